Source: an optimization exercise on an open RTL-to-GDS flow (aim: small area, a short achievable clock period and few clock cycles per item). Production flows keep margins and buffers that such runs may drop.
RTL that was checked went through simulation tests only; none was proved equivalent to the original.
Runs are listed by start time; runs that overlapped did not see each other's results, and the first one shown may already differ from the original design.
Some runs may be left out. An edit can pass the tests and still lose a function that they never use.
Only the layout flow was run in runs 2 to 4; the RTL was not checked for function there.
Power is estimated from default activity; no workload was simulated.

<file path="design/flow/config.mk">
export PLATFORM = sky130hd
export DESIGN_NAME = FGHI
export DESIGN_NICKNAME = FGHI
export VERILOG_FILES = /design/flow/design.v
export SDC_FILE = /design/flow/constraint.sdc
export NUM_CORES = 4
export LEC_CHECK = 0
export CAP_MARGIN = 20
export CORE_MARGIN = 2
export CORE_UTILIZATION = 40
export SLEW_MARGIN = 20
</file>
<file path="design/flow/constraint.sdc">
create_clock -name core_clock -period 10.0 [get_ports {clk}]
set_input_delay 2.0000 -clock core_clock [delete_from_list [all_inputs] [get_ports {clk}]]
set_output_delay 2.0000 -clock core_clock [all_outputs]
set_load 0.01 [all_outputs]
</file>
<file path="design/flow/design.v">
module FGHI(
    input clk,
    input reset_n,
    input go,
    input [31 : 0] M_0,
    input [31 : 0] M_1,
    input [31 : 0] M_2,
    input [31 : 0] M_3,
    input [31 : 0] M_4,
    input [31 : 0] M_5,
    input [31 : 0] M_6,
    input [31 : 0] M_7,
    input [31 : 0] M_8,
    input [31 : 0] M_9,
    input [31 : 0] M_10,
    input [31 : 0] M_11,
    input [31 : 0] M_12,
    input [31 : 0] M_13,
    input [31 : 0] M_14,
    input [31 : 0] M_15,
    output reg valid,
    output reg [31 : 0] Oword_0,
    output reg [31 : 0] Oword_1,
    output reg [31 : 0] Oword_2,
    output reg [31 : 0] Oword_3
    );
reg         busy;
reg [6 : 0] j;           
reg [5 : 0] n;           
reg [31 : 0] a, b, c, d;
reg [31 : 0] P;          
reg [511 : 0] X;
reg [31 : 0] Kn;
reg [3 : 0]  gn;
reg [31 : 0] Xg;
reg [31 : 0] f;
reg [31 : 0] t;
reg [31 : 0] r;
always @(*) begin
  case (n)
    6'd0 : Kn = 32'hd76aa478;
    6'd1 : Kn = 32'he8c7b756;
    6'd2 : Kn = 32'h242070db;
    6'd3 : Kn = 32'hc1bdceee;
    6'd4 : Kn = 32'hf57c0faf;
    6'd5 : Kn = 32'h4787c62a;
    6'd6 : Kn = 32'ha8304613;
    6'd7 : Kn = 32'hfd469501;
    6'd8 : Kn = 32'h698098d8;
    6'd9 : Kn = 32'h8b44f7af;
    6'd10 : Kn = 32'hffff5bb1;
    6'd11 : Kn = 32'h895cd7be;
    6'd12 : Kn = 32'h6b901122;
    6'd13 : Kn = 32'hfd987193;
    6'd14 : Kn = 32'ha679438e;
    6'd15 : Kn = 32'h49b40821;
    6'd16 : Kn = 32'hf61e2562;
    6'd17 : Kn = 32'hc040b340;
    6'd18 : Kn = 32'h265e5a51;
    6'd19 : Kn = 32'he9b6c7aa;
    6'd20 : Kn = 32'hd62f105d;
    6'd21 : Kn = 32'h02441453;
    6'd22 : Kn = 32'hd8a1e681;
    6'd23 : Kn = 32'he7d3fbc8;
    6'd24 : Kn = 32'h21e1cde6;
    6'd25 : Kn = 32'hc33707d6;
    6'd26 : Kn = 32'hf4d50d87;
    6'd27 : Kn = 32'h455a14ed;
    6'd28 : Kn = 32'ha9e3e905;
    6'd29 : Kn = 32'hfcefa3f8;
    6'd30 : Kn = 32'h676f02d9;
    6'd31 : Kn = 32'h8d2a4c8a;
    6'd32 : Kn = 32'hfffa3942;
    6'd33 : Kn = 32'h8771f681;
    6'd34 : Kn = 32'h6d9d6122;
    6'd35 : Kn = 32'hfde5380c;
    6'd36 : Kn = 32'ha4beea44;
    6'd37 : Kn = 32'h4bdecfa9;
    6'd38 : Kn = 32'hf6bb4b60;
    6'd39 : Kn = 32'hbebfbc70;
    6'd40 : Kn = 32'h289b7ec6;
    6'd41 : Kn = 32'heaa127fa;
    6'd42 : Kn = 32'hd4ef3085;
    6'd43 : Kn = 32'h04881d05;
    6'd44 : Kn = 32'hd9d4d039;
    6'd45 : Kn = 32'he6db99e5;
    6'd46 : Kn = 32'h1fa27cf8;
    6'd47 : Kn = 32'hc4ac5665;
    6'd48 : Kn = 32'hf4292244;
    6'd49 : Kn = 32'h432aff97;
    6'd50 : Kn = 32'hab9423a7;
    6'd51 : Kn = 32'hfc93a039;
    6'd52 : Kn = 32'h655b59c3;
    6'd53 : Kn = 32'h8f0ccc92;
    6'd54 : Kn = 32'hffeff47d;
    6'd55 : Kn = 32'h85845dd1;
    6'd56 : Kn = 32'h6fa87e4f;
    6'd57 : Kn = 32'hfe2ce6e0;
    6'd58 : Kn = 32'ha3014314;
    6'd59 : Kn = 32'h4e0811a1;
    6'd60 : Kn = 32'hf7537e82;
    6'd61 : Kn = 32'hbd3af235;
    6'd62 : Kn = 32'h2ad7d2bb;
    6'd63 : Kn = 32'heb86d391;
  endcase
  case (n[5 : 4])
    2'd0 : gn = n[3 : 0];
    2'd1 : gn = 4'd5 * n[3 : 0] + 4'd1;
    2'd2 : gn = 4'd3 * n[3 : 0] + 4'd5;
    2'd3 : gn = 4'd7 * n[3 : 0];
  endcase
  case (gn)
    4'd0 : Xg = X[31 : 0];
    4'd1 : Xg = X[63 : 32];
    4'd2 : Xg = X[95 : 64];
    4'd3 : Xg = X[127 : 96];
    4'd4 : Xg = X[159 : 128];
    4'd5 : Xg = X[191 : 160];
    4'd6 : Xg = X[223 : 192];
    4'd7 : Xg = X[255 : 224];
    4'd8 : Xg = X[287 : 256];
    4'd9 : Xg = X[319 : 288];
    4'd10 : Xg = X[351 : 320];
    4'd11 : Xg = X[383 : 352];
    4'd12 : Xg = X[415 : 384];
    4'd13 : Xg = X[447 : 416];
    4'd14 : Xg = X[479 : 448];
    4'd15 : Xg = X[511 : 480];
  endcase
  case (j[5 : 4])
    2'd0 : f = (b & c) | (~b & d);
    2'd1 : f = (b & d) | (c & ~d);
    2'd2 : f = b ^ c ^ d;
    2'd3 : f = c ^ (b | ~d);
  endcase
  t = P + f;
  case ({j[5 : 4], j[1 : 0]})
    4'd0 : r = {t[24 : 0], t[31 : 25]};
    4'd1 : r = {t[19 : 0], t[31 : 20]};
    4'd2 : r = {t[14 : 0], t[31 : 15]};
    4'd3 : r = {t[9 : 0], t[31 : 10]};
    4'd4 : r = {t[26 : 0], t[31 : 27]};
    4'd5 : r = {t[22 : 0], t[31 : 23]};
    4'd6 : r = {t[17 : 0], t[31 : 18]};
    4'd7 : r = {t[11 : 0], t[31 : 12]};
    4'd8 : r = {t[27 : 0], t[31 : 28]};
    4'd9 : r = {t[20 : 0], t[31 : 21]};
    4'd10 : r = {t[15 : 0], t[31 : 16]};
    4'd11 : r = {t[8 : 0], t[31 : 9]};
    4'd12 : r = {t[25 : 0], t[31 : 26]};
    4'd13 : r = {t[21 : 0], t[31 : 22]};
    4'd14 : r = {t[16 : 0], t[31 : 17]};
    4'd15 : r = {t[10 : 0], t[31 : 11]};
  endcase
end
wire [31 : 0] nb  = b + r;
wire [31 : 0] fin = Oword_0 + b;
wire [31 : 0] Pn  = (busy ? d : Oword_0) + Kn + (busy ? Xg : M_0);
wire          fin_en = busy && (j >= 7'd61);
always @(posedge clk) begin
  if (!reset_n) begin
    busy    <= 1'b0;
    valid   <= 1'b0;
    n       <= 6'd0;
    Oword_0 <= 32'h67452301;
    Oword_1 <= 32'hefcdab89;
    Oword_2 <= 32'h98badcfe;
    Oword_3 <= 32'h10325476;
  end else begin
    if (!busy) begin
      if (go) begin
        X     <= {M_15, M_14, M_13, M_12, M_11, M_10, M_9, M_8,
                  M_7, M_6, M_5, M_4, M_3, M_2, M_1, M_0};
        a     <= Oword_0;
        b     <= Oword_1;
        c     <= Oword_2;
        d     <= Oword_3;
        P     <= Pn;
        j     <= 7'd0;
        n     <= 6'd1;
        busy  <= 1'b1;
        valid <= 1'b0;
      end
    end else begin
      a <= d;
      b <= nb;
      c <= b;
      d <= c;
      P <= Pn;
      j <= j + 7'd1;
      n <= (j == 7'd64) ? 6'd0 : n + 6'd1;
      if (j == 7'd64) begin
        busy  <= 1'b0;
        valid <= 1'b1;
      end
    end
    if (fin_en) begin
      Oword_0 <= Oword_3;
      Oword_1 <= fin;
      Oword_2 <= Oword_1;
      Oword_3 <= Oword_2;
    end
  end
end
endmodule
</file>
<file path="design/flow/run.sh">
#!/bin/bash
# synth_recipe.tcl (not shown) runs the flow's synth.tcl, then flattens the netlist and writes it again
# the make line also repeats each setting of config.mk as NAME=value (left out here)
make -C /OpenROAD-flow-scripts/flow DESIGN_CONFIG=/design/flow/config.mk WORK_HOME=/design/flow/orfs CLKGATE_MAP_FILE= SYNTH_SCRIPT=/design/flow/synth_recipe.tcl finish
</file>
==> results of run 1 <==
worst max path at each step:
stage	startpoint	slack, ns	to
floorplan	reset_n	-0.44	X[0]
global placement	n[0]	1.21	P[30]
detailed placement	n[0]	1.28	P[30]
CTS	n[0]	1.22	P[30]
global route	n[0]	0.79	P[30]
finish	n[0]	1.41	P[30]
per-stage QoR:
| step | worst slack (ns) | hold slack [ns] | cells | instance area, µm² | util (%) |
|---|---|---|---|---|---|
| final | 1.41 | 0.500 | 6545 | 57500 | 50.1 |
| after global routing | 0.794 | 0.522 | 6542 | 57500 | 50.1 |
| after CTS | 1.22 | 0.504 | 6533 | 57400 | 50.1 |
| after detailed placement | 1.28 | 0.497 | 6367 | 54400 | 47.5 |
| after global placement | 1.21 | 0.482 | 6367 | 54400 | 47.5 |
| after floorplan | -0.436 | 0.497 | 4438 | 46400 | - |
power by group through the flow:
stage	sequential (mW)	clock, mW	combinational [mW]
floorplan	4.22	0	3.69
global placement	4.34	0	5.69
detailed placement	4.34	0	5.69
CTS	4.27	3.50	5.71
global route	4.29	3.61	6.29
finish	4.28	3.45	5.93
sequential cells by signal, indices dropped and copies added (netlist names):
| name | flops |
|---|---|
| Oword_1 | 32 |
| busy | 1 |
| P | 32 |
| X | 512 |
| d | 32 |
| n | 6 |
| b | 32 |
| Oword_2 | 32 |
| Oword_3 | 32 |
| j | 7 |
| Kn | 32 |
| c | 32 |
| valid | 1 |
| Oword_0 | 32 |
cell type report:
type	instances	area (µm²)	share of cell area [%]
Sequential cell	815	22800	39.6
Multi-Input combinational cell	3206	22100	38.5
Timing Repair Buffer	742	7270	12.6
Clock buffer	115	2430	4.23
Tap cell	1512	1890	3.29
Clock inverter	51	594	1.03
Inverter	94	353	0.614
Antenna cell	10	25.0	0.0435
worst max-delay path: stages, from the launching register on:
cell	delay, ns
dfxtp_1	0.69
inv_1	0.19
fa_1	0.57
inv_1	0.04
ha_1	0.18
xnor2_1	0.18
xnor2_1	0.09
o21ai_1	0.25
mux2_2	0.65
nand2_1	0.40
nor2_4	0.72
a222oi_1	0.25
o21ai_0	0.31
o221ai_1	0.17
o21ai_0	0.36
fa_1	0.57
ha_1	0.24
a2111o_1	0.46
a211oi_1	0.29
a211o_1	0.26
o22a_1	0.25
o21ai_1	0.17
a21o_1	0.21
or4b_1	0.48
a31oi_1	0.23
xnor2_1	0.09
per-layer routing:
layer	GRT usage [%]	vias up	routed length (µm)
met5	0	-	127
met4	11.9	20	8420
met3	5.52	456	17100
met2	55.1	2426	95700
met1	43.7	20262	80200
li1	-	18074	-
kinds of logic after synthesis:
group                    after synthesis
adder cells (fa/ha/maj)              227
flip-flops                           815
AO/OA/AOI/OAI                       1424
XOR/XNOR                             169
buffers and inverters                417
multiplexers                         151
AND/OR/NAND/NOR                     1235
cells in the mapped netlist, types with 92 or more instances:
library cell,instances
a21oi_1,262
ha_1,188
edfxtp_1,647
o21ai_0,268
inv_1,92
clkbuf_1,258
nor2_1,245
o221ai_1,94
nand3_1,185
mux2_2,123
xnor2_1,121
a22oi_1,146
a221oi_1,100
nand2_1,526
dfxtp_1,168
==> summary.md, run 1 <==
| Metric | Value |
|---|---|
| Outcome | `no timing/DRC/antenna violations` |
| Root Buffer | `clkbuf_16` |
| Clock transition at path regs | `around 0.060 ns` |
| First-pass GRT wire length | `285000 µm` |
| Final slew viol count | `0` |
| Vias in the first global route | `just under 40000` |
| Starting density of the core | `approximately two fifths` |
| Flop pwr share | `around 31%` |
| Most common cell after layout, fill and taps aside | `edfxtp_1` |
| Peak supply drop | `about 140 µV` |
| Synth Warn # | `1` |
| Max Cap Viol | `0` |
| Setup Skew | `around 0.05 ns` |
| Startpoint Class | `flip-flop` |
| Crit. End Element | `flip-flop` |
| Synth Area in Adders | `around 6.7%` |
| Post-CTS setup buffer count | `0` |
| Asr flop ratio synth | `0%` |
| Multiplexer share of the synthesized area | `under 10%` |
| DR vias | `slightly above 40000` |
| GP Congestion | `approximately 1` |
| Die Width | `344 µm` |
| HP Class | `reg2reg` |
| Initial drt markers | `about 6000` |
| Total Power | `roughly 14 mW` |
| Synth Area in Compound Gates | `between 20% and 30%` |
| Total congestion overflow | `0` |
| Nets | `between 5000 and 6000` |
| Hold path depth | `2` |
| Drt pass-1 iters | `8` |
| Final period util | `85.9%` |
| Clk pwr share | `between 20% and 30%` |
| Largest cells by area after synthesis | `edfxtp_1 (42%), dfxtp_1 (7.3%), ha_1 (5.1%)` |
| Sw Pwr | `between 5 and 6 mW` |
| Reg2reg end | `P[30]` |
| Final Hold Fails | `0` |
| Yosys cell types | `100` |
| CTS tree | `done` |
| Vias per inst | `6.30` |
| Hold path startpoint | `Oword_3[18]` |
| Max Fanout on Critical Path | `29` |
| Combinational share of power | `43.4%` |
| Critical Path AT | `9.03 ns` |
| Post-Synth XOR/XNOR Area | `approximately 3.4%` |
| PostCTS Resize Cnt | `0` |
| Routed WL | `around 200000 µm` |
| Proportion of layout cells with a drive suffix above 1 | `under 10%` |
| FILL cells | `10361` |
| Syn_nets | `between 5000 and 6000` |
| DP HPWL | `around 150000 µm` |
| # DRC | `0` |
| Largest family of logic cells by synthesized area | `compound AO/OA/AOI/OAI gates` |
| CP Class | `reg2reg` |
| I/O Pins | `644` |
| Worst slew pin tran | `between 1 and 1.5 ns` |
| Area leader, netlist | `edfxtp_1` |
| Port bufs | `about 640` |
| GRT Util Overall | `between 30% and 40%` |
| Deepest clock path buffer count | `3` |
| Synthesis-stage register bit count | `slightly above 800` |
| Setup_tns | `0 ns` |
| Slew headroom | `a little over a fifth` |
| Minimum clock period | `roughly 8.6 ns` |
| ANT nets after route | `0` |
| Internal | `~8.2 mW` |
| Post-synth top area share | `a little over two fifths` |
| Cell count of the worst reg-to-reg path | `25` |
| RSZ-0062 raised after global routing | `false` |
| FP Rows | `~120` |
| Post-synthesis to final-layout area growth | `24.1%` |
| Clk sinks | `around 820` |
| Initial antenna violation count | `27` |
| Simple-gate share of the synthesized area | `12.0%` |
| LEAKAGE | `a little over 20 nW` |
| CTS Hold Bufs | `0` |
| Synth Cell Area | `46300 µm²` |
| Number of enable flip-flop cells after synthesis | `between 600 and 700` |
| Max Clk Rate | `around 120 MHz` |
| Die area | `roughly 120000 µm²` |
| Die Span Y | `344 µm` |
| Synthesized area per cell | `roughly 10 µm²` |
| Largest net degree at the start of global routing | `roughly 190` |
| Dominant synthesized flop cell | `edfxtp_1` |
| CTS buffer count | `around 90` |
| Switching part of the total power | `a little over 40%` |
| Setup violations, final | `0` |
| Cells after synthesis | `approximately 4400` |
| Reg2reg start | `n[0]` |
| Hold Path End | `Oword_0[18]` |
| Clk latency of the worst-skew pair | `approximately 0.7 ns` |
| H-tree Lvls | `3` |
| Core area | `about 110000 µm²` |
| Register area share after synthesis | `between 40 and 50%` |
| Power Density | `approximately 240 nW/µm²` |
| Most frequent cells in the layout | `edfxtp_1 (647), clkdlybuf4s50_1 (642), nand2_1 (524)` |
| Wirelength per Cell | `a little over 30 µm` |
| Worst Path Required | `10.44 ns` |
| Worst R2R Setup Slack | `1.41 ns` |
Testbench counts, summed over its fixed seeds: cycles 8,448, items 128.
==> inputs of run 2 (changes only) <==
--- a/design/flow/design.v
+++ b/design/flow/design.v
@@ -26,11 +26,40 @@
     );
-reg         busy;
-reg [6 : 0] j;           
-reg [5 : 0] n;           
+reg          busy;
+reg [6 : 0]  j;           
+reg [5 : 0]  n;           
+reg [7 : 0]  xs;          
+reg [15 : 0] rh;          
+reg [3 : 0]  fh;          
+reg          finq;        
 reg [31 : 0] a, b, c, d;
-reg [31 : 0] P;          
-reg [511 : 0] X;
+reg [31 : 0] P;           
+reg [511 : 0] X;          
+function [31 : 0] bk_add(input [31 : 0] u, input [31 : 0] v);
+  reg [31 : 0] p, g, pp, gg;
+  integer i, l;
+  begin
+    p = u ^ v;
+    g = u & v;
+    pp = p;
+    gg = g;
+    for (l = 1; l < 32; l = l * 2)
+      for (i = 2 * l - 1; i < 32; i = i + 2 * l) begin
+        gg[i] = gg[i] | (pp[i] & gg[i - l]);
+        pp[i] = pp[i] & pp[i - l];
+      end
+    for (l = 8; l >= 1; l = l / 2)
+      for (i = 3 * l - 1; i < 32; i = i + 2 * l) begin
+        gg[i] = gg[i] | (pp[i] & gg[i - l]);
+        pp[i] = pp[i] & pp[i - l];
+      end
+    bk_add = p ^ {gg[30 : 0], 1'b0};
+  end
+endfunction
+wire       acc  = !busy && go;
+wire       last = j[6];
+wire [6 : 0] j_nx = acc ? 7'd0 : j + 7'd1;
+wire [5 : 0] n_nx = (busy && !last) ? n + 6'd1 : (acc ? 6'd1 : 6'd0);
 reg [31 : 0] Kn;
-reg [3 : 0]  gn;
 reg [31 : 0] Xg;
+reg [7 : 0]  xs_nx;
 reg [31 : 0] f;
@@ -105,57 +134,125 @@
   endcase
-  case (n[5 : 4])
-    2'd0 : gn = n[3 : 0];
-    2'd1 : gn = 4'd5 * n[3 : 0] + 4'd1;
-    2'd2 : gn = 4'd3 * n[3 : 0] + 4'd5;
-    2'd3 : gn = 4'd7 * n[3 : 0];
+  xs_nx = 8'd0;
+  case (j_nx[5 : 0])
+    6'd0 : xs_nx = 8'd2;
+    6'd1 : xs_nx = 8'd8;
+    6'd2 : xs_nx = 8'd16;
+    6'd3 : xs_nx = 8'd32;
+    6'd4 : xs_nx = 8'd32;
+    6'd5 : xs_nx = 8'd8;
+    6'd6 : xs_nx = 8'd16;
+    6'd7 : xs_nx = 8'd2;
+    6'd8 : xs_nx = 8'd2;
+    6'd9 : xs_nx = 8'd8;
+    6'd10 : xs_nx = 8'd16;
+    6'd11 : xs_nx = 8'd32;
+    6'd12 : xs_nx = 8'd32;
+    6'd13 : xs_nx = 8'd8;
+    6'd14 : xs_nx = 8'd16;
+    6'd15 : xs_nx = 8'd4;
+    6'd16 : xs_nx = 8'd128;
+    6'd17 : xs_nx = 8'd2;
+    6'd18 : xs_nx = 8'd1;
+    6'd19 : xs_nx = 8'd64;
+    6'd20 : xs_nx = 8'd128;
+    6'd21 : xs_nx = 8'd2;
+    6'd22 : xs_nx = 8'd8;
+    6'd23 : xs_nx = 8'd4;
+    6'd24 : xs_nx = 8'd128;
+    6'd25 : xs_nx = 8'd2;
+    6'd26 : xs_nx = 8'd1;
+    6'd27 : xs_nx = 8'd64;
+    6'd28 : xs_nx = 8'd128;
+    6'd29 : xs_nx = 8'd2;
+    6'd30 : xs_nx = 8'd8;
+    6'd31 : xs_nx = 8'd1;
+    6'd32 : xs_nx = 8'd16;
+    6'd33 : xs_nx = 8'd2;
+    6'd34 : xs_nx = 8'd2;
+    6'd35 : xs_nx = 8'd1;
+    6'd36 : xs_nx = 8'd16;
+    6'd37 : xs_nx = 8'd32;
+    6'd38 : xs_nx = 8'd32;
+    6'd39 : xs_nx = 8'd1;
+    6'd40 : xs_nx = 8'd16;
+    6'd41 : xs_nx = 8'd2;
+    6'd42 : xs_nx = 8'd2;
+    6'd43 : xs_nx = 8'd1;
+    6'd44 : xs_nx = 8'd16;
+    6'd45 : xs_nx = 8'd32;
+    6'd46 : xs_nx = 8'd32;
+    6'd47 : xs_nx = 8'd2;
+    6'd48 : xs_nx = 8'd1;
+    6'd49 : xs_nx = 8'd4;
+    6'd50 : xs_nx = 8'd128;
+    6'd51 : xs_nx = 8'd2;
+    6'd52 : xs_nx = 8'd8;
+    6'd53 : xs_nx = 8'd64;
+    6'd54 : xs_nx = 8'd128;
+    6'd55 : xs_nx = 8'd2;
+    6'd56 : xs_nx = 8'd1;
+    6'd57 : xs_nx = 8'd4;
+    6'd58 : xs_nx = 8'd128;
+    6'd59 : xs_nx = 8'd2;
+    6'd60 : xs_nx = 8'd8;
+    6'd61 : xs_nx = 8'd64;
+    6'd62 : xs_nx = 8'd128;
+    default : xs_nx = 8'd0;
   endcase
-  case (gn)
-    4'd0 : Xg = X[31 : 0];
-    4'd1 : Xg = X[63 : 32];
-    4'd2 : Xg = X[95 : 64];
-    4'd3 : Xg = X[127 : 96];
-    4'd4 : Xg = X[159 : 128];
-    4'd5 : Xg = X[191 : 160];
-    4'd6 : Xg = X[223 : 192];
-    4'd7 : Xg = X[255 : 224];
-    4'd8 : Xg = X[287 : 256];
-    4'd9 : Xg = X[319 : 288];
-    4'd10 : Xg = X[351 : 320];
-    4'd11 : Xg = X[383 : 352];
-    4'd12 : Xg = X[415 : 384];
-    4'd13 : Xg = X[447 : 416];
-    4'd14 : Xg = X[479 : 448];
-    4'd15 : Xg = X[511 : 480];
-  endcase
-  case (j[5 : 4])
-    2'd0 : f = (b & c) | (~b & d);
-    2'd1 : f = (b & d) | (c & ~d);
-    2'd2 : f = b ^ c ^ d;
-    2'd3 : f = c ^ (b | ~d);
-  endcase
+  Xg = 32'd0;
+  Xg = Xg | ({32{xs[0]}} & X[95 : 64]);
+  Xg = Xg | ({32{xs[1]}} & X[191 : 160]);
+  Xg = Xg | ({32{xs[2]}} & X[223 : 192]);
+  Xg = Xg | ({32{xs[3]}} & X[351 : 320]);
+  Xg = Xg | ({32{xs[4]}} & X[415 : 384]);
+  Xg = Xg | ({32{xs[5]}} & X[447 : 416]);
+  Xg = Xg | ({32{xs[6]}} & X[479 : 448]);
+  Xg = Xg | ({32{xs[7]}} & X[511 : 480]);
+  f = ({32{fh[0]}} & ((b & c) | (~b & d)))
+    | ({32{fh[1]}} & ((b & d) | (c & ~d)))
+    | ({32{fh[2]}} & (b ^ c ^ d))
+    | ({32{fh[3]}} & (c ^ (b | ~d)));
   t = P + f;
-  case ({j[5 : 4], j[1 : 0]})
-    4'd0 : r = {t[24 : 0], t[31 : 25]};
-    4'd1 : r = {t[19 : 0], t[31 : 20]};
-    4'd2 : r = {t[14 : 0], t[31 : 15]};
-    4'd3 : r = {t[9 : 0], t[31 : 10]};
-    4'd4 : r = {t[26 : 0], t[31 : 27]};
-    4'd5 : r = {t[22 : 0], t[31 : 23]};
-    4'd6 : r = {t[17 : 0], t[31 : 18]};
-    4'd7 : r = {t[11 : 0], t[31 : 12]};
-    4'd8 : r = {t[27 : 0], t[31 : 28]};
-    4'd9 : r = {t[20 : 0], t[31 : 21]};
-    4'd10 : r = {t[15 : 0], t[31 : 16]};
-    4'd11 : r = {t[8 : 0], t[31 : 9]};
-    4'd12 : r = {t[25 : 0], t[31 : 26]};
-    4'd13 : r = {t[21 : 0], t[31 : 22]};
-    4'd14 : r = {t[16 : 0], t[31 : 17]};
-    4'd15 : r = {t[10 : 0], t[31 : 11]};
-  endcase
+  r = 32'd0;
+  r = r | ({32{rh[0]}} & {t[24 : 0], t[31 : 25]});
+  r = r | ({32{rh[1]}} & {t[19 : 0], t[31 : 20]});
+  r = r | ({32{rh[2]}} & {t[14 : 0], t[31 : 15]});
+  r = r | ({32{rh[3]}} & {t[9 : 0], t[31 : 10]});
+  r = r | ({32{rh[4]}} & {t[26 : 0], t[31 : 27]});
+  r = r | ({32{rh[5]}} & {t[22 : 0], t[31 : 23]});
+  r = r | ({32{rh[6]}} & {t[17 : 0], t[31 : 18]});
+  r = r | ({32{rh[7]}} & {t[11 : 0], t[31 : 12]});
+  r = r | ({32{rh[8]}} & {t[27 : 0], t[31 : 28]});
+  r = r | ({32{rh[9]}} & {t[20 : 0], t[31 : 21]});
+  r = r | ({32{rh[10]}} & {t[15 : 0], t[31 : 16]});
+  r = r | ({32{rh[11]}} & {t[8 : 0], t[31 : 9]});
+  r = r | ({32{rh[12]}} & {t[25 : 0], t[31 : 26]});
+  r = r | ({32{rh[13]}} & {t[21 : 0], t[31 : 22]});
+  r = r | ({32{rh[14]}} & {t[16 : 0], t[31 : 17]});
+  r = r | ({32{rh[15]}} & {t[10 : 0], t[31 : 11]});
 end
 wire [31 : 0] nb  = b + r;
-wire [31 : 0] fin = Oword_0 + b;
+wire [31 : 0] fin = bk_add(Oword_0, b);
 wire [31 : 0] Pn  = (busy ? d : Oword_0) + Kn + (busy ? Xg : M_0);
-wire          fin_en = busy && (j >= 7'd61);
 always @(posedge clk) begin
+  j    <= j_nx;
+  xs   <= xs_nx;
+  rh   <= 16'd1 << {j_nx[5 : 4], j_nx[1 : 0]};
+  fh   <= 4'd1 << j_nx[5 : 4];
+  P    <= Pn;
+  if (busy) begin
+    a <= d;
+    b <= nb;
+    c <= b;
+    d <= c;
+  end else begin
+    a <= Oword_0;
+    b <= Oword_1;
+    c <= Oword_2;
+    d <= Oword_3;
+  end
+  if (acc)
+    X <= {M_6, M_3, M_9, M_8, M_2, M_15, M_13, M_12, M_14, M_11, M_1, M_0, M_10, M_7, M_5, M_4};
+  else
+    X <= {X[31 : 0], X[511 : 32]};
   if (!reset_n) begin
@@ -163,2 +260,3 @@
     valid   <= 1'b0;
+    finq    <= 1'b0;
     n       <= 6'd0;
@@ -169,30 +267,12 @@
   end else begin
-    if (!busy) begin
-      if (go) begin
-        X     <= {M_15, M_14, M_13, M_12, M_11, M_10, M_9, M_8,
-                  M_7, M_6, M_5, M_4, M_3, M_2, M_1, M_0};
-        a     <= Oword_0;
-        b     <= Oword_1;
-        c     <= Oword_2;
-        d     <= Oword_3;
-        P     <= Pn;
-        j     <= 7'd0;
-        n     <= 6'd1;
-        busy  <= 1'b1;
-        valid <= 1'b0;
-      end
-    end else begin
-      a <= d;
-      b <= nb;
-      c <= b;
-      d <= c;
-      P <= Pn;
-      j <= j + 7'd1;
-      n <= (j == 7'd64) ? 6'd0 : n + 6'd1;
-      if (j == 7'd64) begin
-        busy  <= 1'b0;
-        valid <= 1'b1;
-      end
+    n    <= n_nx;
+    finq <= busy && !last && (j[5 : 0] >= 6'd60);
+    if (acc) begin
+      busy  <= 1'b1;
+      valid <= 1'b0;
+    end else if (busy && last) begin
+      busy  <= 1'b0;
+      valid <= 1'b1;
     end
-    if (fin_en) begin
+    if (finq) begin
       Oword_0 <= Oword_3;
--- a/design/flow/config.mk
+++ b/design/flow/config.mk
@@ -10,2 +10,3 @@
 export CORE_UTILIZATION = 40
+export SETUP_SLACK_MARGIN = 5
 export SLEW_MARGIN = 20
==> run 2 against run 1 <==
Net effect: routed wire length rose by 1.6%; synthesized area is 5.9% lower; final area increased by 0.66%; via count is 7.3% higher; synthesized cell count increased by 26%; sequential cell count is 3 lower; worst setup slack better by 2.0 ns; combinational power rose by 89%; clock skew rose by 0.015 ns; non-clock buffer count rose by 155; clock-buffer cell count up 14; still clean; critical path depth grew 6.
==> summary.md, run 2 <==
| Metric | Value |
|---|---|
| Largest register FFs | `512 (unchanged)` |
| Worst Path Required | `10.59 ns (was 10.44 ns)` |
| Final Hold Fails | `0 (unchanged)` |
| Deepest clock path buffer count | `3 (unchanged)` |
| CTS Hold Bufs | `0 (unchanged)` |
| # DRC | `0 (unchanged)` |
| Crit-path max cell delay | `0.47 ns (was 0.72 ns)` |
| Critical Path AT | `7.22 ns (was 9.03 ns)` |
| Count leader, synth | `nand2_1 (was edfxtp_1)` |
| Register area share after synthesis | `37.3% (was 49.2%)` |
| Clk latency of the worst-skew pair | `0.72 ns (was 0.70 ns)` |
| Die Span Y | `334 µm (was 344 µm)` |
| Outcome | `no timing/DRC/antenna violations (unchanged)` |
| Die Width | `334 µm (was 344 µm)` |
| Synth Warn # | `1 (unchanged)` |
| H-tree Lvls | `3 (unchanged)` |
| Vias per inst | `5.77 (was 6.30)` |
| Most common cell after layout, fill and taps aside | `nand2_1 (was edfxtp_1)` |
| Largest net degree at the start of global routing | `223 (was 192)` |
| Yosys cell types | `101 (was 100)` |
| Final period util | `66.3% (was 85.9%)` |
| CP Class | `reg2reg (unchanged)` |
| Area leader, netlist | `dfxtp_1 (was edfxtp_1)` |
| Synth Cell Area | `43600 µm² (was 46300 µm²)` |
| Cells after synthesis | `5576 (was 4438)` |
| Post-synthesis to final-layout area growth | `32.8% (was 24.1%)` |
| Number of enable flip-flop cells after synthesis | `0 (was 647)` |
| Syn_nets | `6299 (was 5178)` |
| GRT Util Overall | `35.4% (was 33.2%)` |
| Area of the multi-input gates | `27300 µm² (was 22100 µm²)` |
| Max Clk Rate | `151 MHz (was 116 MHz)` |
| CTS buffer count | `91 (was 92)` |
| Clk sinks | `812 (was 815)` |
| Max Cap Viol | `0 (unchanged)` |
| Root Buffer | `clkbuf_16 (unchanged)` |
| Total congestion overflow | `0 (unchanged)` |
| Wirelength per Cell | `26.7 µm (was 30.8 µm)` |
| Nets | `6880 (was 5691)` |
| Reg area | `16300 µm² (was 22800 µm²)` |
| CP max stage cell | `dfxtp_4 (was nor2_4)` |
| Largest cells by area after synthesis | `dfxtp_1 (37%), nand2_1 (17%), ha_1 (4.5%) (was edfxtp_1 (42%), dfxtp_1 (7.3%), ha_1 (5.1%))` |
| Synthesis-stage register bit count | `812 (was 815)` |
| Proportion of layout cells with a drive suffix above 1 | `14.1% (was 8.64%)` |
| Setup violations, final | `0 (unchanged)` |
| Placed Cells | `7312 (was 6367)` |
| Synthesized area per cell | `7.82 µm² (was 10.4 µm²)` |
| ANT nets after route | `0 (unchanged)` |
| GP Congestion | `0.973 (was 1.02)` |
| Power Density | `328 nW/µm² (was 237 nW/µm²)` |
| Startpoint Class | `flip-flop (unchanged)` |
| Hold path depth | `2 (unchanged)` |
| Final slew viol count | `0 (unchanged)` |
| CTS tree | `done (unchanged)` |
| Cell count of the worst reg-to-reg path | `31 (was 25)` |
| CP dominant cell by count | `a221o_1 (was xnor2_1)` |
| RSZ-0062 raised after global routing | `true (was false)` |
| Starting density of the core | `40.2% (was 40.4%)` |
| Max Fanout on Critical Path | `7 (was 29)` |
| Worst slew pin tran | `1.15 ns (was 1.18 ns)` |
| DP HPWL | `153000 µm (was 152000 µm)` |
| Port bufs | `643 (unchanged)` |
| Minimum clock period | `6.63 ns (was 8.59 ns)` |
| Routed WL | `205000 µm (was 202000 µm)` |
| Clock transition at path regs | `0.06 ns (about the same)` |
| LEAKAGE | `24.4 nW (was 20.5 nW)` |
| Biggest register | `X (unchanged)` |
| Core area | `108000 µm² (was 115000 µm²)` |
| Peak supply drop | `255 µV (was 139 µV)` |
| DR vias | `44228 (was 41238)` |
| Initial antenna violation count | `49 (was 27)` |
| Crit. End Element | `flip-flop (unchanged)` |
| Initial drt markers | `5153 (was 5975)` |
| Die area | `112000 µm² (was 119000 µm²)` |
| Setup Skew | `0.0631 ns (was 0.0486 ns)` |
| Setup_tns | `0 ns (unchanged)` |
| Most frequent cells after synthesis | `nand2_1 (1925), dfxtp_1 (812), clkbuf_1 (357) (was edfxtp_1 (647), nand2_1 (526), o21ai_0 (268))` |
| I/O Pins | `644 (unchanged)` |
| Drt pass-1 iters | `12 (was 8)` |
| Vias in the first global route | `42291 (was 39195)` |
| Post-synth top area share | `37.3% (was 41.9%)` |
| HP Class | `reg2reg (unchanged)` |
| First-pass GRT wire length | `292000 µm (was 285000 µm)` |
| Dominant synthesized flop cell | `dfxtp_1 (was edfxtp_1)` |
| FP Rows | `121 (was 124)` |
| Asr flop ratio synth | `0% (unchanged)` |
| Final std cells w/o fill | `7666 (was 6545)` |
| FILL cells | `10290 (was 10361)` |
| Most frequent cells in the layout | `nand2_1 (1917), dfxtp_1 (780), clkdlybuf4s50_1 (641) (was edfxtp_1 (647), clkdlybuf4s50_1 (642), nand2_1 (524))` |
| Slew headroom | `23.3% (was 21.1%)` |
## run 2: cell types whose count changed in the layout (fill, tap and decap cells not counted), moves of 89 or more
cell,delta
a21oi_1,-115
nand2_1,+1393
dfxtp_1,+613
nand3_1,-115
o221ai_1,-89
o21ai_0,-170
buf_4,+95
mux2i_1,+103
edfxtp_1,-647
## run 2: cell families (layout without fill, tap and decap cells)
logic type / after synthesis / after routing / share of synthesized area [%]
AO/OA/AOI/OAI: 1071 / 1071 / 17.7
XOR/XNOR: 162 / 162 / 3.29
adder cells (fa/ha/maj): 208 / 208 / 6.83
buffers and inverters: 505 / 1160 / 4.43
flip-flops: 812 / 812 / 37.3
multiplexers: 249 / 249 / 6.19
other: 0 / 21 / 0
AND/OR/NAND/NOR: 2569 / 2569 / 24.3
## run 2: path summary, 6_finish.rpt
check	start	end	slack (ns)
max	fh[3]	b[30]	3.37
min	X[295]	X[263]	0.42
max reg2reg	fh[3]	b[30]	3.37
min reg2reg	X[295]	X[263]	0.42
## run 2: final cells by class
type / instances / area share (%)
Tap cell: 1414 / 3.06
Timing Repair Buffer: 897 / 15.3
Clock inverter: 38 / 0.886
Multi-Input combinational cell: 4259 / 47.2
Inverter: 96 / 0.679
Clock buffer: 129 / 4.54
Antenna cell: 21 / 0.0908
Sequential cell: 812 / 28.2
## run 2: routing by layer
metal / vias up / share of wire [%] / GRT usage (%) / wire length, µm
li1: 20401 / - / - / -
met1: 21124 / 39 / 43.1 / 79800
met2: 2172 / 45 / 56.6 / 92600
met3: 479 / 9.3 / 9.27 / 19100
met4: 52 / 6.3 / 20.1 / 13000
met5: - / 0.16 / 0 / 330
## run 2: per-stage QoR
stage	hold WS (ns)	power [mW]	setup slack [ns]	cell area, µm²	util [%]
after detailed placement	0.406	12.5	2.36	51100	47.1
after CTS	0.403	17.7	3.57	56700	52.3
after global routing	0.435	19.8	3.21	57900	53.4
final	0.415	19.0	3.37	57900	53.4
after global placement	0.402	12.4	2.48	51100	47.1
after floorplan	0.399	9.79	4.19	43700	-
## run 2: power by group
group / internal [mW] / switching, mW
clock network: 2.03 / 1.48
registers: 3.78 / 0.518
logic: 4.91 / 6.27
total: 10.7 / 8.26
## run 2: critical path: cells and delay by family, from the launching register on
family / cells / cell delay [ns]
AO/OA/AOI/OAI: 16 / 3.46
XOR/XNOR: 1 / 0.14
AND/OR/NAND/NOR: 6 / 0.95
adder cells (fa/ha/maj): 2 / 0.70
buffers and inverters: 6 / 0.76
flip-flops: 1 / 0.47
## run 2: timing repair
item,CTS,global route
gates cloned,5,2
endpoints found under the setup margin,55,41
setup buffers,118,41
hold endpoints to repair,0,0
resized for setup,306,163
pin swaps,109,118
==> inputs of run 3 (changes only) <==
--- a/design/flow/design.v
+++ b/design/flow/design.v
@@ -26,3 +26,3 @@
     );
-reg          busy;
+reg          busy;        
 reg [6 : 0]  j;           
@@ -30,8 +30,9 @@
 reg [7 : 0]  xs;          
-reg [15 : 0] rh;          
 reg [3 : 0]  fh;          
 reg          finq;        
-reg [31 : 0] a, b, c, d;
+reg [31 : 0] a, b, c, d;  
 reg [31 : 0] P;           
 reg [511 : 0] X;          
+reg [3 : 0]  rl;          
+reg [3 : 0]  rc;          
 function [31 : 0] bk_add(input [31 : 0] u, input [31 : 0] v);
@@ -57,6 +58,7 @@
 endfunction
-wire       acc  = !busy && go;
-wire       last = j[6];
-wire [6 : 0] j_nx = acc ? 7'd0 : j + 7'd1;
-wire [5 : 0] n_nx = (busy && !last) ? n + 6'd1 : (acc ? 6'd1 : 6'd0);
+wire         acc     = !busy && go;
+wire         last    = j[6];
+wire         busy_nx = acc || (busy && !last);
+wire [6 : 0] j_nx    = acc ? 7'd0 : j + 7'd1;
+wire [5 : 0] n_nx    = (busy && !last) ? n + 6'd1 : (acc ? 6'd1 : 6'd0);
 reg [31 : 0] Kn;
@@ -67,2 +69,5 @@
 reg [31 : 0] r;
+reg [31 : 0] r1;
+reg [3 : 0]  rl_nx;
+reg [3 : 0]  rc_nx;
 always @(*) begin
@@ -134,3 +139,2 @@
   endcase
-  xs_nx = 8'd0;
   case (j_nx[5 : 0])
@@ -201,11 +205,10 @@
   endcase
-  Xg = 32'd0;
-  Xg = Xg | ({32{xs[0]}} & X[95 : 64]);
-  Xg = Xg | ({32{xs[1]}} & X[191 : 160]);
-  Xg = Xg | ({32{xs[2]}} & X[223 : 192]);
-  Xg = Xg | ({32{xs[3]}} & X[351 : 320]);
-  Xg = Xg | ({32{xs[4]}} & X[415 : 384]);
-  Xg = Xg | ({32{xs[5]}} & X[447 : 416]);
-  Xg = Xg | ({32{xs[6]}} & X[479 : 448]);
-  Xg = Xg | ({32{xs[7]}} & X[511 : 480]);
+  Xg = ({32{xs[0]}} & X[95 : 64])
+     | ({32{xs[1]}} & X[191 : 160])
+     | ({32{xs[2]}} & X[223 : 192])
+     | ({32{xs[3]}} & X[351 : 320])
+     | ({32{xs[4]}} & X[415 : 384])
+     | ({32{xs[5]}} & X[447 : 416])
+     | ({32{xs[6]}} & X[479 : 448])
+     | ({32{xs[7]}} & X[511 : 480]);
   f = ({32{fh[0]}} & ((b & c) | (~b & d)))
@@ -215,21 +218,31 @@
   t = P + f;
-  r = 32'd0;
-  r = r | ({32{rh[0]}} & {t[24 : 0], t[31 : 25]});
-  r = r | ({32{rh[1]}} & {t[19 : 0], t[31 : 20]});
-  r = r | ({32{rh[2]}} & {t[14 : 0], t[31 : 15]});
-  r = r | ({32{rh[3]}} & {t[9 : 0], t[31 : 10]});
-  r = r | ({32{rh[4]}} & {t[26 : 0], t[31 : 27]});
-  r = r | ({32{rh[5]}} & {t[22 : 0], t[31 : 23]});
-  r = r | ({32{rh[6]}} & {t[17 : 0], t[31 : 18]});
-  r = r | ({32{rh[7]}} & {t[11 : 0], t[31 : 12]});
-  r = r | ({32{rh[8]}} & {t[27 : 0], t[31 : 28]});
-  r = r | ({32{rh[9]}} & {t[20 : 0], t[31 : 21]});
-  r = r | ({32{rh[10]}} & {t[15 : 0], t[31 : 16]});
-  r = r | ({32{rh[11]}} & {t[8 : 0], t[31 : 9]});
-  r = r | ({32{rh[12]}} & {t[25 : 0], t[31 : 26]});
-  r = r | ({32{rh[13]}} & {t[21 : 0], t[31 : 22]});
-  r = r | ({32{rh[14]}} & {t[16 : 0], t[31 : 17]});
-  r = r | ({32{rh[15]}} & {t[10 : 0], t[31 : 11]});
+  r1 = ({32{rl[0]}} & t)
+     | ({32{rl[1]}} & {t[30 : 0], t[31 : 31]})
+     | ({32{rl[2]}} & {t[29 : 0], t[31 : 30]})
+     | ({32{rl[3]}} & {t[28 : 0], t[31 : 29]});
+  r  = ({32{rc[0]}} & {r1[27 : 0], r1[31 : 28]})
+     | ({32{rc[1]}} & {r1[22 : 0], r1[31 : 23]})
+     | ({32{rc[2]}} & {r1[17 : 0], r1[31 : 18]})
+     | ({32{rc[3]}} & {r1[11 : 0], r1[31 : 12]});
+  case ({j_nx[5 : 4], j_nx[1 : 0]})
+    4'd0 : begin rl_nx = 4'd8; rc_nx = 4'd1; end
+    4'd1 : begin rl_nx = 4'd8; rc_nx = 4'd2; end
+    4'd2 : begin rl_nx = 4'd8; rc_nx = 4'd4; end
+    4'd3 : begin rl_nx = 4'd4; rc_nx = 4'd8; end
+    4'd4 : begin rl_nx = 4'd2; rc_nx = 4'd1; end
+    4'd5 : begin rl_nx = 4'd1; rc_nx = 4'd2; end
+    4'd6 : begin rl_nx = 4'd1; rc_nx = 4'd4; end
+    4'd7 : begin rl_nx = 4'd1; rc_nx = 4'd8; end
+    4'd8 : begin rl_nx = 4'd1; rc_nx = 4'd1; end
+    4'd9 : begin rl_nx = 4'd4; rc_nx = 4'd2; end
+    4'd10 : begin rl_nx = 4'd4; rc_nx = 4'd4; end
+    4'd11 : begin rl_nx = 4'd8; rc_nx = 4'd8; end
+    4'd12 : begin rl_nx = 4'd4; rc_nx = 4'd1; end
+    4'd13 : begin rl_nx = 4'd2; rc_nx = 4'd2; end
+    4'd14 : begin rl_nx = 4'd2; rc_nx = 4'd4; end
+    4'd15 : begin rl_nx = 4'd2; rc_nx = 4'd8; end
+  endcase
 end
-wire [31 : 0] nb  = b + r;
+wire [31 : 0] bo  = busy ? b : Oword_1;
+wire [31 : 0] nb  = bo + r;
 wire [31 : 0] fin = bk_add(Oword_0, b);
@@ -239,8 +252,9 @@
   xs   <= xs_nx;
-  rh   <= 16'd1 << {j_nx[5 : 4], j_nx[1 : 0]};
   fh   <= 4'd1 << j_nx[5 : 4];
+  rl   <= rl_nx;
+  rc   <= (reset_n && busy_nx) ? rc_nx : 4'd0;
   P    <= Pn;
+  b    <= nb;
   if (busy) begin
     a <= d;
-    b <= nb;
     c <= b;
@@ -249,3 +263,2 @@
     a <= Oword_0;
-    b <= Oword_1;
     c <= Oword_2;
@@ -267,11 +280,9 @@
   end else begin
+    busy <= busy_nx;
     n    <= n_nx;
     finq <= busy && !last && (j[5 : 0] >= 6'd60);
-    if (acc) begin
-      busy  <= 1'b1;
+    if (acc)
       valid <= 1'b0;
-    end else if (busy && last) begin
-      busy  <= 1'b0;
+    else if (busy && last)
       valid <= 1'b1;
-    end
     if (finq) begin
==> design/flow/flow/run.sh (new file) <==
#!/bin/bash
# Own layout flow: the standard ORFS flow, with two changes:
#  - the port buffers are the smallest buffer (buf_1) instead of ORFS's default pick;
#  - clock tree synthesis uses clkbuf_8 and inserts no dummy loads.
# Each make run's full output goes to a log file in the work folder.
set -euo pipefail
bash standard.sh \
  "BUFFER_PORTS_ARGS=-buffer_cell sky130_fd_sc_hd__buf_1" \
  "CTS_ARGS=-sink_clustering_enable -repair_clock_nets -dont_use_dummy_load -buf_list sky130_fd_sc_hd__clkbuf_8" \
  finish > flow_make.log 2>&1
==> design/flow/standard.sh (new file) <==
#!/bin/bash
# synth_recipe.tcl (not shown) runs the flow's synth.tcl, then flattens the netlist and writes it again
# the make line also repeats each setting of config.mk as NAME=value (left out here)
make -C /OpenROAD-flow-scripts/flow DESIGN_CONFIG=/design/flow/config.mk WORK_HOME=/design/flow/orfs CLKGATE_MAP_FILE= SYNTH_SCRIPT=/design/flow/synth_recipe.tcl "${@:-finish}"
removed: design/flow/run.sh
==> run 3 against run 2 <==
Net effect: sequential power about the same; highest routed layer unchanged; die area is 6.1% lower; sequential share of layout area is 4.4 points higher; largest power group unchanged; clock-buffer cell count grew 11; critical path type unchanged; still clean on timing, DRC and antenna; core utilization down 4.6 points.
==> summary.md, run 3 <==
| Metric | Value |
|---|---|
| Startpoint Class | `flip-flop (unchanged)` |
| DR vias | `40167 (was 44228)` |
| Nets | `6610 (was 6880)` |
| Clk pwr share | `18.7% (was 18.5%)` |
| Most common cell after layout, fill and taps aside | `nand2_1 (unchanged)` |
| Final std cells w/o fill | `7270 (was 7666)` |
| Initial drt markers | `3918 (was 5153)` |
| Power Density | `264 nW/µm² (was 328 nW/µm²)` |
| Dominant synthesized flop cell | `dfxtp_1 (unchanged)` |
| Biggest register | `X (unchanged)` |
| Die Width | `324 µm (was 334 µm)` |
| Initial antenna violation count | `34 (was 49)` |
| Wirelength per Cell | `22.5 µm (was 26.7 µm)` |
| Minimum clock period | `6.77 ns (was 6.63 ns)` |
| Synthesized area per cell | `7.87 µm² (was 7.82 µm²)` |
| Post-synth top area share | `39.3% (was 37.3%)` |
| Crit-path max cell delay | `0.45 ns (was 0.47 ns)` |
| Core area | `102000 µm² (was 108000 µm²)` |
| Final period util | `67.7% (was 66.3%)` |
| Critical Path AT | `7.40 ns (was 7.22 ns)` |
| Internal | `7.72 mW (was 10.7 mW)` |
| ANT nets after route | `0 (unchanged)` |
| Outcome | `no timing/DRC/antenna violations (unchanged)` |
| # DRC | `0 (unchanged)` |
| CTS buffer count | `140 (was 91)` |
| I/O Pins | `644 (unchanged)` |
| Vias in the first global route | `37704 (was 42291)` |
| Worst slew pin tran | `1.00 ns (was 1.15 ns)` |
| Largest cells by area after synthesis | `dfxtp_1 (39%), nand2_1 (17%), ha_1 (4.9%) (was dfxtp_1 (37%), nand2_1 (17%), ha_1 (4.5%))` |
| Total Power | `13.1 mW (was 19.0 mW)` |
| Port bufs | `643 (unchanged)` |
| Largest net degree at the start of global routing | `206 (was 223)` |
| Synth Warn # | `1 (unchanged)` |
| Most frequent cells in the layout | `nand2_1 (1887), dfxtp_1 (781), buf_1 (642) (was nand2_1 (1917), dfxtp_1 (780), clkdlybuf4s50_1 (641))` |
| Combinational share of power | `48.7% (was 58.9%)` |
| Proportion of layout cells with a drive suffix above 1 | `12.6% (was 14.1%)` |
| DP HPWL | `119000 µm (was 153000 µm)` |
| Setup Skew | `0.107 ns (was 0.0631 ns)` |
| H-tree Lvls | `4 (was 3)` |
| GRT Util Overall | `30.0% (was 35.4%)` |
| FP Rows | `117 (was 121)` |
| CTS tree | `done (unchanged)` |
| Switching part of the total power | `41.2% (was 43.5%)` |
| Flop pwr share | `32.6% (was 22.6%)` |
| Peak supply drop | `141 µV (was 255 µV)` |
| CTS Hold Bufs | `0 (unchanged)` |
| Clock transition at path regs | `0.06 ns (about the same)` |
| Synth Cell Area | `40900 µm² (was 43600 µm²)` |
| Clk sinks | `804 (was 812)` |
| LEAKAGE | `21.3 nW (was 24.4 nW)` |
| Vias per inst | `5.53 (was 5.77)` |
| Total congestion overflow | `0 (unchanged)` |
| Setup_tns | `0 ns (unchanged)` |
| Register area share after synthesis | `39.3% (was 37.3%)` |
| Number of enable flip-flop cells after synthesis | `0 (unchanged)` |
| Largest register FFs | `512 (unchanged)` |
| Max Fanout on Critical Path | `8 (was 7)` |
| CP max stage cell | `a2111o_1 (was dfxtp_4)` |
| Final slew viol count | `0 (unchanged)` |
| Slew headroom | `33.1% (was 23.3%)` |
| Sw Pwr | `5.40 mW (was 8.26 mW)` |
| Final Hold Fails | `0 (unchanged)` |
| Synthesis-stage register bit count | `804 (was 812)` |
| Syn_nets | `5923 (was 6299)` |
| Routed WL | `163000 µm (was 205000 µm)` |
| GP Congestion | `0.961 (was 0.973)` |
| Setup violations, final | `0 (unchanged)` |
| Yosys cell types | `80 (was 101)` |
| Starting density of the core | `40.3% (was 40.2%)` |
| Area leader, netlist | `dfxtp_1 (unchanged)` |
| Clk latency of the worst-skew pair | `0.85 ns (was 0.72 ns)` |
| Asr flop ratio synth | `0% (unchanged)` |
| Root Buffer | `clkbuf_8 (was clkbuf_16)` |
| Post-synthesis to final-layout area growth | `21.3% (was 32.8%)` |
| RSZ-0062 raised after global routing | `true (unchanged)` |
| Die area | `105000 µm² (was 112000 µm²)` |
| Crit. End Element | `flip-flop (unchanged)` |
| First-pass GRT wire length | `236000 µm (was 292000 µm)` |
| CP Class | `reg2reg (unchanged)` |
| Placed Cells | `6942 (was 7312)` |
| Max Clk Rate | `148 MHz (was 151 MHz)` |
| Drt pass-1 iters | `9 (was 12)` |
| Most frequent cells after synthesis | `nand2_1 (1898), dfxtp_1 (804), clkbuf_1 (276) (was nand2_1 (1925), dfxtp_1 (812), clkbuf_1 (357))` |
| Worst Path Required | `10.63 ns (was 10.59 ns)` |
| Max Cap Viol | `0 (unchanged)` |
| HP Class | `reg2reg (unchanged)` |
| Deepest clock path buffer count | `3 (unchanged)` |
| Cells after synthesis | `5199 (was 5576)` |
| Count leader, synth | `nand2_1 (unchanged)` |
| Die Span Y | `324 µm (was 334 µm)` |
| Util after Layout | `48.8% (was 53.4%)` |
run 3: cell types whose count changed after synthesis, moves of 30 or more:
cell	before	now
mux2_2	114	61
o22ai_1	44	14
and3_1	62	16
nor2_1	218	148
a221oi_1	98	67
a22oi_1	88	13
clkbuf_1	357	276
o21ai_0	144	194
o211ai_1	22	63
a31oi_1	110	49
run 3: logic make-up (layout without fill, tap and decap cells):
kind of cell,count (synthesis),in the layout,share of synthesized area [%]
buffers and inverters,434,1119,3.99
flip-flops,804,804,39.3
adder cells (fa/ha/maj),209,209,7.31
other,0,18,0
AND/OR/NAND/NOR,2427,2427,24.6
XOR/XNOR,178,178,3.81
multiplexers,167,167,4.40
AO/OA/AOI/OAI,980,980,16.6
run 3: final cells by class:
cell class              instances  area, µm²
repair buffers                859       4440
well taps                    1368       1710
repair inverters                4       60.1
diodes                         18       45.0
flip-flops and latches        804      16100
clock buffers                 140       1930
fillers                     10159      52000
multi-input cells            3961      24800
inverters                     116        477
run 3: per-stage QoR:
stage	hold slack [ns]	setup slack, ns	area (µm²)
detailed placement	0.403	2.28	44500
finish	0.383	3.23	49600
global placement	0.401	2.37	44500
global route	0.417	3.10	49600
CTS	0.372	3.51	48600
floorplan	0.399	4.07	41100
run 3: metal layers:
metal,GRT usage [%],up-vias,wire length [µm]
met4,13.4,24,7740
met3,6.07,420,13600
met2,47.3,1814,72700
li1,-,18965,-
met1,39.7,18944,69200
met5,0,-,159
run 3: power groups by stage:
| stage | registers (mW) | clock network [mW] | logic, mW |
|---|---|---|---|
| after CTS | 4.25 | 2.51 | 5.90 |
| final | 4.27 | 2.46 | 6.39 |
| after global placement | 4.29 | 0 | 5.20 |
| after detailed placement | 4.30 | 0 | 5.21 |
| after global routing | 4.32 | 2.64 | 6.89 |
| after floorplan | 4.10 | 0 | 3.78 |
run 3: what timing repair did:
item                       CTS  global route
setup buffers              123            41
setup endpoints to repair   59            44
pin swaps                  130           123
cloned                       6             0
gates resized for setup    257           147
run 3: worst paths after layout:
path              startpoint    end  slack, ns  depth (start not counted)
setup / recovery       fh[1]  b[31]       3.23                         29
hold / removal         X[62]  X[30]       0.38                          2
hold reg to reg        X[62]  X[30]       0.38                          2
setup reg to reg       fh[1]  b[31]       3.23                         29
run 3: worst max-delay path: cells and delay by family (launching register included):
family	cells	cell delay, ns
compound gates	16	3.74
flops	1	0.35
simple gates	5	0.90
xor+xnor	2	0.27
buf+inv	4	0.58
fa+ha+maj	2	0.75
==> inputs of run 4 (changes only) <==
--- a/design/flow/config.mk
+++ b/design/flow/config.mk
@@ -9,3 +9,3 @@
 export CORE_MARGIN = 2
-export CORE_UTILIZATION = 40
+export CORE_UTILIZATION = 55
 export SETUP_SLACK_MARGIN = 5
==> run 4 against run 3 <==
Net effect: still clean on timing, DRC and antenna; die area decreased by 27%; hold slack worse by 0.0078 ns; cell count decreased by 6.0%; clock power decreased by 2%; global-route usage up 8.5 points; sequential share of layout area rose by 0.81 points; first-iteration DRC count rose by 19%; maximum frequency increased by 0.11%; register-to-register slack about the same; combinational power decreased by 3.9%; via count rose by 0.40%; critical path type unchanged; largest power group unchanged; highest routed layer unchanged.
==> summary.md, run 4 <==
| Metric | Value |
|---|---|
| LEAKAGE | `20.9 nW (was 21.3 nW)` |
| Vias in the first global route | `37537 (was 37704)` |
| Clock transition at path regs | `0.06 ns (about the same)` |
| First-pass GRT wire length | `227000 µm (was 236000 µm)` |
| Core area | `73300 µm² (was 102000 µm²)` |
| Deepest clock path buffer count | `3 (unchanged)` |
| Number of enable flip-flop cells after synthesis | `0 (unchanged)` |
| Final slew viol count | `0 (unchanged)` |
| Clk sinks | `804 (unchanged)` |
| Worst Path Required | `10.70 ns (was 10.63 ns)` |
| Most frequent cells in the layout | `nand2_1 (1891), dfxtp_1 (783), buf_1 (642) (was nand2_1 (1887), dfxtp_1 (781), buf_1 (642))` |
| Nets | `6575 (was 6610)` |
| Yosys cell types | `80 (unchanged)` |
| GP Congestion | `0.990 (was 0.961)` |
| Max Fanout on Critical Path | `6 (was 8)` |
| Routed WL | `155000 µm (was 163000 µm)` |
| Setup Skew | `0.108 ns (was 0.107 ns)` |
| Placed Cells | `6534 (was 6942)` |
| Drt pass-1 iters | `14 (was 9)` |
| Synth Warn # | `1 (unchanged)` |
| Count leader, synth | `nand2_1 (unchanged)` |
| Die Span Y | `277 µm (was 324 µm)` |
| ANT nets after route | `0 (unchanged)` |
| FP Rows | `99 (was 117)` |
| Most common cell after layout, fill and taps aside | `nand2_1 (unchanged)` |
| Syn_nets | `5923 (unchanged)` |
| CTS buffer count | `135 (was 140)` |
| # DRC | `0 (unchanged)` |
| Largest net degree at the start of global routing | `215 (was 206)` |
| CTS Hold Bufs | `0 (unchanged)` |
| FILL cells | `6345 (was 10159)` |
| Starting density of the core | `55.8% (was 40.3%)` |
| Minimum clock period | `6.76 ns (was 6.77 ns)` |
| RSZ-0062 raised after global routing | `true (unchanged)` |
| Asr flop ratio synth | `0% (unchanged)` |
| Total congestion overflow | `0 (unchanged)` |
| Die Width | `277 µm (was 324 µm)` |
| Peak supply drop | `151 µV (was 141 µV)` |
| Startpoint Class | `flip-flop (unchanged)` |
| Crit-path max cell delay | `0.43 ns (was 0.45 ns)` |
| Clk latency of the worst-skew pair | `0.83 ns (was 0.85 ns)` |
| DR vias | `40329 (was 40167)` |
| Vias per inst | `5.90 (was 5.53)` |
| Max Clk Rate | `148 MHz (about the same)` |
| Reg area | `16100 µm² (about the same)` |
| HP Class | `reg2reg (unchanged)` |
| Proportion of layout cells with a drive suffix above 1 | `11.2% (was 12.6%)` |
| DP HPWL | `112000 µm (was 119000 µm)` |
| Util after Layout | `66.0% (was 48.8%)` |
| Largest register FFs | `512 (unchanged)` |
| Synthesized area per cell | `7.87 µm² (unchanged)` |
| Final period util | `67.6% (was 67.7%)` |
| Synth Cell Area | `40900 µm² (unchanged)` |
| Slew headroom | `19.6% (was 33.1%)` |
| Register area share after synthesis | `39.3% (unchanged)` |
| Outcome | `no timing/DRC/antenna violations (unchanged)` |
| Area leader, netlist | `dfxtp_1 (unchanged)` |
| Post-synth top area share | `39.3% (unchanged)` |
| Initial drt markers | `4646 (was 3918)` |
| Final std cells w/o fill | `6833 (was 7270)` |
| CTS tree | `done (unchanged)` |
| Die area | `76600 µm² (was 105000 µm²)` |
| CP max stage cell | `dfxtp_4 (was a2111o_1)` |
| Area of the multi-input gates | `24400 µm² (was 24800 µm²)` |
| CP dominant cell by count | `buf_6` |
| Crit. End Element | `flip-flop (unchanged)` |
| GRT Util Overall | `38.5% (was 30.0%)` |
| Worst slew pin tran | `1.19 ns (was 1.00 ns)` |
| Post-synthesis to final-layout area growth | `18.3% (was 21.3%)` |
| Biggest register | `X (unchanged)` |
| Most frequent cells after synthesis | `nand2_1 (1898), dfxtp_1 (804), clkbuf_1 (276) (unchanged)` |
| Initial antenna violation count | `34 (unchanged)` |
| I/O Pins | `644 (unchanged)` |
| Critical Path AT | `7.46 ns (was 7.40 ns)` |
| Power Density | `264 nW/µm² (about the same)` |
| Root Buffer | `clkbuf_8 (unchanged)` |
| Setup_tns | `0 ns (unchanged)` |
| Final Hold Fails | `0 (unchanged)` |
| Wirelength per Cell | `22.7 µm (was 22.5 µm)` |
| Dominant synthesized flop cell | `dfxtp_1 (unchanged)` |
| CP Class | `reg2reg (unchanged)` |
| Largest cells by area after synthesis | `dfxtp_1 (39%), nand2_1 (17%), ha_1 (4.9%) (unchanged)` |
| Port bufs | `643 (unchanged)` |
| Max Cap Viol | `0 (unchanged)` |
| Setup violations, final | `0 (unchanged)` |
| Synthesis-stage register bit count | `804 (unchanged)` |
| Cells after synthesis | `5199 (unchanged)` |
| H-tree Lvls | `4 (unchanged)` |
-- run 4: cell counts after synthesis --
No cell type changed its count.
-- run 4: power breakdown --
part / switching (mW) / internal (mW) / total, mW
sequential: 0.468 / 3.77 / 4.24
combinational: 3.57 / 2.57 / 6.14
clock: 1.21 / 1.19 / 2.40
total: 5.24 / 7.53 / 12.8
-- run 4: what timing repair did --
action / in CTS / in global routing
buffers inserted: 86 / 49
endpoints found under the setup margin: 59 / 45
pin swaps: 110 / 104
cloned: 3 / 1
resized for setup: 197 / 136
-- run 4: critical path: cells and delay by family, from the launching register on --
family / cells / cell delay [ns]
and+or+nand+nor: 9 / 1.53
buffers and inverters: 5 / 0.64
DFF: 1 / 0.43
adders and majority gates: 2 / 0.54
xor gates and xnor gates: 2 / 0.31
AOI/OAI and AO/OA: 15 / 3.23
-- run 4: metal layers --
| layer | vias to the layer above | part of all wire (%) | track usage (%) |
|---|---|---|---|
| met1 | 18897 | 41 | 50.9 |
| met2 | 2071 | 45 | 60.1 |
| met3 | 438 | 9.2 | 8.04 |
| li1 | 18905 | - | - |
| met5 | - | 0.10 | 0.625 |
| met4 | 18 | 5.1 | 18.4 |
-- run 4: final timing paths --
path                            slack (ns)     end  cells past startpoint    from
worst max-delay path                  3.24   b[31]                     33   fh[3]
worst min-delay path                  0.38  X[110]                      2  X[142]
worst max register to register        3.24   b[31]                     33   fh[3]
worst min register to register        0.38  X[110]                      2  X[142]
-- run 4: layout make-up --
cell class / instances / area share (%)
Multi-Input combinational cell: 3961 / 50.5
Clock buffer: 135 / 3.84
Tap cell: 959 / 2.48
Timing Repair Buffer: 832 / 8.67
Timing Repair inverter: 1 / 0.0103
Sequential cell: 804 / 33.4
Inverter: 116 / 0.983
Antenna cell: 25 / 0.129
-- run 4: per-stage QoR --
| step | hold slack (ns) | setup slack [ns] | power, mW | area [µm²] |
|---|---|---|---|---|
| 2_1_floorplan | 0.399 | 4.07 | 7.88 | 41100 |
| 3_3_place_gp | 0.401 | 2.47 | 9.38 | 43900 |
| 4_1_cts | 0.375 | 3.49 | 12.3 | 47300 |
| 5_1_grt | 0.402 | 2.98 | 13.4 | 48400 |
| 3_5_place_dp | 0.405 | 2.53 | 9.41 | 43900 |
| 6_report | 0.376 | 3.24 | 12.8 | 48400 |
-- run 4: cell families after synthesis --
logic type / Yosys count / share of synthesized area, %
xor+xnor: 178 / 3.81
fa+ha+maj: 209 / 7.31
buf+inv: 434 / 3.99
compound gates: 980 / 16.6
flops: 804 / 39.3
mux: 167 / 4.40
simple gates: 2427 / 24.6
==> inputs of run 5 (changes only) <==
--- a/design/flow/design.v
+++ b/design/flow/design.v
@@ -30,5 +30,5 @@
 reg [7 : 0]  xs;          
-reg [3 : 0]  fh;          
+reg [31 : 0] f1, f0;      
 reg          finq;        
-reg [31 : 0] a, b, c, d;  
+reg [31 : 0] b, c, d;     
 reg [31 : 0] P;           
@@ -205,3 +205,3 @@
   endcase
-  Xg = ({32{xs[0]}} & X[95 : 64])
+  Xg = {32{~j[0]}} ^ (({32{xs[0]}} & X[95 : 64])
      | ({32{xs[1]}} & X[191 : 160])
@@ -212,7 +212,4 @@
      | ({32{xs[6]}} & X[479 : 448])
-     | ({32{xs[7]}} & X[511 : 480]);
-  f = ({32{fh[0]}} & ((b & c) | (~b & d)))
-    | ({32{fh[1]}} & ((b & d) | (c & ~d)))
-    | ({32{fh[2]}} & (b ^ c ^ d))
-    | ({32{fh[3]}} & (c ^ (b | ~d)));
+     | ({32{xs[7]}} & X[511 : 480]));
+  f = (b & f1) | (~b & f0);
   t = P + f;
@@ -248,3 +245,14 @@
 wire [31 : 0] fin = bk_add(Oword_0, b);
-wire [31 : 0] Pn  = (busy ? d : Oword_0) + Kn + (busy ? Xg : M_0);
+wire [31 : 0] F0o = (Oword_1 & Oword_2) | (~Oword_1 & Oword_3);
+wire [31 : 0] Pn  = (busy ? d : Oword_0) + Kn + (busy ? Xg : F0o);
+wire [31 : 0] c_nx = busy ? b : Oword_2;
+wire [31 : 0] d_nx = busy ? c : Oword_3;
+reg [31 : 0] f1_nx, f0_nx;
+always @(*)
+  case (j_nx[5 : 4])
+    2'd0 : begin f1_nx = c_nx;           f0_nx = d_nx;           end
+    2'd1 : begin f1_nx = c_nx | d_nx;    f0_nx = c_nx & ~d_nx;   end
+    2'd2 : begin f1_nx = ~(c_nx ^ d_nx); f0_nx = c_nx ^ d_nx;    end
+    2'd3 : begin f1_nx = ~c_nx;          f0_nx = ~(c_nx ^ d_nx); end
+  endcase
 always @(posedge clk) begin
@@ -252,3 +260,4 @@
   xs   <= xs_nx;
-  fh   <= 4'd1 << j_nx[5 : 4];
+  f1   <= busy ? f1_nx : M_0;
+  f0   <= busy ? f0_nx : M_0;
   rl   <= rl_nx;
@@ -257,15 +266,8 @@
   b    <= nb;
-  if (busy) begin
-    a <= d;
-    c <= b;
-    d <= c;
-  end else begin
-    a <= Oword_0;
-    c <= Oword_2;
-    d <= Oword_3;
-  end
+  c    <= c_nx;
+  d    <= d_nx;
   if (acc)
-    X <= {M_6, M_3, M_9, M_8, M_2, M_15, M_13, M_12, M_14, M_11, M_1, M_0, M_10, M_7, M_5, M_4};
+    X <= ~{M_6, M_3, M_9, M_8, M_2, M_15, M_13, M_12, M_14, M_11, M_1, M_0, M_10, M_7, M_5, M_4};
   else
-    X <= {X[31 : 0], X[511 : 32]};
+    X <= ~{X[31 : 0], X[511 : 32]};
   if (!reset_n) begin
==> design/flow/flow/run.sh (replaced) <==
#!/bin/bash
# Own layout flow: the standard ORFS flow, with two changes:
#  - the port buffers are the smallest buffer (buf_1) instead of ORFS's default pick;
#  - clock tree synthesis uses clkbuf_8, larger sink clusters and no dummy loads.
# The make run's full output goes to flow_make.log in the work folder.
set -euo pipefail
bash standard.sh \
  "BUFFER_PORTS_ARGS=-buffer_cell sky130_fd_sc_hd__buf_1" \
  "CTS_ARGS=-sink_clustering_enable -repair_clock_nets -dont_use_dummy_load -sink_clustering_size 14 -sink_clustering_max_diameter 60 -buf_list sky130_fd_sc_hd__clkbuf_8" \
  finish > flow_make.log 2>&1
--- a/design/flow/config.mk
+++ b/design/flow/config.mk
@@ -7,5 +7,6 @@
 export LEC_CHECK = 0
+export ABC_AREA = 1
 export CAP_MARGIN = 20
 export CORE_MARGIN = 2
-export CORE_UTILIZATION = 55
+export CORE_UTILIZATION = 50
 export SETUP_SLACK_MARGIN = 5
==> run 5 against run 4 <==
Net effect: worst setup slack improved by 1.8 ns; non-clock buffer count is 112 lower; largest power group unchanged; combinational power up 4.4%; highest routed layer unchanged; core utilization decreased by 9.2 points; sequential share of layout area up 1.8 points; clock-buffer cell count shrank 53; synthesized cell count grew 4.3%; sequential cell count grew 60.
==> summary.md, run 5 <==
| Metric | Value |
|---|---|
| H-tree Lvls | `3 (was 4)` |
| Setup_tns | `0 ns (unchanged)` |
| Power Density | `260 nW/µm² (was 264 nW/µm²)` |
| Setup violations, final | `0 (unchanged)` |
| GP Congestion | `1.07 (was 0.990)` |
| CP Class | `in2reg (was reg2reg)` |
| Nets | `6747 (was 6575)` |
| LEAKAGE | `22.8 nW (was 20.9 nW)` |
| Vias in the first global route | `38799 (was 37537)` |
| Max Cap Viol | `0 (unchanged)` |
| Total congestion overflow | `0 (unchanged)` |
| Clk sinks | `864 (was 804)` |
| Final setup margin | `5.09 ns (was 3.24 ns)` |
| Final slew viol count | `0 (unchanged)` |
| # DRC | `0 (unchanged)` |
| Drt pass-1 iters | `6 (was 14)` |
| Routed WL | `180000 µm (was 155000 µm)` |
| Count leader, synth | `nand2_1 (unchanged)` |
| Synthesis-stage register bit count | `864 (was 804)` |
| Most common cell after layout, fill and taps aside | `nand2_1 (unchanged)` |
| Most frequent cells in the layout | `nand2_1 (994), dfxtp_1 (832), buf_1 (642) (was nand2_1 (1891), dfxtp_1 (783), buf_1 (642))` |
| Final Hold Fails | `0 (unchanged)` |
| Post-synth top area share | `39.4% (was 39.3%)` |
| Max Fanout on Critical Path | `54 (was 6)` |
| Cells after synthesis | `5422 (was 5199)` |
| DP HPWL | `140000 µm (was 112000 µm)` |
| Synth Cell Area | `43900 µm² (was 40900 µm²)` |
| Biggest register | `X (unchanged)` |
| Startpoint Class | `input port (was flip-flop)` |
| RSZ-0062 raised after global routing | `true (unchanged)` |
| Worst Path Required | `10.67 ns (was 10.70 ns)` |
| ANT nets after route | `0 (unchanged)` |
| Vias per inst | `5.80 (was 5.90)` |
| Root Buffer | `clkbuf_8 (unchanged)` |
| First-pass GRT wire length | `256000 µm (was 227000 µm)` |
| Worst slew pin tran | `1.15 ns (was 1.19 ns)` |
| Deepest clock path buffer count | `3 (unchanged)` |
| Post-synthesis to final-layout area growth | `12.3% (was 18.3%)` |
| Die Span Y | `300 µm (was 277 µm)` |
| Wirelength per Cell | `25.2 µm (was 22.7 µm)` |
| Asr flop ratio synth | `0% (unchanged)` |
| Synth Warn # | `1 (unchanged)` |
| Die area | `90100 µm² (was 76600 µm²)` |
| Port bufs | `643 (unchanged)` |
| Clock transition at path regs | `0.09 ns (was 0.06 ns)` |
| Syn_nets | `6204 (was 5923)` |
| FP Rows | `108 (was 99)` |
| Final period util | `49.1% (was 67.6%)` |
| Dominant synthesized flop cell | `dfxtp_1 (unchanged)` |
| Initial drt markers | `4354 (was 4646)` |
| Largest register FFs | `512 (unchanged)` |
| Synthesized area per cell | `8.09 µm² (was 7.87 µm²)` |
| Initial antenna violation count | `32 (was 34)` |
| Outcome | `no timing/DRC/antenna violations (unchanged)` |
| DP Worst Slack | `4.00 ns (was 2.53 ns)` |
| Register area share after synthesis | `39.4% (was 39.3%)` |
| Most frequent cells after synthesis | `nand2_1 (1014), dfxtp_1 (864), inv_1 (531) (was nand2_1 (1898), dfxtp_1 (804), clkbuf_1 (276))` |
| Setup Skew | `0.0867 ns (was 0.108 ns)` |
| GRT Util Overall | `38.6% (was 38.5%)` |
| Largest net degree at the start of global routing | `142 (was 215)` |
| Proportion of layout cells with a drive suffix above 1 | `7.80% (was 11.2%)` |
| Slew headroom | `22.7% (was 19.6%)` |
| Final hold slack | `0.352 ns (was 0.376 ns)` |
| Largest cells by area after synthesis | `dfxtp_1 (39%), mux2i_1 (11%), nand2_1 (8.7%) (was dfxtp_1 (39%), nand2_1 (17%), ha_1 (4.9%))` |
| Critical Path AT | `5.59 ns (was 7.46 ns)` |
| Starting density of the core | `50.5% (was 55.8%)` |
| Minimum clock period | `4.91 ns (was 6.76 ns)` |
| DR vias | `41403 (was 40329)` |
| Core area | `86900 µm² (was 73300 µm²)` |
| Yosys cell types | `62 (was 80)` |
| Number of enable flip-flop cells after synthesis | `0 (unchanged)` |
| HP Class | `reg2reg (unchanged)` |
| CTS tree | `done (unchanged)` |
| Area leader, netlist | `dfxtp_1 (unchanged)` |
| I/O Pins | `644 (unchanged)` |
| CTS Hold Bufs | `0 (unchanged)` |
| Peak supply drop | `146 µV (was 151 µV)` |
| CTS buffer count | `82 (was 135)` |
| Clk latency of the worst-skew pair | `0.79 ns (was 0.83 ns)` |
| Die Width | `300 µm (was 277 µm)` |
| Max Clk Rate | `203 MHz (was 148 MHz)` |
| Crit. End Element | `flip-flop (unchanged)` |
==> run 5: changes by cell type in the layout (fill, tap and decap cells not counted), sizes merged, moves of 58 or more <==
cell / delta
a22o: -71
inv: +433
o21ai: +301
nand2: -868
xnor2: -108
buf: -109
a21oi: +155
nand3: +99
ha: +58
nor2b: -76
nor2: +216
dfxtp: +60
mux2i: +373
==> run 5: cell type report <==
type	instances	area, µm²
Antenna cell	22	55.1
Clock buffer	82	1130
Fill cell	8263	37600
Inverter	548	2090
Multi-Input combinational cell	3749	24100
Sequential cell	864	17400
Tap cell	1155	1450
Timing Repair Buffer	720	3080
==> run 5: kinds of logic (layout without fill, tap and decap cells) <==
group,after synthesis,in the layout,share of synthesized area [%]
DFF,864,864,39.4
xor gates and xnor gates,75,75,1.50
AOI/OAI and AO/OA,1148,1148,14.9
adders and majority gates,267,267,8.47
buffers and inverters,810,1350,7.19
and+or+nand+nor,1752,1753,16.9
muxes,506,506,11.6
other,0,22,0
==> run 5: worst max-delay path, cell delays in order <==
cell and delay (ns):
buf_1 0.21, nand2_8 0.42, inv_2 0.04, buf_4 0.34, nor2_4 0.54, inv_2 0.14
nor2_2 0.39, buf_4 0.50, inv_2 0.41, o221ai_1 0.27, a21oi_1 0.06, o21ai_1 0.14
==> run 5: path summary, 6_finish.rpt <==
| path | from | endpoint | slack, ns | cells after the start |
|---|---|---|---|---|
| min reg2reg | X[130] | X[98] | 0.35 | 1 |
| max | go | f1[22] | 5.09 | 12 |
| min | X[130] | X[98] | 0.35 | 1 |
| max reg2reg | b[23] | b[29] | 5.09 | 23 |
==> run 5: stage by stage <==
step | cells | area [µm²] | util (%) | power [mW]
floorplan | 5422 | 43900 | - | 8.38
global placement | 7015 | 47100 | 54.2 | 10.3
detailed placement | 7015 | 47100 | 54.2 | 10.4
CTS | 7103 | 48500 | 55.8 | 12.3
global route | 7136 | 49300 | 56.7 | 13.5
finish | 7140 | 49300 | 56.7 | 12.8
==> run 5: layer usage <==
layer	global-route usage (%)	wire length, µm	vias to the layer above
met5	0	112	-
met1	50.0	74100	19774
met3	7.12	14300	409
li1	-	-	19307
met4	18.6	9700	16
met2	62.0	81700	1897
==> run 5: report_power, final <==
part           leakage [nW]  switching, mW  internal [mW]  total [mW]
clock                 0.590           1.17          0.730        1.90
sequential             7.23          0.386           4.10        4.49
combinational          15.0           4.23           2.19        6.41
==> run 5: what timing repair did <==
action | 4_1_cts | 5_1_grt
buffers inserted | 5 | 15
gates cloned | 1 | 0
gates resized for setup | 58 | 160
endpoints found under the setup margin | 89 | 49
pin swaps | 5 | 18
Testbench counts for the RTL of run 5, summed over its fixed seeds: cycles 8,448, items 128.
==> inputs of run 6 (changes only) <==
==> design/flow/flow/run.sh (replaced) <==
#!/bin/bash
# Own layout flow: the standard ORFS flow, with these changes:
#  - the port buffers are the smallest buffer (buf_1) instead of ORFS's default pick;
#  - clock tree synthesis uses clkbuf_8, larger sink clusters and no dummy loads;
#  - timing repair aims at a 3.5 ns period (setup slack margin 6.5 ns at the 10 ns clock).
# The make run's full output goes to flow_make.log in the work folder.
set -euo pipefail
bash standard.sh \
  "BUFFER_PORTS_ARGS=-buffer_cell sky130_fd_sc_hd__buf_1" \
  "CTS_ARGS=-sink_clustering_enable -repair_clock_nets -dont_use_dummy_load -sink_clustering_size 14 -sink_clustering_max_diameter 60 -buf_list sky130_fd_sc_hd__clkbuf_8" \
  "SETUP_SLACK_MARGIN=6.5" \
  finish > flow_make.log 2>&1
--- a/design/flow/config.mk
+++ b/design/flow/config.mk
@@ -11,3 +11,2 @@
 export CORE_UTILIZATION = 50
-export SETUP_SLACK_MARGIN = 5
 export SLEW_MARGIN = 20
==> run 6 against run 5 <==
Net effect: hold slack improved by 0.0023 ns; sequential share of layout area fell by 3.1 points; cell count rose by 2.6%; clock-buffer cell count did not move; maximum frequency rose by 5.7%; register-to-register slack improved by 0.26 ns; critical endpoint is now b[25]; via count rose by 2.9%; total power rose by 13%; global-route usage rose by 0.36 points; sequential power barely moved; still clean; core utilization rose by 5.7 points.
==> summary.md, run 6 <==
| Metric | Value |
|---|---|
| Die Width | `300 µm (unchanged)` |
| Hold path depth | `1 (unchanged)` |
| Worst R2R Setup Slack | `5.35 ns (was 5.09 ns)` |
| Combinational share of power | `55.9% (was 50.1%)` |
| Crit-path max cell delay | `0.43 ns (was 0.54 ns)` |
| Setup violations, final | `0 (unchanged)` |
| CTS Hold Bufs | `0 (unchanged)` |
| Post-synth top area share | `39.4% (unchanged)` |
| Max Clk Rate | `215 MHz (was 203 MHz)` |
| Synth Cell Area | `43900 µm² (unchanged)` |
| Core area | `86900 µm² (unchanged)` |
| DP HPWL | `136000 µm (was 140000 µm)` |
| Slew headroom | `26.3% (was 22.7%)` |
| LEAKAGE | `24.6 nW (was 22.8 nW)` |
| Syn_nets | `6204 (unchanged)` |
| Cells after synthesis | `5422 (unchanged)` |
| Final slew viol count | `0 (unchanged)` |
| GRT Util Overall | `39.0% (was 38.6%)` |
| Yosys cell types | `62 (unchanged)` |
| Largest net degree at the start of global routing | `141 (was 142)` |
| Crit. End Element | `flip-flop (unchanged)` |
| Clk pwr share | `13.1% (was 14.8%)` |
| Hold path startpoint | `X[146] (was X[130])` |
| # DRC | `0 (unchanged)` |
| Synthesized area per cell | `8.09 µm² (unchanged)` |
| Clock transition at path regs | `0.09 ns (about the same)` |
| Root Buffer | `clkbuf_8 (unchanged)` |
| Die Span Y | `300 µm (unchanged)` |
| RSZ-0062 raised after global routing | `true (unchanged)` |
| Wirelength per Cell | `25.1 µm (was 25.2 µm)` |
| Count leader, synth | `nand2_1 (unchanged)` |
| Hold Path End | `X[114] (was X[98])` |
| Worst Path Required | `10.58 ns (was 10.67 ns)` |
| Initial drt markers | `4157 (was 4354)` |
| Synth Warn # | `1 (unchanged)` |
| Flop pwr share | `31.0% (was 35.1%)` |
| Reg2reg start | `b[0] (was b[23])` |
| Startpoint Class | `flip-flop (was input port)` |
| Critical Path AT | `5.23 ns (was 5.59 ns)` |
| Dpl cell area | `47700 µm² (was 47100 µm²)` |
| Largest cells by area after synthesis | `dfxtp_1 (39%), mux2i_1 (11%), nand2_1 (8.7%) (unchanged)` |
| Port bufs | `643 (unchanged)` |
| Most common cell after layout, fill and taps aside | `nand2_1 (unchanged)` |
| Reg2reg end | `b[25] (was b[29])` |
| CP dominant cell by count | `nand2_1 (was inv_2)` |
| Total congestion overflow | `0 (unchanged)` |
| Dominant synthesized flop cell | `dfxtp_1 (unchanged)` |
| Most frequent cells after synthesis | `nand2_1 (1014), dfxtp_1 (864), inv_1 (531) (unchanged)` |
| FP Rows | `108 (unchanged)` |
| Synthesis-stage register bit count | `864 (unchanged)` |
| Proportion of layout cells with a drive suffix above 1 | `17.3% (was 7.80%)` |
| Crit-path leading delay family | `simple AND/OR/NAND/NOR gates (was buffers and inverters)` |
| Power Density | `268 nW/µm² (was 260 nW/µm²)` |
| Setup_tns | `0 ns (unchanged)` |
| Vias in the first global route | `40281 (was 38799)` |
| CP max stage cell | `ha_4 (was nor2_4)` |
| Initial antenna violation count | `36 (was 32)` |
| Post-synthesis to final-layout area growth | `23.5% (was 12.3%)` |
| Worst Path Buf+Inv | `3 (was 6)` |
| DR vias | `42620 (was 41403)` |
| HP Class | `reg2reg (unchanged)` |
| Sw Pwr | `6.46 mW (was 5.78 mW)` |
| Biggest register | `X (unchanged)` |
| Vias per inst | `5.82 (was 5.80)` |
| CP Class | `reg2reg (was in2reg)` |
| Routed WL | `184000 µm (was 180000 µm)` |
| First-pass GRT wire length | `262000 µm (was 256000 µm)` |
| Nets | `6938 (was 6747)` |
| Starting density of the core | `50.5% (unchanged)` |
| ANT nets after route | `0 (unchanged)` |
| Asr flop ratio synth | `0% (unchanged)` |
| Peak supply drop | `148 µV (was 146 µV)` |
| Critical Path Stages | `28 (was 12)` |
| Cell count of the worst reg-to-reg path | `28 (was 23)` |
| Max Fanout on Critical Path | `4 (was 54)` |
| Internal | `8.05 mW (was 7.02 mW)` |
| Worst slew pin tran | `1.09 ns (was 1.15 ns)` |
| Most frequent cells in the layout | `nand2_1 (903), dfxtp_1 (814), buf_1 (639) (was nand2_1 (994), dfxtp_1 (832), buf_1 (642))` |
| Drt pass-1 iters | `6 (unchanged)` |
| Switching part of the total power | `44.5% (was 45.2%)` |
| Final instance area | `54200 µm² (was 49300 µm²)` |
| CTS buffer count | `82 (unchanged)` |
| Final Hold Fails | `0 (unchanged)` |
| Final period util | `46.5% (was 49.1%)` |
| GP Congestion | `1.02 (was 1.07)` |
| Final hold slack | `0.354 ns (was 0.352 ns)` |
| Register area share after synthesis | `39.4% (unchanged)` |
| I/O Pins | `644 (unchanged)` |
| Setup Skew | `0.111 ns (was 0.0867 ns)` |
| Deepest clock path buffer count | `3 (unchanged)` |
| Number of enable flip-flop cells after synthesis | `0 (unchanged)` |
| Clk sinks | `864 (unchanged)` |
| Clk latency of the worst-skew pair | `0.77 ns (was 0.79 ns)` |
| CTS tree | `done (unchanged)` |
| Die area | `90100 µm² (unchanged)` |
| Minimum clock period | `4.65 ns (was 4.91 ns)` |
| H-tree Lvls | `3 (unchanged)` |
| Max Cap Viol | `0 (unchanged)` |
| Largest register FFs | `512 (unchanged)` |
| Outcome | `no timing/DRC/antenna violations (unchanged)` |
| Area leader, netlist | `dfxtp_1 (unchanged)` |
==> run 6: cell count changes in the layout (fill, tap and decap cells not counted), sizes merged <==
cell	change
clkbuf	+4
clkinv	+1
bufbuf	+5
diode	-3
buf	+182
clkinvlp	+3
inv	-4
==> run 6: cell families after synthesis <==
logic type | synth area share (%)
flops | 39.4
xor+xnor | 1.50
compound gates | 14.9
mux | 11.6
buf+inv | 7.19
fa+ha+maj | 8.47
simple gates | 16.9
==> run 6: layer usage <==
| metal | routed length [µm] | track usage, % |
|---|---|---|
| met1 | 73200 | 49.8 |
| met2 | 85000 | 63.6 |
| met3 | 16400 | 7.96 |
| met4 | 9240 | 17.1 |
| met5 | 152 | 0 |
==> run 6: worst max path at each step <==
stage | startpoint | to | slack, ns
2_1_floorplan | b[1] | b[28] | 6.23
3_3_place_gp | go | f0[22] | 4.59
3_5_place_dp | go | f0[22] | 4.48
4_1_cts | b[0] | b[30] | 5.48
5_1_grt | b[0] | b[30] | 5.24
6_report | b[0] | b[25] | 5.35
==> run 6: layout make-up <==
class | instances | area [µm²]
antenna | 19 | 47.5
clock buffer | 82 | 1130
fill | 7723 | 32700
inverter | 548 | 2140
multi-input combinational | 3749 | 26900
sequential | 864 | 17400
tap | 1155 | 1450
timing repair buffer | 911 | 5130
==> run 6: power by group through the flow <==
stage                     combinational (mW)  clock (mW)  sequential [mW]
final                                   8.10        1.90             4.50
after global routing                    8.64        2.06             4.55
after CTS                               7.23        1.92             4.48
after detailed placement                6.01           0             4.54
after global placement                  5.98           0             4.54
after floorplan                         4.24           0             4.38
==> run 6: metrics by stage <==
step | worst slack, ns | std cells | util (%) | total power [mW]
after CTS | 5.48 | 7249 | 60.6 | 13.6
final | 5.35 | 7328 | 62.4 | 14.5
after detailed placement | 4.48 | 7012 | 54.8 | 10.6
after floorplan | 6.23 | 5422 | - | 8.62
after global placement | 4.59 | 7012 | 54.8 | 10.5
after global routing | 5.24 | 7323 | 62.4 | 15.3
==> run 6: worst register-to-register path, delay by kind of cell, from the launching register on <==
kind	cells	cell delay [ns]
adder cells (fa/ha/maj)	3	0.99
AND/OR/NAND/NOR	18	2.04
flip-flops	1	0.34
multiplexers	1	0.25
buffers and inverters	3	0.38
AO/OA/AOI/OAI	3	0.53
==> run 6: repair_timing <==
action | CTS | global route
gates resized for setup | 587 | 226
pin swaps | 158 | 112
gates cloned | 6 | 2
endpoints found under the setup margin | 423 | 79
setup buffers | 149 | 58
==> inputs of run 7 (changes only) <==
==> design/flow/flow/run.sh (replaced) <==
#!/bin/bash
# Own layout flow: the standard ORFS flow, with two changes:
#  - the port buffers are the smallest buffer (buf_1) instead of ORFS's default pick;
#  - clock tree synthesis uses clkbuf_8, larger sink clusters and no dummy loads.
# The make run's full output goes to flow_make.log in the work folder.
set -euo pipefail
bash standard.sh \
  "BUFFER_PORTS_ARGS=-buffer_cell sky130_fd_sc_hd__buf_1" \
  "CTS_ARGS=-sink_clustering_enable -repair_clock_nets -dont_use_dummy_load -sink_clustering_size 14 -sink_clustering_max_diameter 60 -buf_list sky130_fd_sc_hd__clkbuf_8" \
  finish > flow_make.log 2>&1
--- a/design/flow/config.mk
+++ b/design/flow/config.mk
@@ -10,3 +10,4 @@
 export CORE_MARGIN = 2
-export CORE_UTILIZATION = 50
+export CORE_UTILIZATION = 65
+export SETUP_SLACK_MARGIN = 5
 export SLEW_MARGIN = 20
==> run 7 against run 6 <==
Net effect: synthesized cell count unchanged; combinational power decreased by 14%; sequential power grew 2%; critical path type unchanged; register-to-register slack got worse by 0.46 ns.
==> summary.md, run 7 <==
| Metric | Value |
|---|---|
| Placed Cells | `6732 (was 7012)` |
| Wirelength per Cell | `27.7 µm (was 25.1 µm)` |
| Minimum clock period | `5.11 ns (was 4.65 ns)` |
| Crit-path max cell delay | `0.43 ns (about the same)` |
| Crit. End Element | `flip-flop (unchanged)` |
| Post-synth top area share | `39.4% (unchanged)` |
| Setup violations, final | `0 (unchanged)` |
| DP HPWL | `141000 µm (was 136000 µm)` |
| Nets | `6764 (was 6938)` |
| GRT Util Overall | `52.2% (was 39.0%)` |
| I/O Pins | `644 (unchanged)` |
| Proportion of layout cells with a drive suffix above 1 | `8.78% (was 17.3%)` |
| Max Cap Viol | `0 (unchanged)` |
| DR vias | `45170 (was 42620)` |
| Internal | `7.23 mW (was 8.05 mW)` |
| Largest register FFs | `512 (unchanged)` |
| Number of enable flip-flop cells after synthesis | `0 (unchanged)` |
| Max Clk Rate | `196 MHz (was 215 MHz)` |
| Die Width | `264 µm (was 300 µm)` |
| Dominant synthesized flop cell | `dfxtp_1 (unchanged)` |
| Drt pass-1 iters | `10 (was 6)` |
| Asr flop ratio synth | `0% (unchanged)` |
| Most frequent cells after synthesis | `nand2_1 (1014), dfxtp_1 (864), inv_1 (531) (unchanged)` |
| First-pass GRT wire length | `271000 µm (was 262000 µm)` |
| Count leader, synth | `nand2_1 (unchanged)` |
| Synthesis-stage register bit count | `864 (unchanged)` |
| Slew headroom | `20.3% (was 26.3%)` |
| CP max stage cell | `ha_2 (was ha_4)` |
| Die area | `69600 µm² (was 90100 µm²)` |
| Syn_nets | `6204 (unchanged)` |
| Area leader, netlist | `dfxtp_1 (unchanged)` |
| Core area | `67000 µm² (was 86900 µm²)` |
| Clk latency of the worst-skew pair | `0.76 ns (was 0.77 ns)` |
| Worst slew pin tran | `1.19 ns (was 1.09 ns)` |
| GP Congestion | `1.08 (was 1.02)` |
| Yosys cell types | `62 (unchanged)` |
| Max Fanout on Critical Path | `5 (was 4)` |
| Critical Path AT | `5.68 ns (was 5.23 ns)` |
| Largest net degree at the start of global routing | `155 (was 141)` |
| Final std cells w/o fill | `6898 (was 7328)` |
| Power Density | `272 nW/µm² (was 268 nW/µm²)` |
| Startpoint Class | `flip-flop (unchanged)` |
| Largest cells by area after synthesis | `dfxtp_1 (39%), mux2i_1 (11%), nand2_1 (8.7%) (unchanged)` |
| Synth Warn # | `1 (unchanged)` |
| H-tree Lvls | `3 (unchanged)` |
| Root Buffer | `clkbuf_8 (unchanged)` |
| Initial drt markers | `7228 (was 4157)` |
| Final slew viol count | `0 (unchanged)` |
| Total congestion overflow | `0 (unchanged)` |
| Final Hold Fails | `0 (unchanged)` |
| HP Class | `reg2reg (unchanged)` |
| Routed WL | `191000 µm (was 184000 µm)` |
| Deepest clock path buffer count | `3 (unchanged)` |
| Final period util | `51.1% (was 46.5%)` |
| Peak supply drop | `188 µV (was 148 µV)` |
| LEAKAGE | `22.9 nW (was 24.6 nW)` |
| CTS tree | `done (unchanged)` |
| Vias per inst | `6.55 (was 5.82)` |
| Worst Path Required | `10.57 ns (was 10.58 ns)` |
| Die Span Y | `264 µm (was 300 µm)` |
| RSZ-0062 raised after global routing | `false (was true)` |
| Synthesized area per cell | `8.09 µm² (unchanged)` |
| Most frequent cells in the layout | `nand2_1 (982), dfxtp_1 (831), buf_1 (642) (was nand2_1 (903), dfxtp_1 (814), buf_1 (639))` |
| Most common cell after layout, fill and taps aside | `nand2_1 (unchanged)` |
| # DRC | `0 (unchanged)` |
| Switching part of the total power | `46.3% (was 44.5%)` |
| Biggest register | `X (unchanged)` |
| Setup Skew | `0.123 ns (was 0.111 ns)` |
| Cells after synthesis | `5422 (unchanged)` |
| Vias in the first global route | `42856 (was 40281)` |
| Post-synthesis to final-layout area growth | `12.7% (was 23.5%)` |
| Initial antenna violation count | `49 (was 36)` |
| CTS buffer count | `78 (was 82)` |
| Worst Path Buf+Inv | `4 (was 3)` |
| ANT nets after route | `0 (unchanged)` |
| Outcome | `no timing/DRC/antenna violations (unchanged)` |
| Crit-path leading delay family | `simple AND/OR/NAND/NOR gates (unchanged)` |
| CP Class | `reg2reg (unchanged)` |
| Clock transition at path regs | `0.10 ns (was 0.09 ns)` |
| Port bufs | `643 (unchanged)` |
| Starting density of the core | `65.5% (was 50.5%)` |
| Sw Pwr | `6.23 mW (was 6.46 mW)` |
| Clk sinks | `864 (unchanged)` |
| Synth Cell Area | `43900 µm² (unchanged)` |
| Clk pwr share | `14.1% (was 13.1%)` |
| FP Rows | `95 (was 108)` |
| Flop pwr share | `33.9% (was 31.0%)` |
| Final hold slack | `0.378 ns (was 0.354 ns)` |
| Setup_tns | `0 ns (unchanged)` |
| Combinational share of power | `51.9% (was 55.9%)` |
| Register area share after synthesis | `39.4% (unchanged)` |
-- run 7: per-layer routing --
layer,track usage [%],vias to the layer above,wire length (µm)
li1,-,19341,-
met1,62.1,20725,64800
met2,78.5,3988,80400
met3,16.1,1104,27000
met4,41.1,12,18900
met5,0,-,85
-- run 7: metrics by stage --
step	utilization (%)	total power [mW]	worst slack, ns	cell area [µm²]
after floorplan	-	8.38	5.73	43900
after global placement	69.7	10.3	4.29	46700
after detailed placement	69.7	10.4	4.24	46700
after global routing	73.7	14.0	4.82	49400
after CTS	72.0	12.4	5.01	48300
final	73.8	13.5	4.89	49400
-- run 7: cells by family after synthesis --
logic type | after synthesis | synth area share [%]
and+or+nand+nor | 1752 | 16.9
AOI/OAI and AO/OA | 1148 | 14.9
DFF | 864 | 39.4
buffers and inverters | 810 | 7.19
muxes | 506 | 11.6
adders and majority gates | 267 | 8.47
xor gates and xnor gates | 75 | 1.50
-- run 7: what timing repair did --
item | CTS | global route
pin swaps | 12 | 42
hold buffers | 0 | 0
endpoints found under the setup margin | 42 | 36
buffers inserted | 14 | 29
gates cloned | 0 | 0
hold endpoints to repair | 0 | 0
gates resized for setup | 72 | 219
-- run 7: path summary, 6_finish.rpt --
check / end / slack (ns) / start / cells after the start
worst max-delay path: b[21] / 4.89 / b[20] / 26
worst min-delay path: X[490] / 0.38 / X[10] / 1
worst max register to register: b[21] / 4.89 / b[20] / 26
worst min register to register: X[490] / 0.38 / X[10] / 1
-- run 7: power groups by stage --
stage          combinational [mW]  clock [mW]  sequential (mW)
4_1_cts                      6.10        1.85             4.50
3_3_place_gp                 5.74           0             4.52
6_report                     6.99        1.90             4.57
5_1_grt                      7.40        1.96             4.59
3_5_place_dp                 5.83           0             4.55
2_1_floorplan                4.03           0             4.36
-- run 7: cell type report --
cell class | count | area (µm²)
Tap cell | 873 | 1090
Clock buffer | 78 | 1070
Sequential cell | 864 | 17400
Fill cell | 4886 | 17600
Multi-Input combinational cell | 3748 | 24500
Inverter | 548 | 2080
Antenna cell | 45 | 113
Timing Repair Buffer | 742 | 3210
==> inputs of run 8 (changes only) <==
--- a/design/flow/config.mk
+++ b/design/flow/config.mk
@@ -10,3 +10,4 @@
 export CORE_MARGIN = 2
-export CORE_UTILIZATION = 65
+export CORE_UTILIZATION = 55
+export PLACE_DENSITY = 0.75
 export SETUP_SLACK_MARGIN = 5
==> run 8 against run 7 <==
Net effect: global-route usage shrank 10 points; combinational power down 12%; non-clock buffer count down 40; synthesized cell count unchanged; sequential share of layout area increased by 0.57 points; sequential power hardly changed; synthesized area unchanged; first-iteration DRC count is 29% lower; total power shrank 6.7%; clock skew increased by 0.012 ns.
==> summary.md, run 8 <==
| Metric | Value |
|---|---|
| Crit. End Element | `flip-flop (unchanged)` |
| Dominant synthesized flop cell | `dfxtp_1 (unchanged)` |
| Slew headroom | `25.1% (was 20.3%)` |
| Vias per inst | `5.98 (was 6.55)` |
| M1 GR Usage | `52.9% (was 62.1%)` |
| Largest register FFs | `512 (unchanged)` |
| FP Rows | `103 (was 95)` |
| HP Class | `reg2reg (unchanged)` |
| Crit-path leading delay family | `compound AO/OA/AOI/OAI gates (was simple AND/OR/NAND/NOR gates)` |
| Clock transition at path regs | `0.09 ns (was 0.10 ns)` |
| Cell Chain, Critical Path | `buf_8, inv_4, ha_1, nor2_1, nor2_1, o211ai_1, o32ai_2, inv_1, fa_1, inv_1, ha_1, a21oi_1, o21a_1, o21ai_0, nand2_1, nand3_1, a21o_1, nand2_1, nand3b_1, nand3b_1, nand2_1` |
| Routed WL | `179000 µm (was 191000 µm)` |
| Initial antenna violation count | `26 (was 49)` |
| Vias in the first global route | `38980 (was 42856)` |
| Area leader, netlist | `dfxtp_1 (unchanged)` |
| Setup violations, final | `0 (unchanged)` |
| Worst R2R Setup Slack | `5.04 ns (was 4.89 ns)` |
| Biggest register | `X (unchanged)` |
| Cell count of the worst reg-to-reg path | `21 (was 26)` |
| H-tree Lvls | `3 (unchanged)` |
| Final period util | `49.6% (was 51.1%)` |
| Cells after synthesis | `5422 (unchanged)` |
| Max Cap Viol | `0 (unchanged)` |
| Peak supply drop | `158 µV (was 188 µV)` |
| RSZ-0062 raised after global routing | `true (was false)` |
| Largest net degree at the start of global routing | `160 (was 155)` |
| Most Used Layer, Global Route | `met2 (unchanged)` |
| Worst slew pin tran | `1.12 ns (was 1.19 ns)` |
| Worst Path Buf+Inv | `4 (unchanged)` |
| Starting density of the core | `55.5% (was 65.5%)` |
| Reg2reg end | `P[31] (was b[21])` |
| Synth Cell Area | `43900 µm² (unchanged)` |
| Max Fanout on Critical Path | `32 (was 5)` |
| Final instance area | `48600 µm² (was 49400 µm²)` |
| DR vias | `41884 (was 45170)` |
| Final slew viol count | `0 (unchanged)` |
| DP HPWL | `140000 µm (was 141000 µm)` |
| Nets | `6726 (was 6764)` |
| Synthesis-stage register bit count | `864 (unchanged)` |
| Syn_nets | `6204 (unchanged)` |
| Synth Warn # | `1 (unchanged)` |
| Power Density | `259 nW/µm² (was 272 nW/µm²)` |
| Clk sinks | `864 (unchanged)` |
| Proportion of layout cells with a drive suffix above 1 | `6.50% (was 8.78%)` |
| CTS Hold Bufs | `0 (unchanged)` |
| I/O Pins | `644 (unchanged)` |
| Die Span Y | `286 µm (was 264 µm)` |
| Critical Path AT | `5.59 ns (was 5.68 ns)` |
| First-pass GRT wire length | `255000 µm (was 271000 µm)` |
| CP Class | `reg2reg (unchanged)` |
| GP Congestion | `1.09 (was 1.08)` |
| Post-synth top area share | `39.4% (unchanged)` |
| Final std cells w/o fill | `7007 (was 6898)` |
| Post-synthesis to final-layout area growth | `10.8% (was 12.7%)` |
| Most frequent cells after synthesis | `nand2_1 (1014), dfxtp_1 (864), inv_1 (531) (unchanged)` |
| Reg2reg start | `n[2] (was b[20])` |
| Minimum clock period | `4.96 ns (was 5.11 ns)` |
| FILL cells | `7148 (was 4886)` |
| LEAKAGE | `22.6 nW (was 22.9 nW)` |
| Setup_tns | `0 ns (unchanged)` |
| Die Width | `286 µm (was 264 µm)` |
| Total congestion overflow | `0 (unchanged)` |
| Most frequent cells in the layout | `nand2_1 (1005), dfxtp_1 (833), buf_1 (642) (was nand2_1 (982), dfxtp_1 (831), buf_1 (642))` |
| Dpl cell area | `47000 µm² (was 46700 µm²)` |
| Hold Path End | `X[117] (was X[490])` |
| Largest cells by area after synthesis | `dfxtp_1 (39%), mux2i_1 (11%), nand2_1 (8.7%) (unchanged)` |
| CP dominant cell by count | `nand2_1` |
| Register area share after synthesis | `39.4% (unchanged)` |
| CP max stage cell | `fa_1 (was ha_2)` |
| Synthesized area per cell | `8.09 µm² (unchanged)` |
| CTS buffer count | `80 (was 78)` |
| Max Clk Rate | `202 MHz (was 196 MHz)` |
| Setup Skew | `0.135 ns (was 0.123 ns)` |
| Drt pass-1 iters | `19 (was 10)` |
| Hold path startpoint | `X[149] (was X[10])` |
| Die area | `82100 µm² (was 69600 µm²)` |
| Final Hold Fails | `0 (unchanged)` |
| GR Layer Usage met2 | `66.7% (was 78.5%)` |
| Clk latency of the worst-skew pair | `0.77 ns (was 0.76 ns)` |
| Final setup margin | `5.04 ns (was 4.89 ns)` |
| Port bufs | `643 (unchanged)` |
| CTS tree | `done (unchanged)` |
| Deepest clock path buffer count | `3 (unchanged)` |
| Startpoint Class | `flip-flop (unchanged)` |
| Root Buffer | `clkbuf_8 (unchanged)` |
| GRT Util Overall | `42.1% (was 52.2%)` |
| DP Worst Slack | `4.60 ns (was 4.24 ns)` |
| Most common cell after layout, fill and taps aside | `nand2_1 (unchanged)` |
| Core area | `79000 µm² (was 67000 µm²)` |
| Asr flop ratio synth | `0% (unchanged)` |
| # DRC | `0 (unchanged)` |
| Met3 Use GR | `8.33% (was 16.1%)` |
| Outcome | `no timing/DRC/antenna violations (unchanged)` |
| Wirelength per Cell | `25.5 µm (was 27.7 µm)` |
| Number of enable flip-flop cells after synthesis | `0 (unchanged)` |
| Initial drt markers | `5117 (was 7228)` |
| Placed Cells | `6902 (was 6732)` |
| Area of the multi-input gates | `23800 µm² (was 24500 µm²)` |
| Reg area | `17400 µm² (about the same)` |
| Yosys cell types | `62 (unchanged)` |
| Count leader, synth | `nand2_1 (unchanged)` |
| Hold path depth | `1 (unchanged)` |
| ANT nets after route | `0 (unchanged)` |
| Worst Path Required | `10.63 ns (was 10.57 ns)` |
| Crit-path max cell delay | `0.51 ns (was 0.43 ns)` |
## run 8: changes by cell type in the layout (fill, tap and decap cells not counted), sizes merged
cell    delta
clkbuf     +1
diode     -30
buf       -39
## run 8: cell type report
type / count / area share (%)
Antenna cell: 15 / 0.0772
Sequential cell: 864 / 35.7
Clock buffer: 80 / 2.26
Multi-Input combinational cell: 3748 / 49.0
Inverter: 548 / 4.28
Timing Repair Buffer: 702 / 6.00
Tap cell: 1050 / 2.70
## run 8: cells by family (layout without fill, tap and decap cells)
logic type      after synthesis  after routing  synth area share [%]
buf+inv                     810           1330                  7.19
xor+xnor                     75             75                  1.50
simple gates               1752           1752                  16.9
fa+ha+maj                   267            267                  8.47
mux                         506            506                  11.6
flops                       864            864                  39.4
other cells                   0             15                     0
compound gates             1148           1148                  14.9
## run 8: worst reg2reg max path: cells and delay by family, from the launching register on
| kind | cells | cell delay (ns) |
|---|---|---|
| buffers and inverters | 4 | 0.60 |
| AO/OA/AOI/OAI | 6 | 1.37 |
| adder cells (fa/ha/maj) | 3 | 1.26 |
| AND/OR/NAND/NOR | 8 | 1.25 |
| flip-flops | 1 | 0.32 |
## run 8: through the flow
step	hold WS, ns	power [mW]	util (%)
after floorplan	0.391	8.38	-
final	0.333	12.6	61.5
after global placement	0.393	10.2	59.4
after CTS	0.331	12.2	61.0
after global routing	0.347	13.2	61.5
after detailed placement	0.397	10.3	59.4
## run 8: repair_timing
item | in CTS | in global routing
buffers inserted | 6 | 4
endpoints found under the setup margin | 25 | 173
gates resized for setup | 41 | 92
pin swaps | 4 | 9
## run 8: how the worst max path moves through the flow
stage / cells past startpoint / from / to
floorplan: 26 / n[0] / P[31]
global placement: 6 / go / X[173]
detailed placement: 6 / go / X[489]
CTS: 17 / busy / P[31]
global route: 24 / n[0] / P[31]
finish: 21 / n[2] / P[31]
## run 8: power breakdown
| part | switching (mW) | leakage, nW | internal [mW] |
|---|---|---|---|
| Clock | 1.18 | 0.575 | 0.713 |
| Sequential | 0.440 | 7.23 | 4.10 |
| Combinational | 4.08 | 14.8 | 2.06 |
| Total | 5.69 | 22.6 | 6.88 |
## run 8: routing by layer
metal / share of wire [%] / vias up
met4: 7.0 / 10
met1: 38 / 19639
met5: 0.041 / -
met3: 9.8 / 542
li1: - / 19266
met2: 45 / 2427
==> inputs of run 9 (changes only) <==
--- a/design/flow/design.v
+++ b/design/flow/design.v
@@ -250,4 +250,5 @@
 reg [31 : 0] f1_nx, f0_nx;
+wire [6 : 0] j_inc = j + 7'd1;       
 always @(*)
-  case (j_nx[5 : 4])
+  case (j_inc[5 : 4])
     2'd0 : begin f1_nx = c_nx;           f0_nx = d_nx;           end
==> design/flow/flow/run.sh (replaced) <==
#!/bin/bash
# Own layout flow: the standard ORFS flow, with these changes:
#  - synthesis leaves adders to ABC (no full/half-adder cell extraction, ADDER_MAP_FILE empty);
#    registers and everything else in synthesis are as in the standard synthesis;
#  - the port buffers are the smallest buffer (buf_1) instead of ORFS's default pick;
#  - clock tree synthesis uses clkbuf_8, sink clusters of 14 and no dummy loads;
#  - timing repair aims at a 4.0 ns period (setup slack margin 6.0 ns at the 10 ns clock).
# The make run's full output goes to flow_make.log in the work folder.
set -euo pipefail
bash standard.sh \
  "ADDER_MAP_FILE=" \
  "BUFFER_PORTS_ARGS=-buffer_cell sky130_fd_sc_hd__buf_1" \
  "CTS_ARGS=-sink_clustering_enable -repair_clock_nets -dont_use_dummy_load -sink_clustering_size 14 -sink_clustering_max_diameter 60 -buf_list sky130_fd_sc_hd__clkbuf_8" \
  "SETUP_SLACK_MARGIN=6.0" \
  finish > flow_make.log 2>&1
--- a/design/flow/config.mk
+++ b/design/flow/config.mk
@@ -12,3 +12,2 @@
 export PLACE_DENSITY = 0.75
-export SETUP_SLACK_MARGIN = 5
 export SLEW_MARGIN = 20
==> run 9 against run 8 <==
Net effect: still clean on timing, DRC and antenna; routed wire length up 9.9%; clock power about the same; combinational power up 1%; synthesized area up 3.7%; worst setup slack better by 1.0 ns; sequential cell count unchanged; clock skew up 0.040 ns; total power up 0.99%; critical path type unchanged; largest power group unchanged.
==> summary.md, run 9 <==
| Metric | Value |
|---|---|
| DR vias | `47986 (was 41884)` |
| Die Width | `292 µm (was 286 µm)` |
| Worst Path Required | `10.61 ns (was 10.63 ns)` |
| Post-synthesis to final-layout area growth | `12.6% (was 10.8%)` |
| LEAKAGE | `25.0 nW (was 22.6 nW)` |
| Max Cap Viol | `0 (unchanged)` |
| Vias in the first global route | `43997 (was 38980)` |
| H-tree Lvls | `3 (unchanged)` |
| Setup violations, final | `0 (unchanged)` |
| FILL cells | `7761 (was 7148)` |
| Number of enable flip-flop cells after synthesis | `0 (unchanged)` |
| Core area | `82000 µm² (was 79000 µm²)` |
| Register area share after synthesis | `38.0% (was 39.4%)` |
| I/O Pins | `644 (unchanged)` |
| Asr flop ratio synth | `0% (unchanged)` |
| Worst slew pin tran | `1.11 ns (was 1.12 ns)` |
| Synth Warn # | `1 (unchanged)` |
| Clk latency of the worst-skew pair | `0.81 ns (was 0.77 ns)` |
| Switching part of the total power | `47.1% (was 45.3%)` |
| Syn_nets | `7051 (was 6204)` |
| Largest cells by area after synthesis | `dfxtp_1 (38%), nand2_1 (14%), mux2i_1 (9.9%) (was dfxtp_1 (39%), mux2i_1 (11%), nand2_1 (8.7%))` |
| Root Buffer | `clkbuf_8 (unchanged)` |
| Sw Pwr | `5.98 mW (was 5.69 mW)` |
| Clk pwr share | `15.1% (was 15.0%)` |
| Area leader, netlist | `dfxtp_1 (unchanged)` |
| Internal | `6.71 mW (was 6.88 mW)` |
| Final Hold Fails | `0 (unchanged)` |
| Minimum clock period | `3.91 ns (was 4.96 ns)` |
| CTS tree | `done (unchanged)` |
| CTS Hold Bufs | `0 (unchanged)` |
| # DRC | `0 (unchanged)` |
| Max Clk Rate | `256 MHz (was 202 MHz)` |
| Dominant synthesized flop cell | `dfxtp_1 (unchanged)` |
| Biggest register | `X (unchanged)` |
| Clk sinks | `864 (unchanged)` |
| Clock transition at path regs | `0.10 ns (was 0.09 ns)` |
| CP Class | `reg2reg (unchanged)` |
| Total congestion overflow | `0 (unchanged)` |
| Peak supply drop | `164 µV (was 158 µV)` |
| Yosys cell types | `69 (was 62)` |
| Setup_tns | `0 ns (unchanged)` |
| Most frequent cells after synthesis | `nand2_1 (1745), dfxtp_1 (864), inv_1 (665) (was nand2_1 (1014), dfxtp_1 (864), inv_1 (531))` |
| Reg area | `17400 µm² (about the same)` |
| Max Fanout on Critical Path | `4 (was 32)` |
| Worst Path Buf+Inv | `3 (was 4)` |
| Setup Skew | `0.175 ns (was 0.135 ns)` |
| Wirelength per Cell | `23.9 µm (was 25.5 µm)` |
| Starting density of the core | `55.5% (about the same)` |
| Final slew viol count | `0 (unchanged)` |
| Worst R2R Setup Slack | `6.09 ns (was 5.04 ns)` |
| Largest register FFs | `512 (unchanged)` |
| Area of the multi-input gates | `25400 µm² (was 23800 µm²)` |
| Hold path depth | `1 (unchanged)` |
| Most frequent cells in the layout | `nand2_1 (1675), dfxtp_1 (828), inv_1 (658) (was nand2_1 (1005), dfxtp_1 (833), buf_1 (642))` |
| Crit-path max cell delay | `0.46 ns (was 0.51 ns)` |
| Vias per inst | `5.85 (was 5.98)` |
| First-pass GRT wire length | `281000 µm (was 255000 µm)` |
| Outcome | `no timing/DRC/antenna violations (unchanged)` |
| Critical Path AT | `4.52 ns (was 5.59 ns)` |
| Initial drt markers | `5520 (was 5117)` |
| FP Rows | `105 (was 103)` |
| GP Congestion | `1.06 (was 1.09)` |
| DP HPWL | `153000 µm (was 140000 µm)` |
| Synthesis-stage register bit count | `864 (unchanged)` |
| Hold path startpoint | `X[366] (was X[149])` |
| Count leader, synth | `nand2_1 (unchanged)` |
| Deepest clock path buffer count | `3 (unchanged)` |
| Nets | `7600 (was 6726)` |
| Die Span Y | `292 µm (was 286 µm)` |
| Most common cell after layout, fill and taps aside | `nand2_1 (unchanged)` |
| Reg2reg end | `b[27] (was P[31])` |
| CP max stage cell | `dfxtp_4 (was fa_1)` |
| Proportion of layout cells with a drive suffix above 1 | `8.80% (was 6.50%)` |
| ANT nets after route | `0 (unchanged)` |
| Routed WL | `196000 µm (was 179000 µm)` |
| Reg2reg start | `b[6] (was n[2])` |
| Synth Cell Area | `45500 µm² (was 43900 µm²)` |
| Initial antenna violation count | `45 (was 26)` |
| Cells after synthesis | `6536 (was 5422)` |
| Drt pass-1 iters | `9 (was 19)` |
| Power Density | `248 nW/µm² (was 259 nW/µm²)` |
| Crit. End Element | `flip-flop (unchanged)` |
| CTS buffer count | `81 (was 80)` |
| Largest net degree at the start of global routing | `151 (was 160)` |
| Port bufs | `643 (unchanged)` |
| Final instance area | `51200 µm² (was 48600 µm²)` |
| Slew headroom | `24.9% (was 25.1%)` |
| GRT Util Overall | `44.1% (was 42.1%)` |
| Die area | `85000 µm² (was 82100 µm²)` |
| CP dominant cell by count | `nand2_1 (unchanged)` |
| Combinational share of power | `48.9% (was 48.8%)` |
| RSZ-0062 raised after global routing | `true (unchanged)` |
| Synthesized area per cell | `6.96 µm² (was 8.09 µm²)` |
| Hold Path End | `X[334] (was X[117])` |
| Dpl cell area | `48600 µm² (was 47000 µm²)` |
| Final period util | `39.1% (was 49.6%)` |
| Flop pwr share | `36.1% (about the same)` |
| HP Class | `reg2reg (unchanged)` |
| Crit-path leading delay family | `simple AND/OR/NAND/NOR gates (was compound AO/OA/AOI/OAI gates)` |
| Post-synth top area share | `38.0% (was 39.4%)` |
| Cell count of the worst reg-to-reg path | `27 (was 21)` |
| Startpoint Class | `flip-flop (unchanged)` |
-- run 9: changes by cell type in the layout (fill, tap and decap cells not counted), moves of 50 or more --
cell	previous run	this run
nand2_1	1005	1675
ha_1	206	0
nand3_1	158	341
nor2_1	340	490
inv_1	523	658
nand2_2	22	116
nor2_2	15	86
o21ai_1	25	75
-- run 9: metrics by stage --
step | std cells | setup WS [ns] | util (%) | hold slack, ns | power, mW
finish | 8197 | 6.09 | 62.5 | 0.340 | 12.7
global route | 8188 | 5.91 | 62.5 | 0.355 | 13.4
CTS | 8126 | 5.93 | 61.0 | 0.335 | 12.1
detailed placement | 8038 | 5.07 | 59.3 | 0.398 | 10.1
global placement | 8038 | 5.16 | 59.3 | 0.392 | 10.1
floorplan | 6536 | 6.45 | - | 0.391 | 8.23
-- run 9: how the worst max path moves through the flow --
stage	start	to	slack [ns]	depth (start not counted)
3_3_place_gp	reset_n	n[0]	5.16	7
5_1_grt	b[7]	b[29]	5.91	29
3_5_place_dp	reset_n	n[0]	5.07	7
4_1_cts	xs[1]	P[22]	5.93	17
2_1_floorplan	go	X[498]	6.45	5
6_report	b[6]	b[27]	6.09	27
-- run 9: kinds of logic after synthesis --
group | count (synthesis) | share of synthesized area (%)
AO/OA/AOI/OAI | 1177 | 14.3
XOR/XNOR | 88 | 1.71
buffers and inverters | 958 | 8.03
flip-flops | 864 | 38.0
multiplexers | 452 | 9.95
AND/OR/NAND/NOR | 2997 | 27.9
-- run 9: what timing repair did --
| action | in CTS | in global routing |
|---|---|---|
| resized for setup | 57 | 316 |
| setup buffers | 7 | 25 |
| pin swaps | 3 | 32 |
| setup endpoints to repair | 74 | 179 |
| gates cloned | 0 | 2 |
-- run 9: metal layers --
| layer | vias up | GRT usage [%] | wire length, µm | part of all wire, % |
|---|---|---|---|---|
| met5 | - | 0 | 0 | 0 |
| met4 | 0 | 29.4 | 14800 | 7.6 |
| met3 | 607 | 9.77 | 20100 | 10 |
| met2 | 2785 | 70.1 | 87300 | 45 |
| met1 | 22158 | 53.8 | 73900 | 38 |
| li1 | 22436 | - | - | - |
-- run 9: layout make-up --
class,instances,area share (%)
Timing Repair Buffer,721,6.30
Inverter,702,5.25
Antenna cell,44,0.215
Multi-Input combinational cell,4714,49.5
Clock buffer,81,2.18
Timing Repair inverter,1,0.00977
Sequential cell,864,33.9
Tap cell,1070,2.61
-- run 9: power by group through the flow --
stage	registers (mW)	logic, mW	clock network [mW]
2_1_floorplan	4.35	3.88	0
3_3_place_gp	4.59	5.49	0
3_5_place_dp	4.60	5.54	0
4_1_cts	4.53	5.64	1.90
5_1_grt	4.62	6.71	2.03
6_report	4.58	6.20	1.91
Testbench counts for the RTL of run 9, summed over its fixed seeds: cycles 8,448, items 128.
==> inputs of run 10 (changes only) <==
--- a/design/flow/design.v
+++ b/design/flow/design.v
@@ -61,4 +61,5 @@
 wire         busy_nx = acc || (busy && !last);
-wire [6 : 0] j_nx    = acc ? 7'd0 : j + 7'd1;
-wire [5 : 0] n_nx    = (busy && !last) ? n + 6'd1 : (acc ? 6'd1 : 6'd0);
+wire [6 : 0] j_nx    = busy ? j + 7'd1 : 7'd0;
+wire [5 : 0] n_nx    = busy ? n + 6'd1 : 6'd1;
+wire [5 : 0] kn      = busy ? n : 6'd0;   
 reg [31 : 0] Kn;
@@ -73,3 +74,3 @@
 always @(*) begin
-  case (n)
+  case (kn)
     6'd0 : Kn = 32'hd76aa478;
@@ -269,3 +270,3 @@
   d    <= d_nx;
-  if (acc)
+  if (!busy)
     X <= ~{M_6, M_3, M_9, M_8, M_2, M_15, M_13, M_12, M_14, M_11, M_1, M_0, M_10, M_7, M_5, M_4};
@@ -284,3 +285,3 @@
     busy <= busy_nx;
-    n    <= n_nx;
+    n    <= n_nx;   
     finq <= busy && !last && (j[5 : 0] >= 6'd60);
==> run 10 against run 9 <==
Net effect: critical endpoint is now b[15]; non-clock buffer count grew 82; die area decreased by 0.84%; cell count barely moved; still clean; synthesized cell count down 1.1%; clock skew fell by 0.028 ns.
==> summary.md, run 10 <==
| Metric | Value |
|---|---|
| Outcome | `no timing/DRC/antenna violations (unchanged)` |
| Crit-path max cell delay | `0.41 ns (was 0.46 ns)` |
| Final Hold Fails | `0 (unchanged)` |
| Number of enable flip-flop cells after synthesis | `0 (unchanged)` |
| Die Width | `290 µm (was 292 µm)` |
| Initial antenna violation count | `50 (was 45)` |
| Nets | `7610 (was 7600)` |
| Cell Chain, Critical Path | `inv_1, nand2_2, nand3_4, o21ai_4, buf_4, nand3_1, nand3_2, nand2_1, nand3_1, nand2_2, nand3_1, nand2_2, nor2_4, nor2_1, nor2_2, nand3b_1, nand2_2, nor2_4, a21oi_1, nand2_2, nand2_1, nand2_2, buf_4, xnor2_1` |
| Count leader, synth | `nand2_1 (unchanged)` |
| Slew headroom | `13.5% (was 24.9%)` |
| HP Class | `reg2reg (unchanged)` |
| Startpoint Class | `flip-flop (unchanged)` |
| H-tree Lvls | `3 (unchanged)` |
| Port bufs | `643 (unchanged)` |
| # DRC | `0 (unchanged)` |
| Vias per inst | `6.37 (was 5.85)` |
| DP Worst Slack | `4.53 ns (was 5.07 ns)` |
| Hold Path End | `X[283] (was X[334])` |
| Final period util | `40.0% (was 39.1%)` |
| Core area | `81600 µm² (was 82000 µm²)` |
| LEAKAGE | `24.4 nW (was 25.0 nW)` |
| Die Span Y | `290 µm (was 292 µm)` |
| Wirelength per Cell | `29.1 µm (was 23.9 µm)` |
| Power Density | `261 nW/µm² (was 248 nW/µm²)` |
| CTS buffer count | `84 (was 81)` |
| Crit. End Element | `flip-flop (unchanged)` |
| CP max stage cell | `dfxtp_4 (unchanged)` |
| Cells after synthesis | `6462 (was 6536)` |
| Worst R2R Setup Slack | `6.00 ns (was 6.09 ns)` |
| ANT nets after route | `0 (unchanged)` |
| FP Rows | `105 (unchanged)` |
| Most common cell after layout, fill and taps aside | `nand2_1 (unchanged)` |
| Setup_tns | `0 ns (unchanged)` |
| Biggest register | `X (unchanged)` |
| Reg2reg start | `b[0] (was b[6])` |
| Routed WL | `239000 µm (was 196000 µm)` |
| DR vias | `52198 (was 47986)` |
| Initial drt markers | `7796 (was 5520)` |
| Final hold slack | `0.366 ns (was 0.340 ns)` |
| Clk latency of the worst-skew pair | `0.81 ns (about the same)` |
| CP Class | `reg2reg (unchanged)` |
| DP HPWL | `181000 µm (was 153000 µm)` |
| Total congestion overflow | `0 (unchanged)` |
| GRT Util Overall | `53.9% (was 44.1%)` |
| Area leader, netlist | `dfxtp_1 (unchanged)` |
| GP Congestion | `1.11 (was 1.06)` |
| Register area share after synthesis | `38.3% (was 38.0%)` |
| Deepest clock path buffer count | `3 (unchanged)` |
| Clock transition at path regs | `0.10 ns (about the same)` |
| Max Fanout on Critical Path | `4 (unchanged)` |
| Worst slew pin tran | `1.28 ns (was 1.11 ns)` |
| Max Clk Rate | `250 MHz (was 256 MHz)` |
| Post-synth top area share | `38.3% (was 38.0%)` |
| Setup Skew | `0.147 ns (was 0.175 ns)` |
| CP dominant cell by count | `nand2_2 (was nand2_1)` |
| Die area | `84300 µm² (was 85000 µm²)` |
| Synth Warn # | `1 (unchanged)` |
| Proportion of layout cells with a drive suffix above 1 | `13.4% (was 8.80%)` |
| Vias in the first global route | `49051 (was 43997)` |
| Peak supply drop | `175 µV (was 164 µV)` |
| Max Cap Viol | `0 (unchanged)` |
| Reg2reg end | `b[15] (was b[27])` |
| First-pass GRT wire length | `331000 µm (was 281000 µm)` |
| Largest net degree at the start of global routing | `106 (was 151)` |
| Clk sinks | `864 (unchanged)` |
| Drt pass-1 iters | `20 (was 9)` |
| Yosys cell types | `60 (was 69)` |
| Starting density of the core | `55.3% (was 55.5%)` |
| Cell count of the worst reg-to-reg path | `24 (was 27)` |
| Synthesis-stage register bit count | `864 (unchanged)` |
| Final setup margin | `6.00 ns (was 6.09 ns)` |
| Most frequent cells in the layout | `nand2_1 (1583), dfxtp_1 (816), buf_1 (642) (was nand2_1 (1675), dfxtp_1 (828), inv_1 (658))` |
| Hold path depth | `1 (unchanged)` |
| Setup violations, final | `0 (unchanged)` |
| Critical Path AT | `4.61 ns (was 4.52 ns)` |
| Util after Layout | `65.1% (was 62.5%)` |
| Worst Path Required | `10.62 ns (was 10.61 ns)` |
| Most frequent cells after synthesis | `nand2_1 (1819), dfxtp_1 (864), inv_1 (635) (was nand2_1 (1745), dfxtp_1 (864), inv_1 (665))` |
| I/O Pins | `644 (unchanged)` |
| Largest register FFs | `512 (unchanged)` |
| Root Buffer | `clkbuf_8 (unchanged)` |
| Largest cells by area after synthesis | `dfxtp_1 (38%), nand2_1 (15%), mux2i_1 (10%) (was dfxtp_1 (38%), nand2_1 (14%), mux2i_1 (9.9%))` |
| Synthesized area per cell | `6.98 µm² (was 6.96 µm²)` |
| Synth Cell Area | `45100 µm² (was 45500 µm²)` |
| CTS tree | `done (unchanged)` |
| Dominant synthesized flop cell | `dfxtp_1 (unchanged)` |
| Hold path startpoint | `X[315] (was X[366])` |
| Syn_nets | `6977 (was 7051)` |
| Asr flop ratio synth | `0% (unchanged)` |
| Post-synthesis to final-layout area growth | `17.8% (was 12.6%)` |
| Total Power | `13.9 mW (was 12.7 mW)` |
| Final slew viol count | `0 (unchanged)` |
| RSZ-0062 raised after global routing | `true (unchanged)` |
| Minimum clock period | `4.00 ns (was 3.91 ns)` |
[run 10: critical path: cells and delay by family (launching register included)]
| kind | cells | cell delay (ns) |
|---|---|---|
| and+or+nand+nor | 18 | 2.31 |
| AOI/OAI and AO/OA | 2 | 0.49 |
| buffers and inverters | 3 | 0.43 |
| DFF | 1 | 0.41 |
| xor gates and xnor gates | 1 | 0.23 |
[run 10: cell families after synthesis]
logic type	Yosys count	share of synthesized area, %
AND/OR/NAND/NOR	2964	27.2
multiplexers	450	9.99
AO/OA/AOI/OAI	1166	14.6
flip-flops	864	38.3
buffers and inverters	923	7.98
XOR/XNOR	95	1.88
[run 10: power by group]
group | leakage (nW) | switching, mW | internal (mW)
Sequential | 7.23 | 0.542 | 4.00
Combinational | 16.5 | 5.10 | 2.23
Clock | 0.604 | 1.24 | 0.746
[run 10: how the worst max path moves through the flow]
| stage | start | slack [ns] | cells past startpoint | endpoint |
|---|---|---|---|---|
| 4_1_cts | xs[0] | 5.98 | 21 | P[31] |
| 3_5_place_dp | busy | 4.53 | 22 | P[26] |
| 3_3_place_gp | busy | 4.44 | 20 | P[26] |
| 5_1_grt | b[3] | 5.80 | 29 | b[22] |
| 2_1_floorplan | n[2] | 7.00 | 24 | P[31] |
| 6_report | b[0] | 6.00 | 24 | b[15] |
[run 10: per-stage QoR]
step / area (µm²) / std cells
6_report: 53100 / 8195
5_1_grt: 53100 / 8171
4_1_cts: 50700 / 8099
3_5_place_dp: 48200 / 7977
3_3_place_gp: 48200 / 7976
2_1_floorplan: 45100 / 6462
[run 10: area by class of cell]
type | instances | area [µm²]
antenna | 32 | 80.1
clock buffer | 84 | 1160
fill | 6835 | 28500
inverter | 666 | 2570
multi-input combinational | 4675 | 26600
sequential | 864 | 17400
tap | 1070 | 1340
timing repair buffer | 803 | 3960
timing repair inverter | 1 | 7.51
[run 10: repair_timing]
action | 4_1_cts | 5_1_grt
hold buffers | 0 | 0
buffers inserted | 35 | 62
gates resized for setup | 335 | 530
endpoints found under the setup margin | 82 | 75
cloned | 3 | 2
pin swaps | 31 | 82
[run 10: layer usage]
layer / share of wire, % / up-vias / track usage (%)
li1: - / 22447 / -
met1: 32 / 23571 / 57.8
met2: 40 / 4496 / 79.2
met3: 14 / 1652 / 22.2
met4: 13 / 32 / 53.8
met5: 0.11 / - / 0
Testbench counts for the RTL of run 10, summed over its fixed seeds: cycles 8,448, items 128.
==> inputs of run 11 (changes only) <==
--- a/design/flow/design.v
+++ b/design/flow/design.v
@@ -61,5 +61,4 @@
 wire         busy_nx = acc || (busy && !last);
-wire [6 : 0] j_nx    = busy ? j + 7'd1 : 7'd0;
-wire [5 : 0] n_nx    = busy ? n + 6'd1 : 6'd1;
-wire [5 : 0] kn      = busy ? n : 6'd0;   
+wire [6 : 0] j_nx    = acc ? 7'd0 : j + 7'd1;
+wire [5 : 0] n_nx    = (busy && !last) ? n + 6'd1 : (acc ? 6'd1 : 6'd0);
 reg [31 : 0] Kn;
@@ -74,3 +73,3 @@
 always @(*) begin
-  case (kn)
+  case (n)
     6'd0 : Kn = 32'hd76aa478;
@@ -270,3 +269,3 @@
   d    <= d_nx;
-  if (!busy)
+  if (acc)
     X <= ~{M_6, M_3, M_9, M_8, M_2, M_15, M_13, M_12, M_14, M_11, M_1, M_0, M_10, M_7, M_5, M_4};
@@ -285,3 +284,3 @@
     busy <= busy_nx;
-    n    <= n_nx;   
+    n    <= n_nx;
     finq <= busy && !last && (j[5 : 0] >= 6'd60);
--- a/design/flow/flow/run.sh
+++ b/design/flow/flow/run.sh
@@ -6,3 +6,3 @@
 #  - clock tree synthesis uses clkbuf_8, sink clusters of 14 and no dummy loads;
-#  - timing repair aims at a 4.0 ns period (setup slack margin 6.0 ns at the 10 ns clock).
+#  - timing repair aims at a 3.85 ns period (setup slack margin 6.15 ns at the 10 ns clock).
 # The make run's full output goes to flow_make.log in the work folder.
@@ -13,3 +13,3 @@
   "CTS_ARGS=-sink_clustering_enable -repair_clock_nets -dont_use_dummy_load -sink_clustering_size 14 -sink_clustering_max_diameter 60 -buf_list sky130_fd_sc_hd__clkbuf_8" \
-  "SETUP_SLACK_MARGIN=6.0" \
+  "SETUP_SLACK_MARGIN=6.15" \
   finish > flow_make.log 2>&1
==> run 11 against run 10 <==
Net effect: cell count is 0.37% higher; global-route usage down 9.7 points; critical path type is now in2reg; clock skew is 0.022 ns higher; largest cell class unchanged; still clean on timing, DRC and antenna; synthesized cell count grew 1.1%; core utilization decreased by 1.4 points; total power is 5.7% lower; highest routed layer is now met4.
==> summary.md, run 11 <==
| Metric | Value |
|---|---|
| Slew headroom | `23.1% (was 13.5%)` |
| Root Buffer | `clkbuf_8 (unchanged)` |
| Internal | `6.89 mW (was 6.97 mW)` |
| CP Class | `in2reg (was reg2reg)` |
| First-pass GRT wire length | `281000 µm (was 331000 µm)` |
| LEAKAGE | `25.3 nW (was 24.4 nW)` |
| Setup violations, final | `0 (unchanged)` |
| Deepest clock path buffer count | `3 (unchanged)` |
| Simple-gate share of the synthesized area | `27.9% (was 27.2%)` |
| Syn_nets | `7051 (was 6977)` |
| Largest net degree at the start of global routing | `151 (was 106)` |
| Most common cell after layout, fill and taps aside | `nand2_1 (unchanged)` |
| Die Width | `292 µm (was 290 µm)` |
| Dominant synthesized flop cell | `dfxtp_1 (unchanged)` |
| Final instance area | `52200 µm² (was 53100 µm²)` |
| Cell count of the worst reg-to-reg path | `24 (unchanged)` |
| H-tree Lvls | `3 (unchanged)` |
| Clock transition at path regs | `0.10 ns (about the same)` |
| Startpoint Class | `input port (was flip-flop)` |
| Largest cells by area after synthesis | `dfxtp_1 (38%), nand2_1 (14%), mux2i_1 (9.9%) (was dfxtp_1 (38%), nand2_1 (15%), mux2i_1 (10%))` |
| Util after Layout | `63.7% (was 65.1%)` |
| Worst Path Required | `10.65 ns (was 10.62 ns)` |
| Asr flop ratio synth | `0% (unchanged)` |
| FILL cells | `7637 (was 6835)` |
| Post-synthesis to final-layout area growth | `14.8% (was 17.8%)` |
| Die area | `85000 µm² (was 84300 µm²)` |
| Synth Area in Compound Gates | `14.3% (was 14.6%)` |
| Flop pwr share | `35.1% (was 32.8%)` |
| Biggest register | `X (unchanged)` |
| I/O Pins | `644 (unchanged)` |
| Hold path depth | `1 (unchanged)` |
| CP max stage cell | `buf_6 (was dfxtp_4)` |
| GP Congestion | `1.06 (was 1.11)` |
| Die Span Y | `292 µm (was 290 µm)` |
| Hold path startpoint | `X[366] (was X[315])` |
| Worst R2R Setup Slack | `6.26 ns (was 6.00 ns)` |
| Dpl cell area | `48600 µm² (was 48200 µm²)` |
| Sw Pwr | `6.18 mW (was 6.88 mW)` |
| Synthesized area per cell | `6.96 µm² (was 6.98 µm²)` |
| Cells after synthesis | `6536 (was 6462)` |
| Largest register FFs | `512 (unchanged)` |
| Switching part of the total power | `47.3% (was 49.7%)` |
| Vias per inst | `5.88 (was 6.37)` |
| Final slew viol count | `0 (unchanged)` |
| Post-synth top area share | `38.0% (was 38.3%)` |
| HP Class | `reg2reg (unchanged)` |
| Clk latency of the worst-skew pair | `0.80 ns (was 0.81 ns)` |
| Reg area | `17400 µm² (about the same)` |
| DR vias | `48381 (was 52198)` |
| Crit. End Element | `flip-flop (unchanged)` |
| Yosys cell types | `69 (was 60)` |
| Post-Synth XOR/XNOR Area | `1.71% (was 1.88%)` |
| Count leader, synth | `nand2_1 (unchanged)` |
| Nets | `7630 (was 7610)` |
| Power Density | `250 nW/µm² (was 261 nW/µm²)` |
| Register area share after synthesis | `38.0% (was 38.3%)` |
| Worst slew pin tran | `1.15 ns (was 1.28 ns)` |
| Synth Warn # | `1 (unchanged)` |
| CTS Hold Bufs | `0 (unchanged)` |
| Peak supply drop | `165 µV (was 175 µV)` |
| Final period util | `37.6% (was 40.0%)` |
| Wirelength per Cell | `24.0 µm (was 29.1 µm)` |
| Area of the multi-input gates | `26100 µm² (was 26600 µm²)` |
| Max Clk Rate | `266 MHz (was 250 MHz)` |
| Synthesis-stage register bit count | `864 (unchanged)` |
| Area leader, netlist | `dfxtp_1 (unchanged)` |
| Total congestion overflow | `0 (unchanged)` |
| Final hold slack | `0.344 ns (was 0.366 ns)` |
| Clk sinks | `864 (unchanged)` |
| Drt pass-1 iters | `10 (was 20)` |
| Proportion of layout cells with a drive suffix above 1 | `11.3% (was 13.4%)` |
| DP HPWL | `153000 µm (was 181000 µm)` |
| Synth Cell Area | `45500 µm² (was 45100 µm²)` |
| Critical Path AT | `4.41 ns (was 4.61 ns)` |
| FP Rows | `105 (unchanged)` |
| Final setup margin | `6.24 ns (was 6.00 ns)` |
| # DRC | `0 (unchanged)` |
| Outcome | `no timing/DRC/antenna violations (unchanged)` |
| Initial drt markers | `5735 (was 7796)` |
| CTS buffer count | `81 (was 84)` |
| Combinational share of power | `50.4% (was 52.9%)` |
| GRT Util Overall | `44.3% (was 53.9%)` |
| DP Worst Slack | `5.07 ns (was 4.53 ns)` |
| Largest family of logic cells by synthesized area | `simple AND/OR/NAND/NOR gates (unchanged)` |
| CTS tree | `done (unchanged)` |
| Most frequent cells after synthesis | `nand2_1 (1745), dfxtp_1 (864), inv_1 (665) (was nand2_1 (1819), dfxtp_1 (864), inv_1 (635))` |
| Hold Path End | `X[334] (was X[283])` |
| Max Cap Viol | `0 (unchanged)` |
| Core area | `82000 µm² (was 81600 µm²)` |
| Vias in the first global route | `44137 (was 49051)` |
| Reg2reg end | `P[25] (was b[15])` |
| Reg2reg start | `n[0] (was b[0])` |
| Setup_tns | `0 ns (unchanged)` |
| Multiplexer share of the synthesized area | `9.95% (was 9.99%)` |
| Clk pwr share | `14.6% (was 14.3%)` |
| Starting density of the core | `55.5% (was 55.3%)` |
| Most frequent cells in the layout | `nand2_1 (1599), dfxtp_1 (827), inv_1 (651) (was nand2_1 (1583), dfxtp_1 (816), buf_1 (642))` |
| Setup Skew | `0.169 ns (was 0.147 ns)` |
| Minimum clock period | `3.76 ns (was 4.00 ns)` |
| Number of enable flip-flop cells after synthesis | `0 (unchanged)` |
| Cell Chain, Critical Path | `clkbuf_2, buf_6, clkinv_4, buf_4, nor3_1, inv_1, a21oi_1 (was inv_1, nand2_2, nand3_4, o21ai_4, buf_4, nand3_1, nand3_2, nand2_1, nand3_1, nand2_2, nand3_1, nand2_2, nor2_4, nor2_1, nor2_2, nand3b_1, nand2_2, nor2_4, a21oi_1, nand2_2, nand2_1, nand2_2, buf_4, xnor2_1)` |
| Max Fanout on Critical Path | `69 (was 4)` |
| Routed WL | `197000 µm (was 239000 µm)` |
| Initial antenna violation count | `44 (was 50)` |
| ANT nets after route | `0 (unchanged)` |
| Synth Area in Adders | `0% (unchanged)` |
| Port bufs | `643 (unchanged)` |
| RSZ-0062 raised after global routing | `true (unchanged)` |
| Final Hold Fails | `0 (unchanged)` |
| Crit-path max cell delay | `0.50 ns (was 0.41 ns)` |
-- run 11: cell families after synthesis --
family,after synthesis
DFF,864
muxes,452
xor gates and xnor gates,88
buffers and inverters,958
AOI/OAI and AO/OA,1177
and+or+nand+nor,2997
-- run 11: through the flow --
stage / power, mW / cells
6_report: 13.1 / 8225
2_1_floorplan: 8.23 / 6536
3_3_place_gp: 10.1 / 8038
4_1_cts: 12.1 / 8135
3_5_place_dp: 10.1 / 8038
5_1_grt: 13.7 / 8217
-- run 11: timing repair --
action                                 4_1_cts  5_1_grt
gates cloned                                 0        3
endpoints found under the hold margin        0        0
resized for setup                          123      469
setup endpoints to repair                  136      186
setup buffers                               16       45
pin swaps                                    4       65
-- run 11: metal layers --
| layer | vias to the layer above | share of wire (%) | GRT usage [%] |
|---|---|---|---|
| li1 | 22507 | - | - |
| met1 | 22324 | 37 | 53.6 |
| met2 | 2911 | 45 | 70.2 |
| met3 | 639 | 11 | 10.1 |
| met4 | 0 | 7.9 | 29.8 |
| met5 | - | 0 | 0 |
-- run 11: how the worst max path moves through the flow --
stage,startpoint,cells after the start,endpoint
6_report,reset_n,7,n[3]
4_1_cts,n[0],21,P[22]
2_1_floorplan,go,5,X[498]
3_5_place_dp,reset_n,7,n[0]
3_3_place_gp,reset_n,7,n[0]
5_1_grt,b[8],27,b[30]
-- run 11: final cells by class --
type	instances	share of cell area, %
antenna	42	0.201
clock buffer	81	2.13
inverter	702	5.17
multi-input combinational	4715	50.0
sequential	864	33.3
tap	1070	2.56
timing repair buffer	750	6.65
timing repair inverter	1	0.0144
-- run 11: power groups by stage --
| stage | clock (mW) | combinational [mW] | sequential (mW) |
|---|---|---|---|
| after CTS | 1.90 | 5.70 | 4.53 |
| after detailed placement | 0 | 5.54 | 4.60 |
| after global placement | 0 | 5.49 | 4.59 |
| after global routing | 2.02 | 7.10 | 4.62 |
| final | 1.90 | 6.59 | 4.58 |
| after floorplan | 0 | 3.88 | 4.35 |
-- run 11: worst max-delay path, delay by kind of cell --
kind	cells	cell delay, ns
buffers and inverters	5	1.73
AO/OA/AOI/OAI	1	0.16
AND/OR/NAND/NOR	1	0.36
Testbench counts for the RTL of run 11, summed over its fixed seeds: cycles 8,448, items 128.

[static timing again, ports no longer ideal]
No port has a modelled driver above. Below, the same layouts with a new extraction and two added sets of constraints. Step 1, drivers: a clkbuf_16 drives clk and a buf_2 each remaining input, both assumed. Step 2 times the ports against the registers' clock, not the clock port: input delays grow and output delays shrink by t, the midpoint of the rising clock arrivals with the driver on. Slacks: no drivers / after step 1 / after step 2; pairs: no drivers / after step 1.
run	t, ns	setup slack, ns	hold WS [ns]
run 1	0.757	1.411 / 1.411 / 1.411	0.500 / 0.500 / 0.500
run 2	0.770	3.372 / 3.372 / 3.372	0.415 / 0.415 / 0.415
run 3	0.860	3.233 / 3.233 / 3.233	0.383 / 0.383 / 0.383
run 4	0.827	3.240 / 3.240 / 3.240	0.376 / 0.376 / 0.376
run 5	0.799	5.086 / 5.008 / 4.208	0.352 / 0.352 / 0.352
run 6	0.766	5.350 / 5.350 / 5.350	0.354 / 0.354 / 0.354
run 7	0.770	4.891 / 4.891 / 4.277	0.378 / 0.378 / 0.378
run 8	0.759	5.039 / 5.039 / 4.351	0.333 / 0.333 / 0.333
run 9	0.783	6.089 / 6.089 / 5.460	0.340 / 0.340 / 0.340
run 10	0.794	6.005 / 6.005 / 5.889	0.366 / 0.366 / 0.366
run 11	0.783	6.240 / 6.258 / 5.496	0.344 / 0.344 / 0.344
After both steps setup and hold are still met in every run listed. The setup slack of run 5, which loses most, moves by -0.078 ns with the drivers and by -0.878 ns with both steps.
